This design comes from an exercise in tuning for small area and a short achievable clock period on the open sky130 flow, not from production work.
In this exercise RTL edits were held to simulation tests only and were not proved equivalent to the original.
Order is by start time. A run may have started before the one above it ended, and the first run may already hold edits.
The series may have gaps, and a smaller design here may also do less where the tests do not look.

[design/flow/design.v]
`timescale 1ns / 100ps
module ALU(
	input wire signed [31:0] A,
	input wire signed [31:0] B,
	input wire [3:0] OP,
	output reg [31:0] C
	);
    always @(*) begin
        case (OP)
			4'b0000: begin
				C=A+B;
			end
			4'b1000: begin
				C=A-B;
			end
			4'b0111: begin
				C = A&B;
			end
			4'b0110: begin
				C = A|B;
			end
			4'b0100: begin
				C = A^B;
			end
			4'b0101: begin
				C = A >> B[4:0];
			end
			4'b1101: begin
				C = A >>> B[4:0];
			end
			4'b0001: begin
				C = A << B[4:0];
			end
			4'b0010: begin
				C = (A < B) ? 1 : 0;
			end
			4'b0011: begin
				C = ({1'b0, A} < {1'b0, B}) ? 1 : 0;
			end
			4'b1110: begin
				C = A * B;
			end
			4'b1111: begin
				if (B == 0)
					C = A;
				else if (B == -1)
					C = 0;
				else
					C = A % B;
			end
			4'b1100: begin
				C = (A % 2 == 0) ? 1 : 0;
			end
			4'b1001: begin
				C = B;
			end
			default: begin
				C=0;
			end
		endcase
    end
endmodule
`timescale 1ns / 100ps
module BCOND(
	input wire signed [31:0] A,
	input wire signed [31:0] B,
	output reg [2:0] Cout
	);
    always @(*) begin
		Cout[2] = (A == B) ? 1 : 0;
		Cout[1] = (A > B) ? 1 : 0;
		Cout[0] = ({1'b0, A} > {1'b0, B}) ? 1 : 0;
    end
endmodule
module CTRL (
    input wire [31:0] INST,
    input wire [2:0] bCond,
	output reg RegWE,
    output reg [3:0] ALUOP,
    output reg ALUsrcA,
    output reg ALUsrcB, 
    output reg [2:0] Immsrc,
    output reg MemWE,
    output reg MemLD,
    output reg PCsrc, 
    output reg isBranch,
    output reg [3:0] byteEnable
    );
    reg [6:0] OPCODE;
    always @(*) begin
        OPCODE = INST[6:0];
        byteEnable = 4'b0000;
        case (OPCODE)
			7'b0110011: begin
                RegWE = 1;
                ALUOP = {1'b0, INST[14:12]};
                if (INST[14:12] == 3'b000 || INST[14:12] == 3'b101)
                    ALUOP[3] = INST[30];
                ALUsrcA = 1;
                ALUsrcB = 1;
                Immsrc = 3'b000;  
                MemWE = 0;
                MemLD = 0;
                PCsrc = 1;
                isBranch = 0;
            end
            7'b0010011: begin
                RegWE = 1;
                ALUOP = {1'b0, INST[14:12]};
                if (INST[14:12] == 3'b101)
                    ALUOP[3] = INST[30];
                ALUsrcA = 1;
                ALUsrcB = 0;
                Immsrc = 3'b000;
                MemWE = 0;
                MemLD = 0;
                PCsrc = 1;
                isBranch = 0;
            end
			7'b0001011: begin
                RegWE = 1;
                ALUOP = {INST[14:12], INST[25]};
                ALUsrcA = 1;
                ALUsrcB = 1;
                Immsrc = 0;  
                MemWE = 0;
                MemLD = 0;
                PCsrc = 1;
                isBranch = 0;
            end
            7'b0100011: begin
                RegWE = 0; 
                ALUOP = 4'b0000;
                ALUsrcA = 1;
                ALUsrcB = 0;
                Immsrc = 3'b001;
                MemWE = 1;
                MemLD = 0;
                PCsrc = 1;
                isBranch = 0;
                case (INST[13:12])
                    2'b00: byteEnable = 4'b0001;
                    2'b01: byteEnable = 4'b0011;
                    2'b10: byteEnable = 4'b1111;
                    default: byteEnable = 4'b0000;
                endcase
            end
            7'b0000011: begin
                RegWE = 1; 
                ALUOP = 4'b0000;
                ALUsrcA = 1;
                ALUsrcB = 0;
                Immsrc = 3'b000;
                MemWE = 0;
                MemLD = 1;
                PCsrc = 1;
                isBranch = 0;
                case (INST[13:12])
                    2'b00: byteEnable = 4'b0001;
                    2'b01: byteEnable = 4'b0011;
                    2'b10: byteEnable = 4'b1111;
                    default: byteEnable = 4'b0000;
                endcase
            end
            7'b1100111: begin
                RegWE = 1; 
                ALUOP = 4'b0000;
                ALUsrcA = 1;
                ALUsrcB = 0;
                Immsrc = 3'b000;
                MemWE = 0;
                MemLD = 0;
                PCsrc = 0;
                isBranch = 0;
            end
            7'b1100011: begin
                RegWE = 0; 
                ALUOP = 4'b0000;
                ALUsrcA = 0;
                ALUsrcB = 0;
                Immsrc = 3'b010;
                MemWE = 0;
                MemLD = 0;
                PCsrc = 1;
                case (INST[14:12])
                    3'b000: isBranch = (bCond[2] == 1'b1);
                    3'b001: isBranch = (bCond[2] == 1'b0);
                    3'b100: isBranch = (bCond[1] == 1'b0 & bCond[2] == 1'b0);
                    3'b101: isBranch = (bCond[1] == 1'b1 | bCond[2] == 1'b1);
                    3'b110: isBranch = (bCond[0] == 1'b0 & bCond[2] == 1'b0);
                    3'b111: isBranch = (bCond[0] == 1'b1 | bCond[2] == 1'b1);
                    default: isBranch = 0;
                endcase
            end
            7'b1101111: begin
                RegWE = 1; 
                ALUOP = 4'b0000;
                ALUsrcA = 0;
                ALUsrcB = 0;
                Immsrc = 3'b011;
                MemWE = 0;
                MemLD = 0;
                PCsrc = 0;
                isBranch = 0;
            end
            7'b0110111: begin
                RegWE = 1; 
                ALUOP = 4'b1001;
                ALUsrcA = 1;
                ALUsrcB = 0;
                Immsrc = 3'b100;
                MemWE = 0;
                MemLD = 0;
                PCsrc = 1;
                isBranch = 0;
            end
            7'b0010111: begin
                RegWE = 1; 
                ALUOP = 4'b0000;
                ALUsrcA = 0;
                ALUsrcB = 0;
                Immsrc = 3'b100;
                MemWE = 0;
                MemLD = 0;
                PCsrc = 1;
                isBranch = 0;
            end
			default: begin
				RegWE = 0;
                ALUOP = 4'b0000;
                ALUsrcA = 1;
                ALUsrcB = 1;
                Immsrc = 3'b000;
                MemWE = 0;
                MemLD = 0;
                PCsrc = 1;
                isBranch = 0;
			end
		endcase
    end
endmodule
module RISCV_TOP (
	input wire CLK,
	input wire RSTn,
	output wire I_MEM_CSN,
	input wire [31:0] I_MEM_DI, 
	output reg [11:0] I_MEM_ADDR, 
	output wire D_MEM_CSN,
	input wire [31:0] D_MEM_DI,
	output wire [31:0] D_MEM_DOUT,
	output wire [11:0] D_MEM_ADDR, 
	output wire D_MEM_WEN,
	output wire [3:0] D_MEM_BE,
	output wire RF_WE,
	output wire [4:0] RF_RA1,
	output wire [4:0] RF_RA2,
	output wire [4:0] RF_WA1,
	input wire [31:0] RF_RD1,
	input wire [31:0] RF_RD2,
	output wire [31:0] RF_WD,
	output wire HALT,                    
	output reg [31:0] NUM_INST,          
	output wire [31:0] OUTPUT_PORT       
	);
	assign OUTPUT_PORT = RF_WD;
	always @ (posedge CLK) begin
		if (!RSTn) NUM_INST <= 32'd0;
		else NUM_INST <= NUM_INST + 1;
	end
	reg [11:0] PC;
	reg [31:0] oldInst;
	wire [11:0] PCplusFour;
	wire [19:0] PC_unused;
	reg [11:0] PC_next;
	wire [3:0] ALUOP;
	wire [31:0] ALUout;
	wire ALUsrcA;
	wire ALUsrcB;
	wire [2:0] Immsrc;
	wire MemWE;
	wire MemLD;
	reg signed [31:0] regWriteData;
	assign I_MEM_CSN = ~RSTn;
	assign D_MEM_CSN = ~RSTn;
	assign RF_RA2 = I_MEM_DI[24:20];
	assign RF_RA1 = I_MEM_DI[19:15];
	assign RF_WA1 = I_MEM_DI[11:7]; 
	assign RF_WD = regWriteData;
	assign D_MEM_WEN = ~MemWE;
	reg signed [31:0] ALUoperandA;
	reg signed [31:0] ALUoperandB;
	reg signed [31:0] immed;
	wire [3:0] byteEnable;
	reg haltReg;
	wire haltNow;
	wire PCsrc;
	wire isBranch;
	assign D_MEM_BE = byteEnable;
	assign D_MEM_DOUT = RF_RD2;
	assign D_MEM_ADDR = ALUout;
	assign haltNow = (oldInst == 32'h00c00093 && I_MEM_DI == 32'h00008067);
	assign HALT = haltReg | haltNow;
	wire [2:0] bCond;
	wire [2:0] whatBranch;
	ALU pcPlusFour (
		.A(4),
		.B({{20{1'b0}}, PC}),
		.OP(4'b0000),
		.C({PC_unused, PCplusFour})
	);
	ALU alu (
		.A(ALUoperandA),
		.B(ALUoperandB),
		.OP(ALUOP),
		.C(ALUout)
	);
	BCOND bcond (
		.A(RF_RD1),
		.B(RF_RD2),
		.Cout(bCond)
	);
	CTRL control (
		.INST(I_MEM_DI),
		.bCond(bCond),
		.RegWE(RF_WE),
		.ALUOP(ALUOP),
		.ALUsrcA(ALUsrcA),
		.ALUsrcB(ALUsrcB),
		.Immsrc(Immsrc),
		.MemWE(MemWE),
		.MemLD(MemLD),
		.PCsrc(PCsrc),
		.isBranch(isBranch),
		.byteEnable(byteEnable)
	);
	always @ (posedge CLK) begin
		if (!RSTn) begin
			PC <= 12'd0;
			haltReg <= 1'b0;
		end
		else begin
			PC <= PC_next;
			if (haltNow) haltReg <= 1'b1;
		end
		oldInst <= I_MEM_DI;
	end
	always @(*) begin
		PC_next = (isBranch | !PCsrc) ? {ALUout[31:1], 1'b0} : PCplusFour;
		I_MEM_ADDR = PC;
		case (Immsrc) 
			3'b000: immed = {{20{I_MEM_DI[31]}}, I_MEM_DI[31:20]};  
			3'b001: immed = {{20{I_MEM_DI[31]}}, I_MEM_DI[31:25], I_MEM_DI[11:7]};  
			3'b010:	immed = {{19{I_MEM_DI[31]}}, I_MEM_DI[31], I_MEM_DI[7], I_MEM_DI[30:25], I_MEM_DI[11:8], 1'b0};  
			3'b011:	immed = {{12{I_MEM_DI[31]}}, I_MEM_DI[31], I_MEM_DI[19:12], I_MEM_DI[20], I_MEM_DI[30:21], 1'b0};  
			3'b100:	immed = {I_MEM_DI[31:12], {12{1'b0}}};  
			default: immed = {{20{I_MEM_DI[31]}}, I_MEM_DI[31:20]};  
		endcase
		ALUoperandA = (ALUsrcA) ? RF_RD1 : PC;
		ALUoperandB = (ALUsrcB) ? RF_RD2 : immed;
		if (MemLD) begin
			case (I_MEM_DI[14:12])
				3'b000: regWriteData = {{24{D_MEM_DI[7]}}, D_MEM_DI[7:0]};  
				3'b001: regWriteData = {{16{D_MEM_DI[15]}}, D_MEM_DI[15:0]};  
				3'b010: regWriteData = D_MEM_DI;  
				3'b100: regWriteData = {{24{1'b0}}, D_MEM_DI[7:0]};  
				3'b101: regWriteData = {{16{1'b0}}, D_MEM_DI[15:0]};  
				default: regWriteData = D_MEM_DI;
			endcase
		end
		else if (!PCsrc)  
			regWriteData = PCplusFour;
		else if (I_MEM_DI[6:0] == 7'b1100011)
			regWriteData = (isBranch) ? 1 : 0;   
		else
			regWriteData = ALUout;
	end
endmodule
[design/flow/run.sh]
#!/bin/bash
# synth_recipe.tcl (not shown) runs the flow's synth.tcl, then flattens the netlist and writes it again
# the make line also repeats each setting of config.mk as NAME=value (left out here)
make -C /OpenROAD-flow-scripts/flow DESIGN_CONFIG=/design/flow/config.mk WORK_HOME=/design/flow/orfs CLKGATE_MAP_FILE= SYNTH_SCRIPT=/design/flow/synth_recipe.tcl finish
[design/flow/config.mk]
export PLATFORM = sky130hd
export DESIGN_NAME = RISCV_TOP
export DESIGN_NICKNAME = RISCV_TOP
export VERILOG_FILES = /design/flow/design.v
export SDC_FILE = /design/flow/constraint.sdc
export NUM_CORES = 4
export LEC_CHECK = 0
export CAP_MARGIN = 20
export CORE_MARGIN = 2
export CORE_UTILIZATION = 40
export SLEW_MARGIN = 20
[design/flow/constraint.sdc]
create_clock -name core_clock -period 200.0 [get_ports {CLK}]
set_input_delay 40.0000 -clock core_clock [delete_from_list [all_inputs] [get_ports {CLK}]]
set_output_delay 40.0000 -clock core_clock [all_outputs]
set_load 0.01 [all_outputs]
==> impl_metrics.csv, run 1 <==
group,metric,value,unit
critical_path,cp-startpoint,"I_MEM_DI[6]",
clock_network,clock_sinks,76,
clock_network,h-tree-depth,3,
floorplanning,fp-row-count,146,
global_route,grt_pass1_wl,492000,um
clock_network,cts_tree,"done",
clock_network,cts_hold_buf,0,
timing,period_needed,190.00,ns
place,gp_congestion,1.12,
place,numPortBuffers,304,
final_layout,mostFrequentLayoutCells,"1148 x nand2_1, 1053 x nor2_1, 818 x ha_1, 776 x inv_1, 656 x a21oi_1",
global_route,antenna_found_initial,23,
final_layout,n_fill_cell,16489,
floorplanning,die_y,402,um
clock_network,cts_resized,0,
drt,drt_iter0_drc,9747,
timing,slew_violations,0,
timing,fin_worst_hold_slack,0.467,ns
worst_hold_path,hold_class,"reg -> reg",
synthesis,seq_area_frac_synth,2.40,%
synthesis,synth_seq_cells,76,
global_route,grt_max_degree,85,
critical_path,reg2regPathDepth,364,
place,dp.final_hpwl,276000,um
timing,post-route-period-util,95.0,%
worst_hold_path,min_delay_path_depth,1,
final_layout,drive_gt1_share,5.78,%
synthesis,synth.distinct_cells,124,
clock_network,clockRootBuffer,"clkbuf_16",
clock_network,clk_path_buf_depth,2,
drt,drc,0,
floorplanning,dieWidth,402,um
critical_path,crit_family,"compound AO/OA/AOI/OAI gates",
synthesis,synth-simple-area-share,24.1,%
critical_path,required,160.00,ns
clock_network,cts_setup_buffers,0,
synthesis,synth_mux_area_share,2.14,%
floorplanning,io_pins,306,
final_layout,area_growth,8.99,%
synthesis,synth_flop_cell,"dfxtp_1",
timing,rsz0062_at_grt,"no",
synthesis,synth_edf_count,0,
timing,tightestPinTransition,1.29,ns
critical_path,cp-start-kind,"input port",
critical_path,cp-endpoint,"OUTPUT_PORT[29]",
synthesis,synth-xor-area-share,7.53,%
synthesis,synth_area_per_cell,6.93,um2
critical_path,slowest_delay,0.92,ns
drt,vias_per_cell,6.56,
timing,setup-violations-final,0,
critical_path,worst_path_most_repeated_cell,"a21oi_1",
synthesis,synth_fa_ha_area_share,29.1,%
timing,relSlewSlack,14.2,%
synthesis,yosysTopAreaCell,"ha_1",
timing,fin_worst_skew,0.00890,ns
synthesis,synth_area_leaders,"ha_1 16%, fa_1 13%, nand2_1 6.8%, nor2_1 6.3%, a21oi_1 5.2%",
synthesis,yosysTopAreaCellShare,16.1,%
final_layout,nets,10553,
job,drv_cap,0,
global_route,grt_overflow,0,
clock_network,cts_made_buffers,9,
synthesis,ys_warn_count,4,
critical_path,cp_slowest_cell,"or4_1",
critical_path,r2r_start,"PC[1]",
critical_path,path_max_fanout,40,
drt,ant_nets,0,
critical_path,worst-path-buf-inv,20,
critical_path,path_class,"in -> out",
drt,detail_route.wl_per_cell,30.8,um
synthesis,synth_top_family_by_area,"adder cells",
critical_path,r2r_slack,94.33,ns
final_layout,layout_commonest_cell,"nand2_1",
floorplanning,die_area,0.162,mm2
drt,drt_pre_antenna_iters,9,
synthesis,synthCells,9146,
floorplanning,start_util,40.2,%
global_route,track_usage,41.1,%
drt,wirelength,348000,um
drt,vias,73994,
global_route,grt_pass1_vias,70011,
synthesis,async_reset_ff_share,0,%
critical_path,reg2reg_to,"PC[11]",
floorplanning,coreArea,0.158,mm2
critical_path,crit_cells,374,
critical_path,cp-end-kind,"output port",
timing,final_hold_viol_count,0,
synthesis,mappedNetlistArea,0.0634,mm2
synthesis,synth_compound_area_share,26.3,%
clock_network,clock_latency,0.36,ns
clock_network,clk_pin_slew_worst_paths,0.07,ns
timing,fin_tns_setup,0,ns
critical_path,critPathArrivalTime,150.00,ns
timing,clock.fmax,0.00526,GHz
outcome,status,"complete, no violations",
[synthesized netlist by cell type (all sizes together) (66+ instances only)]
library cell     n
buf            218
nand4          109
nor3           236
xnor2          365
o21a           171
a21o           196
fa             411
nand2b          82
or3             84
nand2         1149
nand3          191
a211oi          69
a31oi          128
ha             818
o211ai          86
o22ai           78
nor2b           89
dfxtp           76
xor2           179
mux2i           84
a221oi          66
o21ai          529
inv            796
a21oi          664
clkbuf         267
nor2          1068
[how the worst min path moves through the flow]
stage,endpoint,start
3_3_place_gp,NUM_INST[0],NUM_INST[0]
4_1_cts,NUM_INST[0],NUM_INST[0]
3_5_place_dp,NUM_INST[0],NUM_INST[0]
6_report,NUM_INST[0],NUM_INST[0]
5_1_grt,NUM_INST[0],NUM_INST[0]
2_1_floorplan,NUM_INST[0],NUM_INST[0]
[area by class of cell]
class / count / area [um2] / area share [%]
multi-input combinational: 7774 / 56900 / 82.4
timing repair buffer: 522 / 4700 / 6.81
inverter: 811 / 3050 / 4.41
tap: 2072 / 2590 / 3.75
sequential: 76 / 1520 / 2.20
clock buffer: 9 / 225 / 0.326
clock inverter: 7 / 70.1 / 0.101
antenna: 13 / 32.5 / 0.0471
[stage by stage]
stage	instance area (um2)	setup slack, ns	utilization, %	std cells
3_3_place_gp	68700	15.91	43.5	11255
4_1_cts	69000	13.52	43.7	11271
3_5_place_dp	68700	13.88	43.6	11255
6_report	69100	10.0	43.8	11284
2_1_floorplan	63400	31.27	-	9146
5_1_grt	69100	4.02	43.8	11271
[worst reg2reg max path: cells and delay by family (launching register included)]
kind / cells / cell delay (ns)
AOI/OAI and AO/OA: 192 / 55.09
buffers and inverters: 17 / 3.19
DFF: 1 / 0.42
xor gates and xnor gates: 2 / 0.28
muxes: 7 / 1.64
and+or+nand+nor: 114 / 33.88
adders and majority gates: 32 / 11.10
[cell families (layout without fill, tap and decap cells)]
kind of cell	after synthesis	count (layout)
and+or+nand+nor	3345	3345
xor gates and xnor gates	544	544
DFF	76	76
other	1	14
adders and majority gates	1229	1229
muxes	129	129
AOI/OAI and AO/OA	2526	2526
buffers and inverters	1296	1349
[sequential cells by signal (all words and copies together), names as in the netlist]
signal / cells
PC: 11
NUM_INST: 32
oldInst: 32
haltReg: 1
[per-layer routing]
layer	part of all wire (%)	wire length (um)	vias up	global-route usage, %
li1	-	-	32265	-
met1	39	134000	35663	52.2
met2	42	146000	4860	62.3
met3	12	42500	1190	11.3
met4	7.2	25000	16	23.7
met5	0.030	106	-	0
Power of run 1 is not shown: the default activity estimate is doubtful for this run.
==> run 2: changes to the inputs <==
==> design/flow/design.v (replaced) <==
module MULDIV (
	input  wire [31:0] A,
	input  wire [31:0] B,
	input  wire        MUL,
	output wire [31:0] C
	);
	wire [31:0] absA = A[31] ? (32'd0 - A) : A;
	wire [31:0] absB = B[31] ? (32'd0 - B) : B;
	wire [31:0] bhz;
	assign bhz[31] = 1'b1;
	genvar j;
	generate
		for (j = 30; j >= 0; j = j - 1) begin : g_bhz
			assign bhz[j] = bhz[j+1] & ~absB[j+1];
		end
	endgenerate
	wire [31:0] rows [0:31];
	generate
		for (j = 0; j < 32; j = j + 1) begin : g_row
			wire [j:0] x;
			wire [j:0] y;
			wire [j:0] s;
			wire       co;
			wire       sel;
			if (j == 0) begin : g_first
				assign x = MUL ? 1'b0 : absA[31];
			end else begin : g_next
				assign x = {rows[j-1][j-1:0], MUL ? 1'b0 : absA[31-j]};
			end
			assign y = MUL ? (A[j:0] & {(j+1){B[31-j]}}) : ~absB[j:0];
			RADD #(.W(j+1)) add (.x(x), .y(y), .cin(~MUL), .s(s), .co(co));
			assign sel = MUL | (co & bhz[j]);
			if (j == 31) begin : g_last
				assign rows[j] = sel ? s : x;
			end else begin : g_pad
				assign rows[j] = {{(31-j){1'b0}}, sel ? s : x};
			end
		end
	endgenerate
	wire neg = ~MUL & A[31];
	assign C = neg ? (32'd0 - rows[31]) : rows[31];
endmodule
module RADD #(parameter W = 8) (
	input  wire [W-1:0] x,
	input  wire [W-1:0] y,
	input  wire         cin,
	output wire [W-1:0] s,
	output wire         co
	);
	localparam L = (W <= 2) ? 1 : (W <= 4) ? 2 : (W <= 8) ? 3 : (W <= 16) ? 4 : 5;
	wire [W-1:0] p = x ^ y;
	wire [W-1:0] g0 = x & y;
	wire [W-1:0] gl [0:L];
	wire [W-1:0] pl [0:L];
	assign gl[0] = {g0[W-1:1], g0[0] | (p[0] & cin)};
	assign pl[0] = p;
	genvar l, i;
	generate
		for (l = 0; l < L; l = l + 1) begin : g_lvl
			for (i = 0; i < W; i = i + 1) begin : g_bit
				if ((i >> l) & 1) begin : g_comb
					localparam integer K = ((i >> l) << l) - 1;
					assign gl[l+1][i] = gl[l][i] | (pl[l][i] & gl[l][K]);
					assign pl[l+1][i] = pl[l][i] & pl[l][K];
				end else begin : g_pass
					assign gl[l+1][i] = gl[l][i];
					assign pl[l+1][i] = pl[l][i];
				end
			end
		end
	endgenerate
	wire [W-1:0] c = gl[L];    
	generate
		if (W == 1) begin : g_s1
			assign s = p ^ cin;
		end else begin : g_sn
			assign s = p ^ {c[W-2:0], cin};
		end
	endgenerate
	assign co = c[W-1];
endmodule
module RISCV_TOP (
	input wire CLK,
	input wire RSTn,
	output wire I_MEM_CSN,
	input wire [31:0] I_MEM_DI, 
	output wire [11:0] I_MEM_ADDR, 
	output wire D_MEM_CSN,
	input wire [31:0] D_MEM_DI,
	output wire [31:0] D_MEM_DOUT,
	output wire [11:0] D_MEM_ADDR, 
	output wire D_MEM_WEN,
	output wire [3:0] D_MEM_BE,
	output wire RF_WE,
	output wire [4:0] RF_RA1,
	output wire [4:0] RF_RA2,
	output wire [4:0] RF_WA1,
	input wire [31:0] RF_RD1,
	input wire [31:0] RF_RD2,
	output wire [31:0] RF_WD,
	output wire HALT,                    
	output reg [31:0] NUM_INST,          
	output wire [31:0] OUTPUT_PORT       
	);
	wire [31:0] I = I_MEM_DI;
	wire [2:0] f3 = I[14:12];
	reg [11:1] PC;           
	reg haltReg;
	reg prevHaltA;           
	reg [11:1] PC_next;
	always @ (posedge CLK) begin
		if (!RSTn) NUM_INST <= 32'd0;
		else NUM_INST <= NUM_INST + 1;
	end
	wire haltNow = prevHaltA && (I == 32'h00008067);
	always @ (posedge CLK) begin
		if (!RSTn) begin
			PC <= 11'd0;
			haltReg <= 1'b0;
		end
		else begin
			PC <= PC_next;
			if (haltNow) haltReg <= 1'b1;
		end
		prevHaltA <= (I == 32'h00c00093);
	end
	assign HALT = haltReg | haltNow;
	assign I_MEM_CSN = ~RSTn;
	assign D_MEM_CSN = ~RSTn;
	assign I_MEM_ADDR = {PC, 1'b0};
	assign RF_RA1 = I[19:15];
	assign RF_RA2 = I[24:20];
	assign RF_WA1 = I[11:7];
	assign D_MEM_DOUT = RF_RD2;
	assign OUTPUT_PORT = RF_WD;
	wire [6:0] opc = I[6:0];
	wire isR    = (opc == 7'b0110011);
	wire isI    = (opc == 7'b0010011);
	wire isC    = (opc == 7'b0001011);
	wire isLD   = (opc == 7'b0000011);
	wire isST   = (opc == 7'b0100011);
	wire isBR   = (opc == 7'b1100011);
	wire isJAL  = (opc == 7'b1101111);
	wire isJALR = (opc == 7'b1100111);
	wire isLUI  = (opc == 7'b0110111);
	wire isAUI  = (opc == 7'b0010111);
	assign RF_WE = isR | isI | isC | isLD | isJALR | isJAL | isLUI | isAUI;
	assign D_MEM_WEN = ~isST;
	assign D_MEM_BE = (f3[1:0] == 2'b00) ? 4'b0001 :
	                  (f3[1:0] == 2'b01) ? 4'b0011 :
	                  (f3[1:0] == 2'b10) ? 4'b1111 : 4'b0000;
	reg [3:0] op;
	always @(*) begin
		if (isR)       op = {((f3 == 3'b000) || (f3 == 3'b101)) & I[30], f3};
		else if (isI)  op = {(f3 == 3'b101) & I[30], f3};
		else if (isC)  op = {f3, I[25]};
		else if (isLUI) op = 4'b1001;
		else           op = 4'b0000;
	end
	wire [31:0] immI = {{20{I[31]}}, I[31:20]};
	wire [31:0] immS = {{20{I[31]}}, I[31:25], I[11:7]};
	wire [11:0] immB = {I[7], I[30:25], I[11:8], 1'b0};
	wire [11:0] immJ = {I[20], I[30:21], 1'b0};
	wire [31:0] immU = {I[31:12], 12'd0};
	wire useImm = isI | isLD | isJALR | isST | isLUI;
	wire [31:0] B = useImm ? (isST ? immS : (isLUI ? immU : immI)) : RF_RD2;
	wire [31:0] A = RF_RD1;
	wire sub = (op == 4'b1000) | (op == 4'b0010) | (op == 4'b0011) | isBR;
	wire [32:0] sum = {1'b0, A} + {1'b0, B ^ {32{sub}}} + {32'd0, sub};
	wire eq  = (A == B);
	wire ltu = ~sum[32];
	wire lt  = (A[31] ^ B[31]) ? A[31] : sum[31];
	wire [4:0] sh = B[4:0];
	wire shl = (op == 4'b0001);
	reg [31:0] shin;
	reg [31:0] shout;
	integer k;
	always @(*) begin
		for (k = 0; k < 32; k = k + 1) shin[k] = shl ? A[31-k] : A[k];
	end
	wire [63:0] shr = {{32{op[3] & A[31]}}, shin} >> sh;
	always @(*) begin
		for (k = 0; k < 32; k = k + 1) shout[k] = shl ? shr[31-k] : shr[k];
	end
	wire [31:0] md;
	MULDIV muldiv (.A(RF_RD1), .B(RF_RD2), .MUL(~I[25]), .C(md));
	wire isMD = isC & (f3 == 3'b111);
	reg [31:0] alu;
	always @(*) begin
		case (op)
			4'b0000, 4'b1000: alu = sum[31:0];
			4'b0111: alu = A & B;
			4'b0110: alu = A | B;
			4'b0100: alu = A ^ B;
			4'b0001, 4'b0101, 4'b1101: alu = shout;
			4'b0010: alu = {31'd0, lt};
			4'b0011: alu = {31'd0, ltu};
			4'b1100: alu = {31'd0, ~A[0]};
			4'b1001: alu = B;
			default: alu = 32'd0;
		endcase
	end
	wire [11:0] pc = {PC, 1'b0};
	wire [11:0] pc4 = pc + 12'd4;
	wire [11:0] tgt = pc + (isJAL ? immJ : immB);
	reg taken;
	always @(*) begin
		case (f3)
			3'b000: taken = eq;
			3'b001: taken = ~eq;
			3'b100: taken = lt;
			3'b101: taken = ~lt;
			3'b110: taken = ltu;
			3'b111: taken = ~ltu;
			default: taken = 1'b0;
		endcase
	end
	wire usePC = isBR | isJAL;
	wire [31:0] res0 = usePC ? {20'd0, tgt} : (isAUI ? {immU[31:12], pc} : alu);
	wire [31:0] res  = isMD ? md : res0;
	assign D_MEM_ADDR = res[11:0];
	always @(*) begin
		if (isJAL | (isBR & taken)) PC_next = tgt[11:1];
		else if (isJALR)           PC_next = sum[11:1];
		else                       PC_next = pc4[11:1];
	end
	reg [31:0] ld;
	always @(*) begin
		case (f3)
			3'b000: ld = {{24{D_MEM_DI[7]}}, D_MEM_DI[7:0]};
			3'b001: ld = {{16{D_MEM_DI[15]}}, D_MEM_DI[15:0]};
			3'b100: ld = {24'd0, D_MEM_DI[7:0]};
			3'b101: ld = {16'd0, D_MEM_DI[15:0]};
			default: ld = D_MEM_DI;
		endcase
	end
	assign RF_WD = isLD ? ld :
	               (isJAL | isJALR) ? {20'd0, pc4} :
	               isBR ? {31'd0, taken} : res;
endmodule
--- a/design/flow/config.mk
+++ b/design/flow/config.mk
@@ -7,5 +7,6 @@
 export LEC_CHECK = 0
+export ABC_AREA = 1
 export CAP_MARGIN = 20
 export CORE_MARGIN = 2
-export CORE_UTILIZATION = 40
+export CORE_UTILIZATION = 60
 export SLEW_MARGIN = 20
==> run 2 against run 1 <==
  * Register-to-register slack better by 100 ns
  * Cell count down 24%
  * Non-clock buffer count down 76
  * Critical endpoint is now OUTPUT_PORT[28]
  * Fmax up 0.35%
==> impl_metrics.csv, run 2 <==
group,metric,value,unit
timing,relSlewSlack,19.1,%
drt,drt_iter0_drc,6314,
synthesis,yosysTopAreaCell,"ha_1",
critical_path,crit_cells,710,
outcome,status,"complete, no violations",
place,numPortBuffers,304,
drt,vias,53154,
drt,ant_nets,0,
final_layout,layout_commonest_cell,"nand2_1",
critical_path,cp-end-kind,"output port",
final_layout,mostFrequentLayoutCells,"1727 x nand2_1, 816 x inv_1, 638 x o21ai_0, 577 x ha_1, 575 x a21oi_1",
critical_path,cp-endpoint,"OUTPUT_PORT[28]",
clock_network,clk_path_buf_depth,2,
final_layout,largest_register_ffs,32,
global_route,grt_pass1_wl,289000,um
synthesis,yosysTopAreaCellShare,15.8,%
critical_path,crit_family,"compound AO/OA/AOI/OAI gates",
critical_path,r2r_start,"NUM_INST[0]",
synthesis,mappedNetlistArea,0.0456,mm2
floorplanning,io_pins,306,
floorplanning,fp-row-count,101,
critical_path,cp-start-kind,"input port",
floorplanning,die_y,280,um
synthesis,async_reset_ff_share,0,%
place,placed_cell_area,0.0481,mm2
floorplanning,start_util,60.3,%
clock_network,clock_sinks,45,
critical_path,r2r_slack,196.69,ns
worst_hold_path,hold_end,"NUM_INST[6]",
global_route,antenna_found_initial,10,
global_route,track_usage,47.4,%
final_layout,drive_gt1_share,9.97,%
floorplanning,die_area,0.0782,mm2
critical_path,reg2regPathDepth,16,
clock_network,cts_hold_buf,0,
global_route,grt_pass1_vias,49350,
synthesis,synth_common_cells,"1731 x nand2_1, 823 x inv_1, 641 x o21ai_0",
synthesis,ys_warn_count,35,
clock_network,h-tree-depth,2,
critical_path,worst-path-buf-inv,51,
place,gp_congestion,1.09,
critical_path,critPathArrivalTime,149.35,ns
critical_path,path_max_fanout,41,
timing,setup-violations-final,0,
clock_network,clockRootBuffer,"clkbuf_16",
timing,clock.fmax,0.00528,GHz
critical_path,reg2reg_to,"NUM_INST[25]",
global_route,grt_overflow,0,
synthesis,synth.most_common_cell,"nand2_1",
final_layout,reg_top3,"NUM_INST: 32 flops, PC: 11 flops",
timing,post-route-period-util,94.7,%
clock_network,clk_pin_slew_worst_paths,0.07,ns
clock_network,cts_made_buffers,5,
critical_path,slowest_delay,0.61,ns
final_layout,final_area,0.0484,mm2
final_layout,nets,8401,
timing,fin_tns_setup,0,ns
timing,tightestPinTransition,1.21,ns
floorplanning,dieWidth,280,um
critical_path,worst_path_most_repeated_cell,"nand2_1",
critical_path,path_class,"in -> out",
timing,slew_violations,0,
drt,vias_per_cell,6.24,
synthesis,synthCells,7560,
job,drv_cap,0,
final_layout,area_growth,6.31,%
place,dp.final_hpwl,144000,um
drt,drc,0,
critical_path,cp_slowest_cell,"clkdlybuf4s50_1",
worst_hold_path,hold_class,"reg -> reg",
drt,detail_route.wl_per_cell,22.4,um
drt,wirelength,191000,um
worst_hold_path,min_delay_path_depth,1,
timing,final_hold_viol_count,0,
synthesis,synth.distinct_cells,90,
timing,fin_worst_skew,0.00889,ns
global_route,grt_max_degree,195,
synthesis,synth_flop_cell,"dfxtp_1",
synthesis,synth_edf_count,0,
drt,drt_pre_antenna_iters,9,
clock_network,cts_tree,"done",
synthesis,synth_area_leaders,"ha_1 16%, nand2_1 14%, fa_1 7.1%, o21ai_0 7.0%, inv_1 6.8%",
final_layout,regMostFlops,"NUM_INST",
synthesis,seq_area_frac_synth,1.98,%
worst_hold_path,hp-start,"NUM_INST[6]",
synthesis,synth_area_per_cell,6.03,um2
timing,period_needed,189.35,ns
synthesis,synth_seq_cells,45,
critical_path,required,160.00,ns
critical_path,cp-startpoint,"RF_RD2[0]",
clock_network,clock_latency,0.30,ns
floorplanning,coreArea,0.0756,mm2
[run 2: area by class of cell]
class | count | area (um2)
clock inverter | 3 | 21.3
clock buffer | 5 | 125
tap | 978 | 1220
sequential | 45 | 901
inverter | 910 | 3490
fill | 7487 | 27100
antenna | 8 | 20.0
timing repair inverter | 4 | 20.0
multi-input combinational | 6121 | 38500
timing repair buffer | 446 | 4110
[run 2: repair_timing]
item,4_1_cts,5_1_grt
buffers inserted,0,9
setup endpoints to repair,0,76
resized for setup,0,31
[run 2: per-layer routing]
metal	share of wire, %	wire (um)	up-vias	track usage (%)
met5	0.033	63	-	0
met4	6.2	11800	10	24.5
met3	14	26200	721	13.0
met2	42	79500	3321	71.7
met1	38	73300	24305	61.4
li1	-	-	24797	-
[run 2: through the flow]
stage          setup WS [ns]  std cells  hold slack (ns)  utilization (%)
2_1_floorplan          32.11       7560            0.436                -
3_3_place_gp           11.87       8488            0.444             63.6
3_5_place_dp            7.62       8488            0.458             63.6
4_1_cts                 7.36       8496            0.470             63.8
5_1_grt              -0.0166       8514            0.493             64.1
6_report               10.65       8520            0.473             64.1
[run 2: cell families after synthesis]
kind of cell,share of synthesized area [%]
AND/OR/NAND/NOR,30.2
adder cells (fa/ha/maj),22.9
other,0.00823
flip-flops,1.98
XOR/XNOR,6.48
multiplexers,0.228
buffers and inverters,13.8
AO/OA/AOI/OAI,24.4
Power of run 2 is not shown: the default activity estimate is doubtful for this run.
==> run 3: changes to the inputs <==
--- a/design/flow/design.v
+++ b/design/flow/design.v
@@ -7,11 +7,22 @@
 	wire [31:0] absA = A[31] ? (32'd0 - A) : A;
-	wire [31:0] absB = B[31] ? (32'd0 - B) : B;
-	wire [31:0] bhz;
-	assign bhz[31] = 1'b1;
+	wire sB = B[31];
+	wire [31:0] hz;    
+	wire [31:0] ho;    
+	wire [31:0] lz;    
+	assign hz[31] = 1'b1;
+	assign ho[31] = 1'b1;
+	assign lz[0] = ~B[0];
 	genvar j;
 	generate
-		for (j = 30; j >= 0; j = j - 1) begin : g_bhz
-			assign bhz[j] = bhz[j+1] & ~absB[j+1];
+		for (j = 30; j >= 0; j = j - 1) begin : g_hz
+			assign hz[j] = hz[j+1] & ~B[j+1];
+			assign ho[j] = ho[j+1] & B[j+1];
+		end
+		for (j = 1; j < 32; j = j + 1) begin : g_lz
+			assign lz[j] = lz[j-1] & ~B[j];
 		end
 	endgenerate
+	wire [31:0] bfit = sB ? (ho & ~lz) : hz;    
+	wire [31:0] yd = ~(B ^ {32{sB}});           
+	wire cind = ~MUL & ~sB;
 	wire [31:0] rows [0:31];
@@ -29,5 +40,5 @@
 			end
-			assign y = MUL ? (A[j:0] & {(j+1){B[31-j]}}) : ~absB[j:0];
-			RADD #(.W(j+1)) add (.x(x), .y(y), .cin(~MUL), .s(s), .co(co));
-			assign sel = MUL | (co & bhz[j]);
+			assign y = MUL ? (A[j:0] & {(j+1){B[31-j]}}) : yd[j:0];
+			RADD #(.W(j+1), .ARCH(0)) add (.x(x), .y(y), .cin(cind), .s(s), .co(co));
+			assign sel = MUL | (co & bfit[j]);
 			if (j == 31) begin : g_last
@@ -42,3 +53,3 @@
 endmodule
-module RADD #(parameter W = 8) (
+module RADD #(parameter W = 8, parameter ARCH = 0) (
 	input  wire [W-1:0] x,
@@ -52,23 +63,102 @@
 	wire [W-1:0] g0 = x & y;
-	wire [W-1:0] gl [0:L];
-	wire [W-1:0] pl [0:L];
-	assign gl[0] = {g0[W-1:1], g0[0] | (p[0] & cin)};
-	assign pl[0] = p;
+	wire [W-1:0] c;    
 	genvar l, i;
 	generate
-		for (l = 0; l < L; l = l + 1) begin : g_lvl
-			for (i = 0; i < W; i = i + 1) begin : g_bit
-				if ((i >> l) & 1) begin : g_comb
-					localparam integer K = ((i >> l) << l) - 1;
-					assign gl[l+1][i] = gl[l][i] | (pl[l][i] & gl[l][K]);
-					assign pl[l+1][i] = pl[l][i] & pl[l][K];
-				end else begin : g_pass
-					assign gl[l+1][i] = gl[l][i];
-					assign pl[l+1][i] = pl[l][i];
-				end
-			end
-		end
-	endgenerate
-	wire [W-1:0] c = gl[L];    
-	generate
+		if (ARCH == 0 || (ARCH == 3 && W <= 4)) begin : g_skl
+			wire [W-1:0] gl [0:L];
+			wire [W-1:0] pl [0:L];
+			assign gl[0] = {g0[W-1:1], g0[0] | (p[0] & cin)};
+			assign pl[0] = p;
+			for (l = 0; l < L; l = l + 1) begin : g_lvl
+				for (i = 0; i < W; i = i + 1) begin : g_bit
+					if ((i >> l) & 1) begin : g_comb
+						localparam integer K = ((i >> l) << l) - 1;
+						assign gl[l+1][i] = gl[l][i] | (pl[l][i] & gl[l][K]);
+						assign pl[l+1][i] = pl[l][i] & pl[l][K];
+					end else begin : g_pass
+						assign gl[l+1][i] = gl[l][i];
+						assign pl[l+1][i] = pl[l][i];
+					end
+				end
+			end
+			assign c = gl[L];
+		end else if (ARCH == 1) begin : g_bk
+			wire [W-1:0] gu [0:L];
+			wire [W-1:0] pu [0:L];
+			wire [W-1:0] gd [0:L];
+			assign gu[0] = {g0[W-1:1], g0[0] | (p[0] & cin)};
+			assign pu[0] = p;
+			for (l = 0; l < L; l = l + 1) begin : g_up
+				for (i = 0; i < W; i = i + 1) begin : g_bit
+					if (((i + 1) % (2 << l)) == 0) begin : g_comb
+						assign gu[l+1][i] = gu[l][i] | (pu[l][i] & gu[l][i - (1 << l)]);
+						assign pu[l+1][i] = pu[l][i] & pu[l][i - (1 << l)];
+					end else begin : g_pass
+						assign gu[l+1][i] = gu[l][i];
+						assign pu[l+1][i] = pu[l][i];
+					end
+				end
+			end
+			assign gd[L] = gu[L];
+			for (l = L - 1; l >= 0; l = l - 1) begin : g_dn
+				for (i = 0; i < W; i = i + 1) begin : g_bit
+					if (((i + 1) % (2 << l)) == (1 << l) && i >= (2 << l)) begin : g_comb
+						assign gd[l][i] = gd[l+1][i] | (pu[l][i] & gd[l+1][i - (1 << l)]);
+					end else begin : g_pass
+						assign gd[l][i] = gd[l+1][i];
+					end
+				end
+			end
+			assign c = gd[0];
+		end else if (ARCH == 2) begin : g_rc
+			assign c[0] = g0[0] | (p[0] & cin);
+			for (i = 1; i < W; i = i + 1) begin : g_bit
+				assign c[i] = g0[i] | (p[i] & c[i-1]);
+			end
+		end else begin : g_sparse
+			localparam NG = (W + 3) / 4;
+			localparam LG = (NG <= 2) ? 1 : (NG <= 4) ? 2 : 3;
+			wire [NG-1:0] GG, GP;
+			for (i = 0; i < NG; i = i + 1) begin : g_grp
+				localparam integer LO = 4 * i;
+				localparam integer HI = (4 * i + 3 < W) ? 4 * i + 3 : W - 1;
+				wire [HI-LO:0] gg, gp;
+				assign gg[0] = (i == 0) ? (g0[0] | (p[0] & cin)) : g0[LO];
+				assign gp[0] = p[LO];
+				genvar b;
+				for (b = 1; b <= HI - LO; b = b + 1) begin : g_b
+					assign gg[b] = g0[LO+b] | (p[LO+b] & gg[b-1]);
+					assign gp[b] = p[LO+b] & gp[b-1];
+				end
+				assign GG[i] = gg[HI-LO];
+				assign GP[i] = gp[HI-LO];
+			end
+			wire [NG-1:0] gl [0:LG];
+			wire [NG-1:0] pl [0:LG];
+			assign gl[0] = GG;
+			assign pl[0] = GP;
+			for (l = 0; l < LG; l = l + 1) begin : g_lvl
+				for (i = 0; i < NG; i = i + 1) begin : g_bit
+					if ((i >> l) & 1) begin : g_comb
+						localparam integer K = ((i >> l) << l) - 1;
+						assign gl[l+1][i] = gl[l][i] | (pl[l][i] & gl[l][K]);
+						assign pl[l+1][i] = pl[l][i] & pl[l][K];
+					end else begin : g_pass
+						assign gl[l+1][i] = gl[l][i];
+						assign pl[l+1][i] = pl[l][i];
+					end
+				end
+			end
+			wire [NG-1:0] GC = gl[LG];
+			for (i = 0; i < NG; i = i + 1) begin : g_in
+				localparam integer LO = 4 * i;
+				localparam integer HI = (4 * i + 3 < W) ? 4 * i + 3 : W - 1;
+				wire ci = (i == 0) ? cin : GC[i-1];
+				genvar b;
+				assign c[LO] = g0[LO] | (p[LO] & ci);
+				for (b = LO + 1; b <= HI; b = b + 1) begin : g_b
+					assign c[b] = g0[b] | (p[b] & c[b-1]);
+				end
+			end
+		end
 		if (W == 1) begin : g_s1
@@ -219,4 +309,3 @@
 	wire [31:0] res0 = usePC ? {20'd0, tgt} : (isAUI ? {immU[31:12], pc} : alu);
-	wire [31:0] res  = isMD ? md : res0;
-	assign D_MEM_ADDR = res[11:0];
+	assign D_MEM_ADDR = isMD ? md[11:0] : res0[11:0];
 	always @(*) begin
@@ -236,5 +325,6 @@
 	end
-	assign RF_WD = isLD ? ld :
-	               (isJAL | isJALR) ? {20'd0, pc4} :
-	               isBR ? {31'd0, taken} : res;
+	wire [31:0] wd0 = isLD ? ld :
+	                  (isJAL | isJALR) ? {20'd0, pc4} :
+	                  isBR ? {31'd0, taken} : res0;
+	assign RF_WD = isMD ? md : wd0;
 endmodule
--- a/design/flow/config.mk
+++ b/design/flow/config.mk
@@ -10,3 +10,4 @@
 export CORE_MARGIN = 2
-export CORE_UTILIZATION = 60
+export CORE_UTILIZATION = 50
 export SLEW_MARGIN = 20
+export SYNTH_HIERARCHICAL = 1
==> run 3 against run 2 <==
  * Synthesized area up 18%
  * Routed wire length up 20%
  * Flip-flop and latch count unchanged
  * Critical endpoint is now RF_WD[30]
  * Final area up 18%
  * Register-to-register slack better by 0.15 ns
  * Die area up 41%
  * Critical path depth down 252
  * Cell count up 28%
  * Hold slack worse by 0.011 ns
  * Worst setup slack better by 34 ns
  * Count of clock-buffer cells in the layout unchanged
  * Still clean
  * Synthesized cell count up 25%
==> impl_metrics.csv, run 3 <==
group,metric,value,unit
synthesis,synth_common_cells,"2677 x nand2_1, 1308 x inv_1, 829 x nand3_1",
global_route,track_usage,39.9,%
critical_path,cp-start-kind,"input port",
timing,rsz0062_at_grt,"no",
drt,drt_iter0_drc,5674,
clock_network,cts_made_buffers,5,
clock_network,clk_pin_slew_worst_paths,0.07,ns
global_route,antenna_found_initial,4,
clock_network,clockRootBuffer,"clkbuf_16",
floorplanning,start_util,50.3,%
critical_path,slowest_delay,0.85,ns
timing,slew_violations,0,
global_route,grt_overflow,0,
final_layout,nets,10328,
synthesis,yosysTopAreaCellShare,18.7,%
timing,fin_worst_skew,0.00820,ns
timing,relSlewSlack,19.2,%
final_layout,largest_register_ffs,32,
synthesis,seq_area_frac_synth,1.67,%
synthesis,synth_edf_count,0,
worst_hold_path,hold_class,"reg -> reg",
clock_network,clock_latency,0.30,ns
place,numPortBuffers,304,
clock_network,clk_path_buf_depth,2,
floorplanning,fp-row-count,120,
clock_network,cts_setup_buffers,0,
critical_path,worst-path-buf-inv,63,
final_layout,reg_top3,"NUM_INST: 32 flops, PC: 11 flops",
place,gp_congestion,1.06,
timing,period_needed,155.17,ns
clock_network,clock_sinks,45,
synthesis,synth_seq_cells,45,
clock_network,cts_resized,0,
clock_network,h-tree-depth,2,
timing,post-route-period-util,77.6,%
timing,clock.fmax,0.00644,GHz
synthesis,ys_warn_count,41,
drt,wirelength,229000,um
place,dp.final_hpwl,181000,um
floorplanning,die_area,0.110,mm2
critical_path,path_class,"in -> out",
floorplanning,io_pins,306,
drt,vias,62161,
floorplanning,coreArea,0.107,mm2
critical_path,cp_slowest_cell,"a31oi_4",
floorplanning,dieWidth,332,um
critical_path,cp-startpoint,"RF_RD2[30]",
synthesis,synth.most_common_cell,"nand2_1",
synthesis,synth_area_leaders,"nand2_1 19%, ha_1 13%, inv_1 9.1%, nand3_1 7.7%, o21ai_0 6.2%",
synthesis,mappedNetlistArea,0.0538,mm2
synthesis,synth_area_per_cell,5.67,um2
timing,setup-violations-final,0,
final_layout,area_growth,5.93,%
worst_hold_path,hp-start,"haltReg",
critical_path,crit_family,"simple AND/OR/NAND/NOR gates",
critical_path,worst_path_most_repeated_cell,"nand2_1",
synthesis,synthCells,9480,
synthesis,synth.distinct_cells,86,
timing,tightestPinTransition,1.21,ns
critical_path,cp-end-kind,"output port",
final_layout,mostFrequentLayoutCells,"2677 x nand2_1, 1304 x inv_1, 828 x nand3_1, 653 x o21ai_0, 578 x ha_1",
floorplanning,die_y,332,um
drt,drt_pre_antenna_iters,7,
critical_path,required,160.00,ns
critical_path,r2r_start,"NUM_INST[0]",
drt,ant_nets,0,
drt,detail_route.wl_per_cell,21.0,um
final_layout,regMostFlops,"NUM_INST",
final_layout,drive_gt1_share,9.58,%
timing,final_hold_viol_count,0,
outcome,status,"complete, no violations",
job,drv_cap,0,
synthesis,yosysTopAreaCell,"nand2_1",
synthesis,async_reset_ff_share,0,%
clock_network,cts_tree,"done",
global_route,grt_max_degree,73,
final_layout,layout_commonest_cell,"nand2_1",
global_route,grt_pass1_wl,344000,um
critical_path,path_max_fanout,49,
drt,drc,0,
synthesis,synth_flop_cell,"dfxtp_1",
critical_path,critPathArrivalTime,115.17,ns
global_route,grt_pass1_vias,56945,
timing,fin_tns_setup,0,ns
clock_network,cts_hold_buf,0,
drt,vias_per_cell,5.72,
run 3: cell count changes after synthesis, moves of 66 or more:
cell	previous run	this run
nand2_1	1731	2677
a21o_1	109	15
o21ai_1	165	57
nand3_1	388	829
and2_1	35	125
inv_1	823	1308
a31oi_1	14	80
clkbuf_1	277	185
nand2_2	103	208
o21ai_2	127	17
run 3: Yosys stat by module (local to each module, per instance), excerpt:
module,cell area [um2],copies in the design,flops+latches,cells inside
MULDIV,15100,1,0,3024
RISCV_TOP,12900,1,45,2279
run 3: per-layer routing:
layer	track usage (%)	wire length, um	up-vias
met5	0	19	-
met2	63.4	98200	2930
met3	5.67	20400	575
met1	51.5	94300	28367
li1	-	-	30287
met4	23.0	15700	2
run 3: tightest hold or removal path, cell delays in order (launching register included):
cell and delay (ns):
dfxtp_1 0.30, inv_1 0.06, a21oi_1 0.06
run 3: cell type report:
cell class	instances	area, um2
Antenna cell	3	7.51
Clock buffer	5	125
Clock inverter	3	25.0
Fill cell	11583	49900
Inverter	1385	5210
Multi-Input combinational cell	7610	45100
Sequential cell	45	901
Tap cell	1403	1760
Timing Repair Buffer	412	3850
run 3: final timing paths:
| check | end | slack [ns] | cells after the start |
|---|---|---|---|
| setup / recovery | RF_WD[30] | 44.83 | 458 |
| hold / removal | haltReg | 0.46 | 2 |
| setup reg to reg | NUM_INST[30] | 196.84 | 21 |
| hold reg to reg | haltReg | 0.46 | 2 |
run 3: kinds of logic after synthesis:
group                    count (synthesis)  share of synthesized area (%)
XOR/XNOR                               289                           4.71
other                                    1                        0.00697
AND/OR/NAND/NOR                       4985                           42.5
AO/OA/AOI/OAI                         1594                           16.9
multiplexers                             2                         0.0372
flip-flops                              45                           1.67
buffers and inverters                 1825                           14.8
adder cells (fa/ha/maj)                739                           19.4
run 3: through the flow:
stage	worst slack [ns]	area, um2	hold WS [ns]	cells	utilization (%)
2_1_floorplan	56.06	53800	0.436	9480	-
4_1_cts	45.82	57000	0.460	10863	53.3
5_1_grt	38.02	57000	0.480	10863	53.3
3_5_place_dp	45.99	56800	0.449	10855	53.2
3_3_place_gp	47.02	56800	0.444	10855	53.2
6_report	44.83	57000	0.462	10866	53.3
Power of run 3 is not shown: default switching activity piles up to over one toggle a cycle in this logic, so the estimate is an artifact.
==> run 4: changes to the inputs <==
--- a/design/flow/design.v
+++ b/design/flow/design.v
@@ -27,3 +27,8 @@
 	wire cind = ~MUL & ~sB;
-	wire [31:0] rows [0:31];
+	wire [31:0] ydm = yd & {32{~MUL}};
+	wire [31:0] bkm = {32{MUL}} & {B[0], B[1], B[2], B[3], B[4], B[5], B[6], B[7],
+		B[8], B[9], B[10], B[11], B[12], B[13], B[14], B[15], B[16], B[17], B[18],
+		B[19], B[20], B[21], B[22], B[23], B[24], B[25], B[26], B[27], B[28], B[29],
+		B[30], B[31]};    
+	wire [31:0] rw [0:31];
 	generate
@@ -31,18 +36,15 @@
 			wire [j:0] x;
-			wire [j:0] y;
-			wire [j:0] s;
-			wire       co;
-			wire       sel;
+			wire [j:0] o;
+			wire xin = ~MUL & absA[31-j];
 			if (j == 0) begin : g_first
-				assign x = MUL ? 1'b0 : absA[31];
+				assign x = xin;
 			end else begin : g_next
-				assign x = {rows[j-1][j-1:0], MUL ? 1'b0 : absA[31-j]};
+				assign x = {rw[j-1][j-1:0], xin};
 			end
-			assign y = MUL ? (A[j:0] & {(j+1){B[31-j]}}) : yd[j:0];
-			RADD #(.W(j+1), .ARCH(0)) add (.x(x), .y(y), .cin(cind), .s(s), .co(co));
-			assign sel = MUL | (co & bfit[j]);
+			RROW #(.W(j+1)) row (.x(x), .a(A[j:0]), .bkm(bkm[j]), .ydm(ydm[j:0]),
+				.mul(MUL), .cin(cind), .fit(bfit[j]), .o(o));
 			if (j == 31) begin : g_last
-				assign rows[j] = sel ? s : x;
+				assign rw[j] = o;
 			end else begin : g_pad
-				assign rows[j] = {{(31-j){1'b0}}, sel ? s : x};
+				assign rw[j] = {{(31-j){1'b0}}, o};
 			end
@@ -50,4 +52,61 @@
 	endgenerate
+	wire [31:0] r = rw[31];
 	wire neg = ~MUL & A[31];
-	assign C = neg ? (32'd0 - rows[31]) : rows[31];
+	assign C = neg ? (32'd0 - r) : r;
+endmodule
+module RROW #(parameter W = 8) (
+	input  wire [W-1:0] x,
+	input  wire [W-1:0] a,
+	input  wire         bkm,
+	input  wire [W-1:0] ydm,
+	input  wire         mul,
+	input  wire         cin,
+	input  wire         fit,
+	output wire [W-1:0] o
+	);
+	localparam L = (W <= 2) ? 1 : (W <= 4) ? 2 : (W <= 8) ? 3 : (W <= 16) ? 4 : 5;
+	wire [W-1:0] y = (a & {W{bkm}}) | ydm;
+	wire [W-1:0] p = x ^ y;
+	wire [W-1:0] g0 = x & y;
+	wire [W-1:0] c;    
+	wire [W-1:0] gu [0:L];
+	wire [W-1:0] pu [0:L];
+	wire [W-1:0] gd [0:L];
+	assign gu[0] = {g0[W-1:1], g0[0] | (p[0] & cin)};
+	assign pu[0] = p;
+	genvar l, i;
+	generate
+		for (l = 0; l < L; l = l + 1) begin : g_up
+			for (i = 0; i < W; i = i + 1) begin : g_bit
+				if (((i + 1) % (2 << l)) == 0) begin : g_comb
+					assign gu[l+1][i] = gu[l][i] | (pu[l][i] & gu[l][i - (1 << l)]);
+					assign pu[l+1][i] = pu[l][i] & pu[l][i - (1 << l)];
+				end else begin : g_pass
+					assign gu[l+1][i] = gu[l][i];
+					assign pu[l+1][i] = pu[l][i];
+				end
+			end
+		end
+		assign gd[L] = gu[L];
+		for (l = L - 1; l >= 0; l = l - 1) begin : g_dn
+			for (i = 0; i < W; i = i + 1) begin : g_bit
+				if (((i + 1) % (2 << l)) == (1 << l) && i >= (2 << l)) begin : g_comb
+					assign gd[l][i] = gd[l+1][i] | (pu[l][i] & gd[l+1][i - (1 << l)]);
+				end else begin : g_pass
+					assign gd[l][i] = gd[l+1][i];
+				end
+			end
+		end
+		if (W == 1) begin : g_s1
+			assign c = gd[0];
+			wire [W-1:0] s = p ^ cin;
+			wire sel = mul | (c[W-1] & fit);
+			assign o = sel ? s : x;
+		end else begin : g_sn
+			assign c = gd[0];
+			wire [W-1:0] s = p ^ {c[W-2:0], cin};
+			wire sel = mul | (c[W-1] & fit);
+			assign o = sel ? s : x;
+		end
+	endgenerate
 endmodule
@@ -171,2 +230,34 @@
 endmodule
+module RCA #(parameter W = 8) (
+	input  wire [W-1:0] a,
+	input  wire [W-1:0] b,
+	input  wire         cin,
+	output wire [W-1:0] s,
+	output wire         co
+	);
+	wire [W:0] c;
+	assign c[0] = cin;
+	genvar i;
+	generate
+		for (i = 0; i < W; i = i + 1) begin : g_bit
+			assign s[i] = a[i] ^ b[i] ^ c[i];
+			assign c[i+1] = (a[i] & b[i]) | (c[i] & (a[i] ^ b[i]));
+		end
+	endgenerate
+	assign co = c[W];
+endmodule
+module RINC #(parameter W = 8) (
+	input  wire [W-1:0] a,
+	output wire [W-1:0] s
+	);
+	wire [W:0] c;
+	assign c[0] = 1'b1;
+	genvar i;
+	generate
+		for (i = 0; i < W; i = i + 1) begin : g_bit
+			assign s[i] = a[i] ^ c[i];
+			assign c[i+1] = a[i] & c[i];
+		end
+	endgenerate
+endmodule
 module RISCV_TOP (
@@ -200,5 +291,7 @@
 	reg [11:1] PC_next;
+	wire [31:0] numInc;
+	RINC #(.W(32)) numinc (.a(NUM_INST), .s(numInc));
 	always @ (posedge CLK) begin
 		if (!RSTn) NUM_INST <= 32'd0;
-		else NUM_INST <= NUM_INST + 1;
+		else NUM_INST <= numInc;
 	end
@@ -258,4 +351,6 @@
 	wire sub = (op == 4'b1000) | (op == 4'b0010) | (op == 4'b0011) | isBR;
-	wire [32:0] sum = {1'b0, A} + {1'b0, B ^ {32{sub}}} + {32'd0, sub};
-	wire eq  = (A == B);
+	wire [32:0] sum;
+	RCA #(.W(32)) mainadd (.a(A), .b(B ^ {32{sub}}), .cin(sub), .s(sum[31:0]), .co(sum[32]));
+	wire [31:0] axb = A ^ B;
+	wire eq  = ~|axb;
 	wire ltu = ~sum[32];
@@ -283,3 +378,3 @@
 			4'b0110: alu = A | B;
-			4'b0100: alu = A ^ B;
+			4'b0100: alu = axb;
 			4'b0001, 4'b0101, 4'b1101: alu = shout;
@@ -293,4 +388,9 @@
 	wire [11:0] pc = {PC, 1'b0};
-	wire [11:0] pc4 = pc + 12'd4;
-	wire [11:0] tgt = pc + (isJAL ? immJ : immB);
+	wire [11:0] pc4;
+	wire [11:0] tgt;
+	wire tgtc;
+	assign pc4[1:0] = pc[1:0];
+	RINC #(.W(10)) pcinc (.a(pc[11:2]), .s(pc4[11:2]));
+	RCA #(.W(11)) pcadd (.a(pc[11:1]), .b(isJAL ? immJ[11:1] : immB[11:1]), .cin(1'b0), .s(tgt[11:1]), .co(tgtc));
+	assign tgt[0] = 1'b0;
 	reg taken;
--- a/design/flow/config.mk
+++ b/design/flow/config.mk
@@ -10,3 +10,3 @@
 export CORE_MARGIN = 2
-export CORE_UTILIZATION = 50
+export CORE_UTILIZATION = 55
 export SLEW_MARGIN = 20
==> run 4 against run 3 <==
  * Non-clock buffer count grew 17
  * Count of clock-buffer cells in the layout is the same
  * Synthesized cell count shrank 22%
  * Clock skew shrank 0.0025 ns
  * Sequential share of layout area grew 0.16 points
  * Utilization grew 6.2 points
  * Flip-flop and latch count is the same
  * Critical path depth shrank 27
  * Synthesized area shrank 10%
==> impl_metrics.csv, run 4 <==
group,metric,value,unit
drt,top_layer,"met5",
final_layout,layout_commonest_cell,"nand2_1",
worst_hold_path,hold_class,"reg -> reg",
drt,drt_pre_antenna_iters,6,
worst_hold_path,min_delay_path_depth,2,
critical_path,critPathArrivalTime,107.66,ns
final_layout,nets,8474,
global_route,track_usage,42.6,%
clock_network,clockRootBuffer,"clkbuf_16",
critical_path,cp-end-kind,"output port",
floorplanning,die_y,300,um
clock_network,cts_tree,"done",
synthesis,ys_warn_count,41,
global_route,antenna_found_initial,7,
clock_network,cts_setup_buffers,0,
clock_network,clock_sinks,45,
timing,relSlewSlack,25.1,%
critical_path,cp_slowest_cell,"nor2_1",
floorplanning,io_pins,306,
critical_path,path_class,"in -> out",
clock_network,cts_hold_buf,0,
final_layout,regMostFlops,"NUM_INST",
final_layout,reg_top3,"NUM_INST: 32 flops, PC: 11 flops",
critical_path,path_max_fanout,47,
drt,wl_met1,79200,um
final_layout,mostFrequentLayoutCells,"1578 x nand2_1, 975 x inv_1, 737 x nand3_1, 561 x ha_1, 536 x a21oi_1",
synthesis,mappedNetlistArea,0.0483,mm2
timing,slew_violations,0,
drt,wl_met2,81500,um
timing,post-route-period-util,73.8,%
job,drv_cap,0,
place,numPortBuffers,304,
floorplanning,coreArea,0.0869,mm2
critical_path,slowest_delay,0.89,ns
timing,rsz0062_at_grt,"no",
drt,vias_per_cell,6.02,
clock_network,clock_latency,0.29,ns
synthesis,synthCells,7374,
timing,setup-violations-final,0,
floorplanning,die_area,0.0901,mm2
clock_network,cts_resized,0,
timing,clock.fmax,0.00677,GHz
critical_path,worst_path_most_repeated_cell,"nand2_1",
clock_network,clk_pin_slew_worst_paths,0.07,ns
floorplanning,start_util,55.5,%
place,dp.final_hpwl,151000,um
global_route,grt_pass1_wl,296000,um
final_layout,largest_register_ffs,32,
timing,fin_worst_skew,0.00571,ns
floorplanning,dieWidth,300,um
drt,vias,51756,
outcome,status,"complete, no violations",
critical_path,cp-start-kind,"input port",
synthesis,synth_area_per_cell,6.55,um2
timing,fin_tns_setup,0,ns
drt,ant_nets,0,
drt,wirelength,196000,um
timing,period_needed,147.66,ns
timing,final_hold_viol_count,0,
floorplanning,fp-row-count,108,
drt,drc,0,
clock_network,h-tree-depth,2,
global_route,grt_pass1_vias,48997,
global_route,grt_overflow,0,
critical_path,r2r_slack,193.86,ns
place,gp_congestion,1.06,
drt,detail_route.wl_per_cell,22.8,um
clock_network,clk_path_buf_depth,2,
drt,wl_met3,21700,um
final_layout,drive_gt1_share,9.64,%
drt,drt_iter0_drc,5412,
critical_path,required,160.00,ns
final_layout,area_growth,7.12,%
timing,tightestPinTransition,1.12,ns
clock_network,cts_made_buffers,5,
global_route,grt_max_degree,68,
critical_path,reg2regPathDepth,35,
[run 4: changes by cell type in the layout (fill, tap and decap cells not counted), moves of 39 or more]
cell,delta
a21o_1,+393
a21oi_2,+39
and2_1,-122
fa_1,+185
inv_1,-329
mux2_2,+42
nand2_1,-1099
nand3_1,-91
nor2_1,-106
o21ai_0,-483
or2_2,-174
[run 4: area by class of cell]
type | instances | area (um2)
diodes | 6 | 15.0
inverters | 1027 | 3870
flip-flops and latches | 45 | 901
clock inverters | 3 | 22.5
fillers | 8680 | 35200
multi-input cells | 5929 | 41400
well taps | 1155 | 1450
clock buffers | 5 | 125
repair buffers | 429 | 3920
[run 4: worst max-delay path, delay by kind of cell]
kind	cells	cell delay, ns
xor+xnor	1	0.15
simple gates	266	25.99
mux	9	3.09
fa+ha+maj	52	20.54
buf+inv	67	7.97
compound gates	36	9.62
[run 4: final timing paths]
| check | from | to |
|---|---|---|
| setup / recovery | I_MEM_DI[25] | RF_WD[30] |
| hold / removal | haltReg | haltReg |
| setup reg to reg | NUM_INST[0] | NUM_INST[31] |
| hold reg to reg | haltReg | haltReg |
[run 4: metrics by stage]
| stage | hold slack (ns) | setup slack (ns) | util (%) | area [um2] | instances |
|---|---|---|---|---|---|
| 5_1_grt | 0.516 | 46.26 | 59.5 | 51700 | 8596 |
| 6_report | 0.468 | 52.34 | 59.5 | 51700 | 8599 |
| 3_5_place_dp | 0.452 | 53.13 | 59.3 | 51500 | 8584 |
| 3_3_place_gp | 0.445 | 54.61 | 59.3 | 51500 | 8584 |
| 4_1_cts | 0.465 | 52.99 | 59.5 | 51700 | 8592 |
| 2_1_floorplan | 0.436 | 64.63 | - | 48300 | 7375 |
[run 4: metal layers]
layer  GRT usage [%]  vias to the layer above
met1            56.7                    24233
met5               0                        -
met3            8.49                      626
met2            64.1                     2758
met4            24.3                        6
li1                -                    24133
Power of run 4 is left out for the same reason.
==> run 5: changes to the inputs <==
--- a/design/flow/design.v
+++ b/design/flow/design.v
@@ -331,5 +331,6 @@
 	assign D_MEM_WEN = ~isST;
-	assign D_MEM_BE = (f3[1:0] == 2'b00) ? 4'b0001 :
-	                  (f3[1:0] == 2'b01) ? 4'b0011 :
-	                  (f3[1:0] == 2'b10) ? 4'b1111 : 4'b0000;
+	wire isMem = isLD | isST;
+	assign D_MEM_BE = {4{isMem}} & ((f3[1:0] == 2'b00) ? 4'b0001 :
+	                                (f3[1:0] == 2'b01) ? 4'b0011 :
+	                                (f3[1:0] == 2'b10) ? 4'b1111 : 4'b0000);
 	reg [3:0] op;
--- a/design/flow/config.mk
+++ b/design/flow/config.mk
@@ -10,3 +10,3 @@
 export CORE_MARGIN = 2
-export CORE_UTILIZATION = 55
+export CORE_UTILIZATION = 65
 export SLEW_MARGIN = 20
==> run 5 against run 4 <==
  * Still clean on timing, DRC and antenna
  * Die area is 15% lower
  * Routed wire length is 3.9% lower
  * Register-to-register slack hardly changed
  * Non-clock buffer count is 2 lower
  * Synthesized area hardly changed
  * Critical endpoint is now OUTPUT_PORT[30]
  * Highest routed layer unchanged
==> impl_metrics.csv, run 5 <==
group,metric,value,unit
timing,setup-violations-final,0,
timing,fin_worst_skew,0.00722,ns
floorplanning,die_area,0.0764,mm2
global_route,grt_overflow,0,
worst_hold_path,hp-start,"haltReg",
clock_network,h-tree-depth,2,
critical_path,r2r_slack,193.86,ns
timing,tightestPinTransition,1.12,ns
floorplanning,die_y,276,um
floorplanning,io_pins,306,
final_layout,final_area,0.0514,mm2
timing,rsz0062_at_grt,"no",
drt,ant_nets,0,
global_route,grt_pass1_vias,50096,
critical_path,required,160.00,ns
floorplanning,fp-row-count,99,
synthesis,synth_area_per_cell,6.56,um2
synthesis,synthCells,7349,
timing,slew_violations,0,
critical_path,cp-startpoint,"RF_RD2[30]",
clock_network,cts_tree,"done",
place,numPortBuffers,304,
drt,vias_per_cell,6.28,
critical_path,r2r_start,"NUM_INST[0]",
final_layout,n_fill_cell,6602,
critical_path,slowest_delay,0.86,ns
place,gp_congestion,1.07,
final_layout,drive_gt1_share,9.57,%
global_route,grt_max_degree,71,
global_route,antenna_found_initial,3,
place,dp.final_hpwl,143000,um
drt,drt_pre_antenna_iters,7,
floorplanning,coreArea,0.0732,mm2
timing,fin_tns_setup,0,ns
clock_network,cts_setup_buffers,0,
critical_path,cp-end-kind,"output port",
drt,wirelength,189000,um
global_route,grt_pass1_wl,289000,um
synthesis,ys_warn_count,41,
clock_network,clk_path_buf_depth,2,
drt,vias,52573,
clock_network,clk_pin_slew_worst_paths,0.07,ns
critical_path,cp-start-kind,"input port",
timing,clock.fmax,0.00679,GHz
global_route,track_usage,48.0,%
clock_network,clock_latency,0.29,ns
final_layout,area_growth,6.60,%
clock_network,cts_hold_buf,0,
clock_network,clock_sinks,45,
critical_path,worst_path_most_repeated_cell,"nand2_1",
final_layout,layout_commonest_cell,"nand2_1",
timing,period_needed,147.25,ns
timing,relSlewSlack,24.9,%
clock_network,clockRootBuffer,"clkbuf_16",
worst_hold_path,min_delay_path_depth,2,
final_layout,regMostFlops,"NUM_INST",
timing,final_hold_viol_count,0,
critical_path,cp_slowest_cell,"o21bai_4",
drt,drt_iter0_drc,6710,
worst_hold_path,hold_end,"haltReg",
place,placed_cell_area,0.0512,mm2
final_layout,mostFrequentLayoutCells,"1576 x nand2_1, 981 x inv_1, 738 x nand3_1, 561 x ha_1, 510 x a21oi_1",
critical_path,reg2regPathDepth,32,
critical_path,path_max_fanout,47,
critical_path,path_class,"in -> out",
worst_hold_path,hold_class,"reg -> reg",
final_layout,largest_register_ffs,32,
floorplanning,dieWidth,276,um
timing,post-route-period-util,73.6,%
place,place_inst,8360,
job,drv_cap,0,
floorplanning,start_util,65.9,%
critical_path,reg2reg_to,"NUM_INST[30]",
final_layout,multiInputGateArea,0.0413,mm2
outcome,status,"complete, no violations",
critical_path,critPathArrivalTime,107.25,ns
final_layout,reg_top3,"NUM_INST: 32 flops, PC: 11 flops",
drt,drc,0,
final_layout,nets,8445,
clock_network,cts_made_buffers,5,
synthesis,mappedNetlistArea,0.0482,mm2
drt,detail_route.wl_per_cell,22.5,um
clock_network,cts_resized,0,
final_layout,ff_latch_area,901,um2
final_layout,stdcell_count,8372,
[run 5: critical path: cells and delay by family]
family | cells | cell delay [ns]
adders and majority gates | 50 | 19.61
xor gates and xnor gates | 1 | 0.19
and+or+nand+nor | 278 | 27.03
buffers and inverters | 64 | 7.26
AOI/OAI and AO/OA | 37 | 9.81
muxes | 9 | 3.11
[run 5: metrics by stage]
stage	setup WS, ns	util (%)	hold WS (ns)
floorplan	64.67	-	0.436
global placement	55.58	70.0	0.445
detailed placement	53.73	70.0	0.449
CTS	53.60	70.2	0.459
global route	47.11	70.2	0.488
finish	52.75	70.2	0.456
[run 5: worst max-delay path by stage]
stage | to | slack [ns] | cells after the start
4_1_cts | OUTPUT_PORT[30] | 53.60 | 445
3_5_place_dp | OUTPUT_PORT[30] | 53.73 | 445
3_3_place_gp | RF_WD[30] | 55.58 | 434
5_1_grt | OUTPUT_PORT[30] | 47.11 | 451
2_1_floorplan | RF_WD[30] | 64.67 | 380
6_report | OUTPUT_PORT[30] | 52.75 | 439
[run 5: final cells by class]
cell class                      instances  area share (%)
Antenna cell                            4          0.0195
Clock buffer                            5           0.243
Clock inverter                          3          0.0487
Inverter                             1035            7.58
Multi-Input combinational cell       5894            80.4
Sequential cell                        45            1.75
Tap cell                              959            2.33
Timing Repair Buffer                  427            7.65
[run 5: layer usage]
metal | up-vias | track usage, % | part of all wire, %
met4 | 2 | 33.7 | 8.7
met1 | 24105 | 60.1 | 37
met2 | 3387 | 70.9 | 40
met5 | - | 0 | 0.0069
li1 | 24135 | - | -
met3 | 944 | 13.6 | 14
Power of run 5 is left out for the same reason.
==> run 6: changes to the inputs <==
==> design/flow/flow/run.sh (new file) <==
#!/bin/bash
# The standard layout, with timing repair aiming for extra setup slack so
# that the resizer also speeds up the (already passing) critical path.
set -euo pipefail
bash standard.sh SETUP_SLACK_MARGIN=65 finish > orfs_make.log 2>&1
==> design/flow/standard.sh (new file) <==
#!/bin/bash
# synth_recipe.tcl (not shown) runs the flow's synth.tcl, then flattens the netlist and writes it again
# the make line also repeats each setting of config.mk as NAME=value (left out here)
make -C /OpenROAD-flow-scripts/flow DESIGN_CONFIG=/design/flow/config.mk WORK_HOME=/design/flow/orfs CLKGATE_MAP_FILE= SYNTH_SCRIPT=/design/flow/synth_recipe.tcl "${@:-finish}"
removed: design/flow/run.sh
==> run 6 against run 5 <==
  * Synthesized area is the same
  * Synthesized cell count is the same
  * The flow now stops in global routing (5_1_grt)
==> impl_metrics.csv, run 6 <==
group,metric,value,unit
outcome,status,"did not finish",
outcome,lastStage,"global routing (5_1_grt)",
outcome,stop_error,"[ERROR GRT-0232] Routing congestion too high. Check the congestion heatmap in the GUI.",
global_route,grt_max_degree,56,
synthesis,mappedNetlistArea,0.0482,mm2
place,dp.final_hpwl,145000,um
synthesis,synthCells,7349,
clock_network,cts_made_buffers,5,
floorplanning,die_y,276,um
floorplanning,fp-row-count,99,
synthesis,ys_warn_count,41,
synthesis,synth_area_per_cell,6.56,um2
place,gp_congestion,1.08,
place,placed_cell_area,0.0512,mm2
global_route,grt_overflow,1055,
timing,worst-endpoint-pin-kind,"output port",
floorplanning,dieWidth,276,um
place,numPortBuffers,304,
clock_network,clockRootBuffer,"clkbuf_16",
global_route,track_usage,89.6,%
clock_network,cts_hold_buf,0,
clock_network,clock_sinks,45,
clock_network,h-tree-depth,2,
timing,postGrtWorstEndpoint,"OUTPUT_PORT[28]",
floorplanning,io_pins,306,
clock_network,clk_path_buf_depth,2,
floorplanning,start_util,65.9,%
## run 6: worst max path at each step
stage	from	endpoint	slack [ns]	depth (start not counted)
CTS	RF_RD2[27]	OUTPUT_PORT[20]	63.20	417
detailed placement	I_MEM_DI[25]	OUTPUT_PORT[30]	53.52	432
global placement	I_MEM_DI[25]	RF_WD[25]	55.21	430
floorplan	I_MEM_DI[25]	RF_WD[30]	65.71	380
## run 6: layer usage
layer  GRT usage, %  overflow
met4           90.6       262
met3           81.1        85
met2            101       581
met5           66.4        11
met1           87.3       116
## run 6: timing repair
| action | 4_1_cts |
|---|---|
| resized for setup | 405 |
| pin swaps | 81 |
| setup endpoints to repair | 76 |
| hold endpoints to repair | 0 |
| setup buffers | 147 |
| cloned | 38 |
## run 6: through the flow
| stage | cells | utilization (%) | setup WS (ns) | hold WS, ns |
|---|---|---|---|---|
| 4_1_cts | 8556 | 74.5 | 63.20 | 0.461 |
| 3_3_place_gp | 8363 | 70.0 | 55.21 | 0.444 |
| 3_5_place_dp | 8363 | 70.0 | 53.52 | 0.451 |
| 2_1_floorplan | 7350 | - | 65.71 | 0.436 |
==> run 7: changes to the inputs <==
--- a/design/flow/design.v
+++ b/design/flow/design.v
@@ -6,3 +6,29 @@
 	);
-	wire [31:0] absA = A[31] ? (32'd0 - A) : A;
+	genvar gl, gi;
+	wire [31:0] aaU [0:5];
+	wire [31:0] aaD [0:5];
+	assign aaU[0] = {A[30:0], 1'b0};
+	generate
+		for (gl = 0; gl < 5; gl = gl + 1) begin : g_aau
+			for (gi = 0; gi < 32; gi = gi + 1) begin : g_bit
+				if (((gi + 1) % (2 << gl)) == 0) begin : g_comb
+					assign aaU[gl+1][gi] = aaU[gl][gi] | aaU[gl][gi - (1 << gl)];
+				end else begin : g_pass
+					assign aaU[gl+1][gi] = aaU[gl][gi];
+				end
+			end
+		end
+		assign aaD[5] = aaU[5];
+		for (gl = 4; gl >= 0; gl = gl - 1) begin : g_aad
+			for (gi = 0; gi < 32; gi = gi + 1) begin : g_bit
+				if (((gi + 1) % (2 << gl)) == (1 << gl) && gi >= (2 << gl)) begin : g_comb
+					assign aaD[gl][gi] = aaD[gl+1][gi] | aaD[gl+1][gi - (1 << gl)];
+				end else begin : g_pass
+					assign aaD[gl][gi] = aaD[gl+1][gi];
+				end
+			end
+		end
+	endgenerate
+	wire [31:0] aaL = aaD[0];
+	wire [31:0] absA = A ^ ({32{A[31]}} & aaL);
 	wire sB = B[31];
@@ -54,3 +80,28 @@
 	wire neg = ~MUL & A[31];
-	assign C = neg ? (32'd0 - r) : r;
+	wire [31:0] rrU [0:5];
+	wire [31:0] rrD [0:5];
+	assign rrU[0] = {r[30:0], 1'b0};
+	generate
+		for (gl = 0; gl < 5; gl = gl + 1) begin : g_rru
+			for (gi = 0; gi < 32; gi = gi + 1) begin : g_bit
+				if (((gi + 1) % (2 << gl)) == 0) begin : g_comb
+					assign rrU[gl+1][gi] = rrU[gl][gi] | rrU[gl][gi - (1 << gl)];
+				end else begin : g_pass
+					assign rrU[gl+1][gi] = rrU[gl][gi];
+				end
+			end
+		end
+		assign rrD[5] = rrU[5];
+		for (gl = 4; gl >= 0; gl = gl - 1) begin : g_rrd
+			for (gi = 0; gi < 32; gi = gi + 1) begin : g_bit
+				if (((gi + 1) % (2 << gl)) == (1 << gl) && gi >= (2 << gl)) begin : g_comb
+					assign rrD[gl][gi] = rrD[gl+1][gi] | rrD[gl+1][gi - (1 << gl)];
+				end else begin : g_pass
+					assign rrD[gl][gi] = rrD[gl+1][gi];
+				end
+			end
+		end
+	endgenerate
+	wire [31:0] rrL = rrD[0];
+	assign C = r ^ ({32{neg}} & rrL);
 endmodule
==> design/flow/flow/run.sh (replaced) <==
#!/bin/bash
# The standard layout, except that the ports are buffered with the smallest
# buffer (buf_1) instead of the delay buffer buffer_ports picks by default.
set -euo pipefail
bash standard.sh "BUFFER_PORTS_ARGS=-buffer_cell sky130_fd_sc_hd__buf_1" finish > orfs_make.log 2>&1
--- a/design/flow/config.mk
+++ b/design/flow/config.mk
@@ -10,3 +10,3 @@
 export CORE_MARGIN = 2
-export CORE_UTILIZATION = 65
+export CORE_UTILIZATION = 55
 export SLEW_MARGIN = 20
==> run 7 against run 6 <==
  * Now clean on timing, DRC and antenna
  * Synthesized area fell by 0.45%
  * Synthesized cell count fell by 0.53%
==> impl_metrics.csv, run 7 <==
group,metric,value,unit
global_route,grt_max_degree,56,
critical_path,crit_family,"simple AND/OR/NAND/NOR gates",
timing,post-route-period-util,73.1,%
floorplanning,die_area,0.0897,mm2
timing,slew_violations,0,
final_layout,mostFrequentLayoutCells,"1582 x nand2_1, 973 x inv_1, 737 x nand3_1, 559 x ha_1, 496 x a21oi_1",
critical_path,cp-start-kind,"input port",
drt,drc,0,
place,dp_slack,54.58,ns
final_layout,regMostFlops,"NUM_INST",
synthesis,synth_area_per_cell,6.57,um2
critical_path,worst-path-buf-inv,59,
clock_network,clockRootBuffer,"clkbuf_16",
critical_path,slowest_delay,0.82,ns
clock_network,clock_sinks,45,
global_route,antenna_found_initial,11,
drt,top_layer,"met5",
critical_path,cp-endpoint,"RF_WD[30]",
synthesis,synthCells,7310,
critical_path,crit_cells,443,
critical_path,cp-end-kind,"output port",
job,drv_cap,0,
timing,fin_worst_skew,0.00692,ns
floorplanning,fp-row-count,108,
drt,wirelength,195000,um
timing,fin_tns_setup,0,ns
clock_network,clock_latency,0.29,ns
synthesis,mappedNetlistArea,0.0480,mm2
drt,drt_iter0_drc,5866,
worst_hold_path,hold_class,"reg -> reg",
worst_hold_path,hp-start,"haltReg",
drt,vias_per_cell,5.97,
final_layout,layout_commonest_cell,"nand2_1",
final_layout,final_area,0.0497,mm2
drt,vias,50985,
synthesis,ys_warn_count,41,
timing,fin_ws,53.85,ns
critical_path,worst_path_most_repeated_cell,"nand2_1",
global_route,track_usage,42.3,%
timing,fin_worst_hold_slack,0.465,ns
final_layout,area_growth,3.51,%
critical_path,reg2reg_to,"NUM_INST[31]",
critical_path,path_max_fanout,55,
drt,detail_route.wl_per_cell,22.8,um
floorplanning,io_pins,306,
critical_path,cp_slowest_cell,"o21bai_4",
outcome,status,"complete, no violations",
place,gp_congestion,1.02,
floorplanning,die_y,299,um
final_layout,nets,8416,
clock_network,cts_resized,0,
timing,final_hold_viol_count,0,
clock_network,cts_tree,"done",
critical_path,path_class,"in -> out",
floorplanning,coreArea,0.0866,mm2
critical_path,r2r_start,"NUM_INST[0]",
timing,relSlewSlack,26.0,%
drt,ant_nets,0,
place,dp.final_hpwl,149000,um
timing,clock.fmax,0.00684,GHz
clock_network,cts_hold_buf,0,
clock_network,clk_pin_slew_worst_paths,0.08,ns
clock_network,h-tree-depth,2,
drt,wl_met2,80100,um
final_layout,reg_top3,"NUM_INST: 32 flops, PC: 11 flops",
global_route,grt_pass1_vias,47739,
floorplanning,start_util,55.4,%
critical_path,reg2regPathDepth,35,
clock_network,clk_path_buf_depth,2,
timing,tightestPinTransition,1.11,ns
place,numPortBuffers,304,
clock_network,cts_made_buffers,5,
timing,setup-violations-final,0,
clock_network,cts_setup_buffers,0,
final_layout,drive_gt1_share,9.89,%
critical_path,critPathArrivalTime,106.15,ns
drt,drt_pre_antenna_iters,6,
global_route,grt_pass1_wl,293000,um
critical_path,cp-startpoint,"RF_RD2[30]",
drt,wl_met3,22800,um
critical_path,required,160.00,ns
global_route,grt_overflow,0,
timing,period_needed,146.15,ns
drt,wl_met1,78600,um
timing,rsz0062_at_grt,"no",
final_layout,largest_register_ffs,32,
critical_path,r2r_slack,193.85,ns
floorplanning,dieWidth,299,um
place,placed_cell_area,0.0495,mm2
[run 7: cell type report]
class,count,area [um2]
clock inverter,3,25.0
sequential,45,901
multi-input combinational,5862,41100
inverter,1028,3870
fill,8847,36900
timing repair buffer,439,2180
clock buffer,5,125
tap,1155,1450
antenna,5,12.5
[run 7: worst min-delay path: cells and delay by family (launching register included)]
kind                   cells  cell delay [ns]
AOI/OAI and AO/OA          1             0.06
buffers and inverters      1             0.06
DFF                        1             0.30
[run 7: stage by stage]
stage / instances / utilization, %
floorplan: 7311 / -
global placement: 8527 / 57.2
detailed placement: 8527 / 57.2
CTS: 8535 / 57.3
global route: 8538 / 57.4
finish: 8542 / 57.4
[run 7: routing by layer]
layer | track usage (%) | up-vias
met5 | 0 | -
met4 | 22.6 | 12
met3 | 8.98 | 557
met2 | 63.1 | 2629
met1 | 57.1 | 23783
li1 | - | 24004
[run 7: worst min path at each step]
stage / to / slack [ns] / cells past startpoint
CTS: haltReg / 0.46 / 2
floorplan: haltReg / 0.44 / 2
finish: haltReg / 0.47 / 2
global placement: haltReg / 0.45 / 2
global route: haltReg / 0.51 / 2
detailed placement: haltReg / 0.45 / 2
Power of run 7 is left out for the same reason.
==> run 8: changes to the inputs <==
--- a/design/flow/design.v
+++ b/design/flow/design.v
@@ -119,4 +119,10 @@
 	wire [W-1:0] y = (a & {W{bkm}}) | ydm;
-	wire [W-1:0] p = x ^ y;
-	wire [W-1:0] g0 = x & y;
+	wire [W-1:0] p;
+	wire [W-1:0] g0;
+	genvar q;
+	generate
+		for (q = 0; q < W; q = q + 1) begin : g_pg
+			PG pg (.x(x[q]), .y(y[q]), .p(p[q]), .g(g0[q]));
+		end
+	endgenerate
 	wire [W-1:0] c;    
@@ -171,4 +177,10 @@
 	localparam L = (W <= 2) ? 1 : (W <= 4) ? 2 : (W <= 8) ? 3 : (W <= 16) ? 4 : 5;
-	wire [W-1:0] p = x ^ y;
-	wire [W-1:0] g0 = x & y;
+	wire [W-1:0] p;
+	wire [W-1:0] g0;
+	genvar q;
+	generate
+		for (q = 0; q < W; q = q + 1) begin : g_pg
+			PG pg (.x(x[q]), .y(y[q]), .p(p[q]), .g(g0[q]));
+		end
+	endgenerate
 	wire [W-1:0] c;    
@@ -281,2 +293,11 @@
 endmodule
+module PG (
+	input  wire x,
+	input  wire y,
+	output wire p,
+	output wire g
+	);
+	assign p = x ^ y;
+	assign g = x & y;
+endmodule
 module RCA #(parameter W = 8) (
==> design/flow/run.sh (new file) <==
#!/bin/bash
# synth_recipe.tcl (not shown) runs the flow's synth.tcl, then flattens the netlist and writes it again
# the make line also repeats each setting of config.mk as NAME=value (left out here)
make -C /OpenROAD-flow-scripts/flow DESIGN_CONFIG=/design/flow/config.mk WORK_HOME=/design/flow/orfs CLKGATE_MAP_FILE= SYNTH_SCRIPT=/design/flow/synth_recipe.tcl finish
--- a/design/flow/config.mk
+++ b/design/flow/config.mk
@@ -10,3 +10,3 @@
 export CORE_MARGIN = 2
-export CORE_UTILIZATION = 55
+export CORE_UTILIZATION = 60
 export SLEW_MARGIN = 20
removed: design/flow/flow/run.sh
removed: design/flow/standard.sh
==> run 8 against run 7 <==
  * Worst setup slack better by 2.1 ns
  * Utilization up 7.2 points
  * Count of clock-buffer cells in the layout unchanged
  * Synthesized cell count up 0.12%
  * Largest cell class unchanged
==> impl_metrics.csv, run 8 <==
group,metric,value,unit
synthesis,mappedNetlistArea,0.0475,mm2
timing,fin_worst_skew,0.0105,ns
timing,clock.fmax,0.00694,GHz
timing,post-route-period-util,72.0,%
floorplanning,die_y,285,um
final_layout,area_growth,7.01,%
critical_path,required,160.00,ns
final_layout,drive_gt1_share,12.1,%
clock_network,clockRootBuffer,"clkbuf_16",
timing,slew_violations,0,
clock_network,cts_hold_buf,0,
critical_path,cp_slowest_cell,"clkdlybuf4s50_1",
critical_path,cp-endpoint,"OUTPUT_PORT[30]",
synthesis,synthCells,7319,
critical_path,reg2reg_to,"NUM_INST[31]",
critical_path,reg2regPathDepth,35,
clock_network,clk_pin_slew_worst_paths,0.06,ns
drt,vias_per_cell,6.16,
timing,final_hold_viol_count,0,
critical_path,r2r_start,"NUM_INST[0]",
drt,vias,52022,
critical_path,critPathArrivalTime,104.08,ns
clock_network,cts_tree,"done",
outcome,status,"complete, no violations",
critical_path,cp-startpoint,"RF_RD2[31]",
final_layout,largest_register_ffs,32,
final_layout,reg_top3,"NUM_INST: 32 flops, PC: 11 flops",
floorplanning,start_util,60.3,%
drt,wirelength,189000,um
timing,relSlewSlack,22.0,%
critical_path,cp-start-kind,"input port",
floorplanning,die_area,0.0814,mm2
global_route,antenna_found_initial,6,
clock_network,cts_setup_buffers,0,
global_route,grt_pass1_wl,285000,um
place,dp.final_hpwl,144000,um
clock_network,cts_made_buffers,5,
clock_network,cts_resized,0,
critical_path,slowest_delay,0.61,ns
critical_path,cp-end-kind,"output port",
floorplanning,coreArea,0.0787,mm2
timing,setup-violations-final,0,
timing,fin_tns_setup,0,ns
drt,drt_pre_antenna_iters,6,
global_route,grt_overflow,0,
drt,ant_nets,0,
drt,drc,0,
clock_network,clk_path_buf_depth,2,
clock_network,h-tree-depth,2,
timing,rsz0062_at_grt,"no",
worst_hold_path,hold_class,"reg -> reg",
job,drv_cap,0,
clock_network,clock_latency,0.29,ns
global_route,grt_pass1_vias,47792,
floorplanning,fp-row-count,103,
global_route,track_usage,44.7,%
critical_path,worst-path-buf-inv,37,
place,numPortBuffers,304,
final_layout,layout_commonest_cell,"nand2_1",
drt,drt_iter0_drc,5748,
timing,period_needed,144.08,ns
final_layout,mostFrequentLayoutCells,"1614 x nand2_1, 938 x ha_1, 760 x nand3_1, 606 x inv_1, 543 x a21o_1",
clock_network,clock_sinks,45,
final_layout,regMostFlops,"NUM_INST",
critical_path,crit_cells,508,
critical_path,path_max_fanout,42,
critical_path,r2r_slack,193.89,ns
critical_path,worst_path_most_repeated_cell,"nand2_1",
final_layout,nets,8502,
synthesis,ys_warn_count,41,
floorplanning,io_pins,306,
synthesis,synth_area_per_cell,6.49,um2
global_route,grt_max_degree,56,
drt,detail_route.wl_per_cell,22.4,um
place,gp_congestion,1.08,
floorplanning,dieWidth,285,um
critical_path,crit_family,"simple AND/OR/NAND/NOR gates",
timing,tightestPinTransition,1.17,ns
critical_path,path_class,"in -> out",
==> run 8: routing by layer <==
layer | up-vias | share of wire [%] | GRT usage [%]
met5 | - | 0.016 | 0
met4 | 6 | 7.3 | 26.8
met3 | 641 | 12 | 9.77
met2 | 2891 | 41 | 66.6
met1 | 23671 | 40 | 58.8
li1 | 24813 | - | -
==> run 8: worst min path at each step <==
| stage | start | to | cells after the start |
|---|---|---|---|
| global placement | haltReg | haltReg | 2 |
| floorplan | haltReg | haltReg | 2 |
| finish | haltReg | haltReg | 2 |
| global route | haltReg | haltReg | 2 |
| detailed placement | haltReg | haltReg | 2 |
| CTS | haltReg | haltReg | 2 |
==> run 8: stage by stage <==
stage          setup WS (ns)  utilization (%)  hold WS [ns]  instance area, um2  std cells
4_1_cts                56.49             64.5         0.457               50800       8442
6_report               55.92             64.6         0.455               50800       8446
5_1_grt                50.03             64.5         0.485               50800       8442
3_3_place_gp           57.29             64.3         0.443               50700       8433
3_5_place_dp           56.56             64.3         0.447               50700       8434
2_1_floorplan          67.82                -         0.436               47500       7320
==> run 8: tightest hold or removal path: stages, from the launching register on <==
cell     delay [ns]
dfxtp_1        0.30
inv_1          0.06
a21oi_1        0.06
==> run 8: layout make-up <==
| class | count | area [um2] |
|---|---|---|
| diodes | 4 | 10.0 |
| clock buffers | 5 | 125 |
| well taps | 1050 | 1310 |
| clock inverters | 3 | 25.0 |
| inverters | 677 | 2550 |
| repair buffers | 429 | 3920 |
| multi-input cells | 6233 | 42000 |
| flip-flops and latches | 45 | 901 |
| fillers | 7507 | 27900 |
Power of run 8 is left out for the same reason.
==> run 9: changes to the inputs <==
--- a/design/flow/design.v
+++ b/design/flow/design.v
@@ -169,126 +169,2 @@
 endmodule
-module RADD #(parameter W = 8, parameter ARCH = 0) (
-	input  wire [W-1:0] x,
-	input  wire [W-1:0] y,
-	input  wire         cin,
-	output wire [W-1:0] s,
-	output wire         co
-	);
-	localparam L = (W <= 2) ? 1 : (W <= 4) ? 2 : (W <= 8) ? 3 : (W <= 16) ? 4 : 5;
-	wire [W-1:0] p;
-	wire [W-1:0] g0;
-	genvar q;
-	generate
-		for (q = 0; q < W; q = q + 1) begin : g_pg
-			PG pg (.x(x[q]), .y(y[q]), .p(p[q]), .g(g0[q]));
-		end
-	endgenerate
-	wire [W-1:0] c;    
-	genvar l, i;
-	generate
-		if (ARCH == 0 || (ARCH == 3 && W <= 4)) begin : g_skl
-			wire [W-1:0] gl [0:L];
-			wire [W-1:0] pl [0:L];
-			assign gl[0] = {g0[W-1:1], g0[0] | (p[0] & cin)};
-			assign pl[0] = p;
-			for (l = 0; l < L; l = l + 1) begin : g_lvl
-				for (i = 0; i < W; i = i + 1) begin : g_bit
-					if ((i >> l) & 1) begin : g_comb
-						localparam integer K = ((i >> l) << l) - 1;
-						assign gl[l+1][i] = gl[l][i] | (pl[l][i] & gl[l][K]);
-						assign pl[l+1][i] = pl[l][i] & pl[l][K];
-					end else begin : g_pass
-						assign gl[l+1][i] = gl[l][i];
-						assign pl[l+1][i] = pl[l][i];
-					end
-				end
-			end
-			assign c = gl[L];
-		end else if (ARCH == 1) begin : g_bk
-			wire [W-1:0] gu [0:L];
-			wire [W-1:0] pu [0:L];
-			wire [W-1:0] gd [0:L];
-			assign gu[0] = {g0[W-1:1], g0[0] | (p[0] & cin)};
-			assign pu[0] = p;
-			for (l = 0; l < L; l = l + 1) begin : g_up
-				for (i = 0; i < W; i = i + 1) begin : g_bit
-					if (((i + 1) % (2 << l)) == 0) begin : g_comb
-						assign gu[l+1][i] = gu[l][i] | (pu[l][i] & gu[l][i - (1 << l)]);
-						assign pu[l+1][i] = pu[l][i] & pu[l][i - (1 << l)];
-					end else begin : g_pass
-						assign gu[l+1][i] = gu[l][i];
-						assign pu[l+1][i] = pu[l][i];
-					end
-				end
-			end
-			assign gd[L] = gu[L];
-			for (l = L - 1; l >= 0; l = l - 1) begin : g_dn
-				for (i = 0; i < W; i = i + 1) begin : g_bit
-					if (((i + 1) % (2 << l)) == (1 << l) && i >= (2 << l)) begin : g_comb
-						assign gd[l][i] = gd[l+1][i] | (pu[l][i] & gd[l+1][i - (1 << l)]);
-					end else begin : g_pass
-						assign gd[l][i] = gd[l+1][i];
-					end
-				end
-			end
-			assign c = gd[0];
-		end else if (ARCH == 2) begin : g_rc
-			assign c[0] = g0[0] | (p[0] & cin);
-			for (i = 1; i < W; i = i + 1) begin : g_bit
-				assign c[i] = g0[i] | (p[i] & c[i-1]);
-			end
-		end else begin : g_sparse
-			localparam NG = (W + 3) / 4;
-			localparam LG = (NG <= 2) ? 1 : (NG <= 4) ? 2 : 3;
-			wire [NG-1:0] GG, GP;
-			for (i = 0; i < NG; i = i + 1) begin : g_grp
-				localparam integer LO = 4 * i;
-				localparam integer HI = (4 * i + 3 < W) ? 4 * i + 3 : W - 1;
-				wire [HI-LO:0] gg, gp;
-				assign gg[0] = (i == 0) ? (g0[0] | (p[0] & cin)) : g0[LO];
-				assign gp[0] = p[LO];
-				genvar b;
-				for (b = 1; b <= HI - LO; b = b + 1) begin : g_b
-					assign gg[b] = g0[LO+b] | (p[LO+b] & gg[b-1]);
-					assign gp[b] = p[LO+b] & gp[b-1];
-				end
-				assign GG[i] = gg[HI-LO];
-				assign GP[i] = gp[HI-LO];
-			end
-			wire [NG-1:0] gl [0:LG];
-			wire [NG-1:0] pl [0:LG];
-			assign gl[0] = GG;
-			assign pl[0] = GP;
-			for (l = 0; l < LG; l = l + 1) begin : g_lvl
-				for (i = 0; i < NG; i = i + 1) begin : g_bit
-					if ((i >> l) & 1) begin : g_comb
-						localparam integer K = ((i >> l) << l) - 1;
-						assign gl[l+1][i] = gl[l][i] | (pl[l][i] & gl[l][K]);
-						assign pl[l+1][i] = pl[l][i] & pl[l][K];
-					end else begin : g_pass
-						assign gl[l+1][i] = gl[l][i];
-						assign pl[l+1][i] = pl[l][i];
-					end
-				end
-			end
-			wire [NG-1:0] GC = gl[LG];
-			for (i = 0; i < NG; i = i + 1) begin : g_in
-				localparam integer LO = 4 * i;
-				localparam integer HI = (4 * i + 3 < W) ? 4 * i + 3 : W - 1;
-				wire ci = (i == 0) ? cin : GC[i-1];
-				genvar b;
-				assign c[LO] = g0[LO] | (p[LO] & ci);
-				for (b = LO + 1; b <= HI; b = b + 1) begin : g_b
-					assign c[b] = g0[b] | (p[b] & c[b-1]);
-				end
-			end
-		end
-		if (W == 1) begin : g_s1
-			assign s = p ^ cin;
-		end else begin : g_sn
-			assign s = p ^ {c[W-2:0], cin};
-		end
-	endgenerate
-	assign co = c[W-1];
-endmodule
 module PG (
==> design/flow/flow/run.sh (new file) <==
#!/bin/bash
# The standard layout, except that the ports are buffered with the smallest
# buffer (buf_1) instead of the delay buffer buffer_ports picks by default.
set -euo pipefail
bash standard.sh "BUFFER_PORTS_ARGS=-buffer_cell sky130_fd_sc_hd__buf_1" finish > orfs_make.log 2>&1
==> design/flow/standard.sh (new file) <==
#!/bin/bash
# synth_recipe.tcl (not shown) runs the flow's synth.tcl, then flattens the netlist and writes it again
# the make line also repeats each setting of config.mk as NAME=value (left out here)
make -C /OpenROAD-flow-scripts/flow DESIGN_CONFIG=/design/flow/config.mk WORK_HOME=/design/flow/orfs CLKGATE_MAP_FILE= SYNTH_SCRIPT=/design/flow/synth_recipe.tcl "${@:-finish}"
removed: design/flow/run.sh
==> run 9 against run 8 <==
  * Count of clock-buffer cells in the layout is the same
  * Synthesized cell count is the same
  * First-iteration DRC count shrank 0.68%
  * Critical path depth shrank 5
  * Synthesized area is the same
  * Utilization shrank 2.3 points
  * Worst setup slack gained 0.25 ns
  * Critical path type unchanged
  * Critical endpoint is now RF_WD[30]
==> impl_metrics.csv, run 9 <==
group,metric,value,unit
timing,slew_violations,0,
critical_path,cp-end-kind,"output port",
synthesis,synthCells,7319,
critical_path,path_max_fanout,36,
outcome,status,"complete, no violations",
timing,tightestPinTransition,1.18,ns
final_layout,nets,8501,
final_layout,largest_register_ffs,32,
clock_network,h-tree-depth,2,
job,drv_cap,0,
global_route,antenna_found_initial,9,
timing,final_hold_viol_count,0,
critical_path,slowest_delay,0.50,ns
clock_network,clockRootBuffer,"clkbuf_16",
critical_path,worst_path_most_repeated_cell,"nand2_1",
clock_network,cts_setup_buffers,0,
timing,period_needed,143.82,ns
critical_path,r2r_start,"NUM_INST[0]",
floorplanning,die_area,0.0814,mm2
global_route,grt_pass1_vias,47401,
drt,drt_pre_antenna_iters,8,
floorplanning,dieWidth,285,um
global_route,grtUsageMet2,66.5,%
critical_path,worst-path-buf-inv,36,
drt,ant_nets,0,
clock_network,cts_resized,0,
global_route,track_usage,43.9,%
synthesis,synth_area_per_cell,6.49,um2
critical_path,reg2reg_to,"NUM_INST[31]",
floorplanning,coreArea,0.0787,mm2
place,gp_congestion,1.03,
final_layout,layout_commonest_cell,"nand2_1",
global_route,grt_max_degree,62,
global_route,grt_overflow,0,
place,dp.final_hpwl,141000,um
timing,rsz0062_at_grt,"no",
drt,detail_route.wl_per_cell,22.0,um
critical_path,path_class,"in -> out",
drt,drc,0,
critical_path,cp_slowest_cell,"mux2_1",
worst_hold_path,hold_class,"reg -> reg",
clock_network,cts_tree,"done",
drt,vias,51761,
critical_path,crit_cells,503,
final_layout,mostFrequentLayoutCells,"1614 x nand2_1, 938 x ha_1, 760 x nand3_1, 605 x inv_1, 543 x a21o_1",
final_layout,reg_top3,"NUM_INST: 32 flops, PC: 11 flops",
global_route,busiest_layer,"met2",
critical_path,critPathArrivalTime,103.82,ns
final_layout,area_growth,3.15,%
critical_path,crit_family,"simple AND/OR/NAND/NOR gates",
synthesis,ys_warn_count,41,
clock_network,clock_sinks,45,
timing,fin_worst_skew,0.00599,ns
final_layout,drive_gt1_share,12.1,%
critical_path,required,160.00,ns
drt,drt_iter0_drc,5709,
clock_network,clock_latency,0.30,ns
drt,vias_per_cell,6.13,
timing,clock.fmax,0.00695,GHz
clock_network,clk_path_buf_depth,2,
critical_path,cp-startpoint,"RF_RD2[31]",
timing,post-route-period-util,71.9,%
floorplanning,die_y,285,um
timing,relSlewSlack,20.9,%
place,numPortBuffers,304,
floorplanning,io_pins,306,
clock_network,cts_hold_buf,0,
synthesis,mappedNetlistArea,0.0475,mm2
floorplanning,start_util,60.3,%
clock_network,cts_made_buffers,5,
critical_path,r2r_slack,193.88,ns
global_route,grt_pass1_wl,281000,um
final_layout,regMostFlops,"NUM_INST",
drt,wirelength,186000,um
timing,fin_tns_setup,0,ns
critical_path,cp-endpoint,"RF_WD[30]",
critical_path,cp-start-kind,"input port",
timing,setup-violations-final,0,
floorplanning,fp-row-count,103,
global_route,grt_use_met1,57.7,%
global_route,grt_use_met3,9.29,%
clock_network,clk_pin_slew_worst_paths,0.07,ns
critical_path,reg2regPathDepth,34,
-- run 9: per-layer routing --
metal	vias to the layer above	part of all wire, %
li1	24804	-
met1	23632	41
met2	2732	41
met3	585	12
met4	8	6.6
met5	-	0.029
-- run 9: tightest hold or removal path: cells and delay by family (launching register included) --
kind | cells | cell delay, ns
buf+inv | 1 | 0.06
flops | 1 | 0.30
compound gates | 1 | 0.06
-- run 9: layout make-up --
class	count	area, um2
multi-input combinational	6233	42000
fill	7833	29700
inverter	677	2550
timing repair buffer	428	2100
tap	1050	1310
sequential	45	901
clock buffer	5	125
clock inverter	3	25.0
antenna	5	12.5
-- run 9: worst min-delay path by stage --
stage | from | depth (start not counted) | endpoint
global route | haltReg | 2 | haltReg
detailed placement | haltReg | 2 | haltReg
floorplan | haltReg | 2 | haltReg
CTS | haltReg | 2 | haltReg
global placement | haltReg | 2 | haltReg
finish | haltReg | 2 | haltReg
-- run 9: through the flow --
| step | cells | hold WS [ns] | cell area [um2] | setup slack [ns] | utilization (%) |
|---|---|---|---|---|---|
| floorplan | 7320 | 0.436 | 47500 | 67.82 | - |
| global placement | 8433 | 0.444 | 48800 | 58.46 | 62.0 |
| detailed placement | 8433 | 0.452 | 48800 | 56.79 | 62.0 |
| CTS | 8441 | 0.462 | 49000 | 56.70 | 62.2 |
| global route | 8443 | 0.498 | 49000 | 49.96 | 62.2 |
| finish | 8446 | 0.459 | 49000 | 56.18 | 62.2 |
Power of run 9 is left out for the same reason.
==> run 10: changes to the inputs <==
--- a/design/flow/design.v
+++ b/design/flow/design.v
@@ -37,5 +37,25 @@
 	wire [31:0] lz;    
+	assign lz[0] = ~B[0];
+	wire [31:0] nzs [0:5];    
+	wire [31:0] nos [0:5];    
+	genvar sl, sk;
+	generate
+		for (sk = 0; sk < 32; sk = sk + 1) begin : g_s0
+			assign nzs[0][sk] = ~B[31-sk];
+			assign nos[0][sk] = B[31-sk];
+		end
+		for (sl = 0; sl < 5; sl = sl + 1) begin : g_sl
+			for (sk = 0; sk < 32; sk = sk + 1) begin : g_sk
+				if ((sk >> sl) & 1) begin : g_comb
+					assign nzs[sl+1][sk] = nzs[sl][sk] & nzs[sl][((sk >> sl) << sl) - 1];
+					assign nos[sl+1][sk] = nos[sl][sk] & nos[sl][((sk >> sl) << sl) - 1];
+				end else begin : g_pass
+					assign nzs[sl+1][sk] = nzs[sl][sk];
+					assign nos[sl+1][sk] = nos[sl][sk];
+				end
+			end
+		end
+	endgenerate
 	assign hz[31] = 1'b1;
 	assign ho[31] = 1'b1;
-	assign lz[0] = ~B[0];
 	genvar j;
@@ -43,4 +63,4 @@
 		for (j = 30; j >= 0; j = j - 1) begin : g_hz
-			assign hz[j] = hz[j+1] & ~B[j+1];
-			assign ho[j] = ho[j+1] & B[j+1];
+			assign hz[j] = nzs[5][30-j];
+			assign ho[j] = nos[5][30-j];
 		end
==> run 10 against run 9 <==
  * Still clean
  * Utilization is essentially flat
  * Non-clock buffer count shrank 2
  * Cell count grew 0.30%
  * Count of clock-buffer cells in the layout is the same
==> impl_metrics.csv, run 10 <==
group,metric,value,unit
timing,fin_worst_skew,0.00265,ns
timing,fin_tns_setup,0,ns
clock_network,clk_path_buf_depth,2,
timing,setup-violations-final,0,
timing,final_hold_viol_count,0,
outcome,status,"complete, no violations",
timing,fin_worst_hold_slack,0.461,ns
synthesis,ys_warn_count,41,
clock_network,cts_resized,0,
critical_path,slowest_delay,0.51,ns
final_layout,mostFrequentLayoutCells,"1631 x nand2_1, 938 x ha_1, 764 x nand3_1, 617 x inv_1, 543 x a21o_1",
critical_path,r2r_start,"NUM_INST[0]",
drt,wirelength,191000,um
critical_path,r2r_slack,193.90,ns
floorplanning,die_y,286,um
global_route,grt_overflow,0,
clock_network,clock_latency,0.29,ns
timing,tightestPinTransition,1.25,ns
floorplanning,dieWidth,286,um
clock_network,cts_setup_buffers,0,
final_layout,regMostFlops,"NUM_INST",
floorplanning,fp-row-count,103,
critical_path,reg2regPathDepth,35,
place,numPortBuffers,304,
timing,period_needed,142.88,ns
critical_path,worst_path_most_repeated_cell,"nand2_1",
final_layout,nets,8526,
worst_hold_path,hold_class,"reg -> reg",
synthesis,synthCells,7351,
drt,vias_per_cell,6.19,
final_layout,largest_register_ffs,32,
clock_network,cts_tree,"done",
global_route,grt_pass1_vias,47737,
place,gp_congestion,1.06,
critical_path,cp-end-kind,"output port",
clock_network,clk_pin_slew_worst_paths,0.07,ns
final_layout,layout_commonest_cell,"nand2_1",
final_layout,reg_top3,"NUM_INST: 32 flops, PC: 11 flops",
floorplanning,io_pins,306,
clock_network,clock_sinks,45,
synthesis,synth_area_per_cell,6.48,um2
clock_network,cts_made_buffers,5,
job,drv_cap,0,
timing,post-route-period-util,71.4,%
floorplanning,coreArea,0.0789,mm2
floorplanning,die_area,0.0817,mm2
place,dp.final_hpwl,145000,um
drt,detail_route.wl_per_cell,22.6,um
global_route,grt_max_degree,56,
drt,drt_pre_antenna_iters,8,
global_route,antenna_found_initial,11,
critical_path,cp-start-kind,"input port",
critical_path,path_class,"in -> out",
drt,drt_iter0_drc,5695,
global_route,track_usage,44.8,%
clock_network,cts_hold_buf,0,
critical_path,cp_slowest_cell,"nand2_2",
critical_path,critPathArrivalTime,102.88,ns
clock_network,h-tree-depth,2,
drt,drc,0,
worst_hold_path,hp-start,"haltReg",
timing,rsz0062_at_grt,"no",
critical_path,cp-endpoint,"RF_WD[31]",
timing,slew_violations,0,
synthesis,mappedNetlistArea,0.0477,mm2
final_layout,drive_gt1_share,12.0,%
floorplanning,start_util,60.4,%
critical_path,required,160.00,ns
timing,relSlewSlack,16.5,%
critical_path,path_max_fanout,44,
timing,clock.fmax,0.00700,GHz
critical_path,cp-startpoint,"I_MEM_DI[25]",
drt,ant_nets,0,
global_route,grt_pass1_wl,286000,um
drt,vias,52395,
final_layout,area_growth,3.03,%
critical_path,reg2reg_to,"NUM_INST[31]",
clock_network,clockRootBuffer,"clkbuf_16",
[run 10: layout make-up]
class                           instances  area, um2
Antenna cell                            5       12.5
Clock buffer                            5        125
Clock inverter                          3       22.5
Fill cell                            7811      29800
Inverter                              680       2560
Multi-Input combinational cell       6257      42100
Sequential cell                        45        901
Tap cell                             1050       1310
Timing Repair Buffer                  426       2080
[run 10: layer usage]
metal	part of all wire, %	GRT usage [%]
met3	12	10.0
met2	40	67.1
met1	40	58.3
met5	0.10	0.988
met4	7.2	26.8
[run 10: worst min path at each step]
stage	endpoint	cells after the start	slack, ns
3_3_place_gp	haltReg	2	0.45
3_5_place_dp	haltReg	2	0.46
2_1_floorplan	haltReg	2	0.44
5_1_grt	haltReg	2	0.50
6_report	haltReg	2	0.46
4_1_cts	haltReg	2	0.46
[run 10: through the flow]
step	utilization, %	area (um2)	std cells	setup slack (ns)
2_1_floorplan	-	47700	7352	68.27
3_3_place_gp	62.1	48900	8458	59.47
3_5_place_dp	62.1	48900	8458	57.85
4_1_cts	62.3	49100	8466	57.76
5_1_grt	62.3	49100	8467	51.73
6_report	62.3	49100	8471	57.12
[run 10: critical path, delay by kind of cell]
kind                     cells  cell delay [ns]
multiplexers                 9             3.60
AO/OA/AOI/OAI               23             3.72
buffers and inverters       38             5.49
AND/OR/NAND/NOR            342            31.86
adder cells (fa/ha/maj)     77            17.78
XOR/XNOR                     1             0.14
Power of run 10 is left out for the same reason.
==> run 11: changes to the inputs <==
--- a/design/flow/design.v
+++ b/design/flow/design.v
@@ -308,3 +308,2 @@
 		else if (isC)  op = {f3, I[25]};
-		else if (isLUI) op = 4'b1001;
 		else           op = 4'b0000;
@@ -315,5 +314,4 @@
 	wire [11:0] immJ = {I[20], I[30:21], 1'b0};
-	wire [31:0] immU = {I[31:12], 12'd0};
-	wire useImm = isI | isLD | isJALR | isST | isLUI;
-	wire [31:0] B = useImm ? (isST ? immS : (isLUI ? immU : immI)) : RF_RD2;
+	wire useImm = isI | isLD | isJALR | isST;
+	wire [31:0] B = useImm ? (isST ? immS : immI) : RF_RD2;
 	wire [31:0] A = RF_RD1;
@@ -329,3 +327,3 @@
 	reg [31:0] shin;
-	reg [31:0] shout;
+	reg [31:0] shrev;
 	integer k;
@@ -336,3 +334,3 @@
 	always @(*) begin
-		for (k = 0; k < 32; k = k + 1) shout[k] = shl ? shr[31-k] : shr[k];
+		for (k = 0; k < 32; k = k + 1) shrev[k] = shr[31-k];
 	end
@@ -341,17 +339,14 @@
 	wire isMD = isC & (f3 == 3'b111);
-	reg [31:0] alu;
-	always @(*) begin
-		case (op)
-			4'b0000, 4'b1000: alu = sum[31:0];
-			4'b0111: alu = A & B;
-			4'b0110: alu = A | B;
-			4'b0100: alu = axb;
-			4'b0001, 4'b0101, 4'b1101: alu = shout;
-			4'b0010: alu = {31'd0, lt};
-			4'b0011: alu = {31'd0, ltu};
-			4'b1100: alu = {31'd0, ~A[0]};
-			4'b1001: alu = B;
-			default: alu = 32'd0;
-		endcase
-	end
+	wire oSum = (op == 4'b0000) | (op == 4'b1000);
+	wire oAnd = (op == 4'b0111);
+	wire oOr  = (op == 4'b0110);
+	wire oXor = (op == 4'b0100);
+	wire oShr = (op == 4'b0101) | (op == 4'b1101);
+	wire oB   = (op == 4'b1001);
+	wire [31:0] alu = ({32{oSum}} & sum[31:0]) | ({32{oAnd}} & (A & B)) |
+	                  ({32{oOr}} & (A | B)) | ({32{oXor}} & axb) |
+	                  ({32{oShr}} & shr[31:0]) | ({32{shl}} & shrev) |
+	                  ({32{oB}} & B) |
+	                  {31'd0, ((op == 4'b0010) & lt) | ((op == 4'b0011) & ltu) |
+	                          ((op == 4'b1100) & ~A[0])};
 	wire [11:0] pc = {PC, 1'b0};
@@ -377,4 +372,4 @@
 	wire usePC = isBR | isJAL;
-	wire [31:0] res0 = usePC ? {20'd0, tgt} : (isAUI ? {immU[31:12], pc} : alu);
-	assign D_MEM_ADDR = isMD ? md[11:0] : res0[11:0];
+	wire [11:0] res0 = usePC ? tgt : isAUI ? pc : isLUI ? 12'd0 : alu[11:0];
+	assign D_MEM_ADDR = isMD ? md[11:0] : res0;
 	always @(*) begin
@@ -394,6 +389,10 @@
 	end
-	wire [31:0] wd0 = isLD ? ld :
-	                  (isJAL | isJALR) ? {20'd0, pc4} :
-	                  isBR ? {31'd0, taken} : res0;
-	assign RF_WD = isMD ? md : wd0;
+	wire isJ = isJAL | isJALR;
+	wire isU = isLUI | isAUI;
+	wire wAlu = ~(isLD | isJ | isBR | isU | isMD);
+	wire [31:0] wd0 = ({32{isLD}} & ld) | ({32{isJ}} & {20'd0, pc4}) |
+	                  {31'd0, isBR & taken} |
+	                  ({32{isU}} & {I[31:12], isAUI ? pc : 12'd0}) |
+	                  ({32{wAlu}} & alu);
+	assign RF_WD = ({32{isMD}} & md) | wd0;
 endmodule
==> run 11 against run 10 <==
  * Flip-flop and latch count stayed put
  * Routed wire length is 4.1% lower
  * Register-to-register slack worse by 0.05 ns
  * Die area is 1.4% lower
  * Critical path depth is 8 higher
  * Fmax is 0.54% higher
  * Sequential share of layout area hardly changed
  * Largest cell class unchanged
  * Worst setup slack better by 0.76 ns
  * Non-clock buffer count is 5 higher
  * Clock skew is 0.0087 ns higher
==> impl_metrics.csv, run 11 <==
group,metric,value,unit
final_layout,reg_top3,"NUM_INST: 32 flops, PC: 11 flops",
timing,final_hold_viol_count,0,
final_layout,mostFrequentLayoutCells,"1692 x nand2_1, 938 x ha_1, 683 x nand3_1, 599 x inv_1, 543 x a21o_1",
global_route,grt_use_met1,59.3,%
global_route,grt_use_met3,6.95,%
drt,ant_nets,0,
final_layout,layout_commonest_cell,"nand2_1",
floorplanning,coreArea,0.0775,mm2
drt,detail_route.wl_per_cell,21.9,um
drt,wirelength,183000,um
clock_network,clk_path_buf_depth,2,
drt,drt_pre_antenna_iters,6,
global_route,grt_pass1_vias,46645,
synthesis,synthCells,7231,
clock_network,clk_pin_slew_worst_paths,0.07,ns
clock_network,cts_setup_buffers,0,
global_route,antenna_found_initial,4,
critical_path,path_max_fanout,45,
floorplanning,dieWidth,284,um
global_route,grt_overflow,0,
critical_path,cp-end-kind,"output port",
critical_path,cp-start-kind,"input port",
drt,drt_iter0_drc,5761,
timing,relSlewSlack,17.0,%
place,dp.final_hpwl,140000,um
drt,drc,0,
drt,vias,51047,
critical_path,worst_path_most_repeated_cell,"nand2_1",
synthesis,mappedNetlistArea,0.0470,mm2
outcome,status,"complete, no violations",
timing,post-route-period-util,71.1,%
global_route,grt_pass1_wl,276000,um
global_route,busiest_layer,"met2",
timing,setup-violations-final,0,
synthesis,ys_warn_count,41,
timing,rsz0062_at_grt,"no",
timing,slew_violations,0,
global_route,grt_max_degree,70,
floorplanning,fp-row-count,102,
clock_network,clock_latency,0.29,ns
critical_path,cp_slowest_cell,"mux2_1",
final_layout,largest_register_ffs,32,
clock_network,cts_hold_buf,0,
global_route,track_usage,43.5,%
timing,period_needed,142.11,ns
drt,vias_per_cell,6.11,
synthesis,synth_area_per_cell,6.50,um2
floorplanning,die_y,284,um
job,drv_cap,0,
timing,fin_worst_skew,0.0114,ns
critical_path,path_class,"in -> out",
clock_network,clockRootBuffer,"clkbuf_16",
worst_hold_path,hold_class,"reg -> reg",
floorplanning,start_util,60.7,%
final_layout,stdcell_count,8359,
place,place_inst,8348,
final_layout,nets,8426,
place,gp_congestion,1.07,
clock_network,clock_sinks,45,
final_layout,area_growth,3.31,%
final_layout,drive_gt1_share,12.0,%
final_layout,regMostFlops,"NUM_INST",
timing,fin_worst_hold_slack,0.459,ns
clock_network,h-tree-depth,2,
place,numPortBuffers,304,
critical_path,required,160.00,ns
clock_network,cts_resized,0,
critical_path,slowest_delay,0.49,ns
floorplanning,io_pins,306,
clock_network,cts_tree,"done",
final_layout,postLayoutCoreUtil,62.7,%
global_route,grtUsageMet2,66.4,%
floorplanning,die_area,0.0806,mm2
timing,fin_tns_setup,0,ns
clock_network,cts_made_buffers,5,
critical_path,critPathArrivalTime,102.11,ns
timing,clock.fmax,0.00704,GHz
timing,tightestPinTransition,1.25,ns
## run 11: layout make-up
cell class	count	area (um2)
well taps	1040	1300
multi-input cells	6175	41600
clock inverters	3	21.3
diodes	3	7.51
flip-flops and latches	45	901
clock buffers	5	125
repair buffers	431	2120
fillers	7530	28900
inverters	657	2480
## run 11: worst paths after layout
path / slack [ns] / to / cells after the start / startpoint
worst max-delay path: 57.89 / RF_WD[31] / 498 / RF_RD1[31]
worst min-delay path: 0.46 / haltReg / 2 / haltReg
worst max register to register: 193.85 / NUM_INST[31] / 35 / NUM_INST[0]
worst min register to register: 0.46 / haltReg / 2 / haltReg
## run 11: routing by layer
metal / up-vias / part of all wire [%]
li1: 24461 / -
met2: 2669 / 42
met3: 514 / 11
met4: 4 / 5.6
met5: - / 0.016
met1: 23399 / 41
## run 11: worst max-delay path, delay by kind of cell
| kind | cells | cell delay [ns] |
|---|---|---|
| adder cells (fa/ha/maj) | 79 | 17.86 |
| XOR/XNOR | 1 | 0.16 |
| AO/OA/AOI/OAI | 20 | 3.06 |
| AND/OR/NAND/NOR | 350 | 32.09 |
| buffers and inverters | 39 | 5.04 |
| multiplexers | 9 | 3.64 |
## run 11: per-stage QoR
| step | setup slack, ns | cell area [um2] |
|---|---|---|
| 2_1_floorplan | 68.26 | 47000 |
| 3_3_place_gp | 60.13 | 48400 |
| 3_5_place_dp | 58.46 | 48400 |
| 4_1_cts | 58.40 | 48500 |
| 5_1_grt | 52.39 | 48500 |
| 6_report | 57.89 | 48600 |
Power of run 11 is left out for the same reason.
==> run 12: changes to the inputs <==
==> design/flow/run.sh (new file) <==
#!/bin/bash
# synth_recipe.tcl (not shown) runs the flow's synth.tcl, then flattens the netlist and writes it again
# the make line also repeats each setting of config.mk as NAME=value (left out here)
make -C /OpenROAD-flow-scripts/flow DESIGN_CONFIG=/design/flow/config.mk WORK_HOME=/design/flow/orfs CLKGATE_MAP_FILE= SYNTH_SCRIPT=/design/flow/synth_recipe.tcl finish
removed: design/flow/flow/run.sh
removed: design/flow/standard.sh
==> run 12 against run 11 <==
  * Still clean on timing, DRC and antenna
  * Clock skew is 0.0068 ns lower
  * Global-route usage grew 0.72 points
  * Cell count about the same
  * Worst setup slack got worse by 0.59 ns
  * Synthesized cell count unchanged
  * Routed wire length grew 1.5%
  * Utilization increased by 2.3 points
  * Critical path depth rose by 2
  * Register-to-register slack got worse by 0.05 ns
  * Sequential share of layout area shrank 0.067 points
==> impl_metrics.csv, run 12 <==
group,metric,value,unit
timing,fin_ws,57.30,ns
critical_path,r2r_start,"NUM_INST[0]",
outcome,status,"complete, no violations",
clock_network,cts_tree,"done",
clock_network,clock_sinks,45,
timing,post-route-period-util,71.3,%
critical_path,reg2reg_to,"NUM_INST[31]",
timing,period_needed,142.70,ns
critical_path,cp_slowest_cell,"clkdlybuf4s50_1",
synthesis,synthCells,7231,
global_route,grt_pass1_vias,47555,
clock_network,clock_latency,0.29,ns
synthesis,synth_area_per_cell,6.50,um2
timing,slew_violations,0,
floorplanning,coreArea,0.0775,mm2
place,dp_slack,58.09,ns
clock_network,h-tree-depth,2,
worst_hold_path,hold_end,"haltReg",
place,gp_congestion,1.06,
critical_path,path_max_fanout,45,
critical_path,critPathArrivalTime,102.70,ns
drt,drc,0,
clock_network,cts_made_buffers,5,
synthesis,mappedNetlistArea,0.0470,mm2
global_route,grt_max_degree,70,
timing,fin_worst_skew,0.00455,ns
worst_hold_path,hp-start,"haltReg",
final_layout,area_growth,7.16,%
drt,vias_per_cell,6.16,
timing,fin_tns_setup,0,ns
synthesis,ys_warn_count,41,
critical_path,reg2regPathDepth,35,
critical_path,path_class,"in -> out",
final_layout,largest_register_ffs,32,
drt,drt_iter0_drc,5364,
clock_network,cts_hold_buf,0,
floorplanning,dieWidth,284,um
clock_network,clk_path_buf_depth,2,
final_layout,stdcell_count,8353,
clock_network,cts_resized,0,
global_route,antenna_found_initial,12,
critical_path,worst_path_most_repeated_cell,"nand2_1",
final_layout,nets,8421,
timing,final_hold_viol_count,0,
global_route,grt_overflow,0,
critical_path,required,160.00,ns
clock_network,clockRootBuffer,"clkbuf_16",
timing,rsz0062_at_grt,"no",
drt,drt_pre_antenna_iters,6,
drt,detail_route.wl_per_cell,22.3,um
critical_path,cp-start-kind,"input port",
timing,relSlewSlack,14.5,%
final_layout,regMostFlops,"NUM_INST",
timing,setup-violations-final,0,
final_layout,mostFrequentLayoutCells,"1692 x nand2_1, 938 x ha_1, 683 x nand3_1, 600 x inv_1, 543 x a21o_1",
final_layout,reg_top3,"NUM_INST: 32 flops, PC: 11 flops",
floorplanning,die_y,284,um
clock_network,clk_pin_slew_worst_paths,0.07,ns
place,place_inst,8341,
place,numPortBuffers,304,
floorplanning,fp-row-count,102,
timing,clock.fmax,0.00701,GHz
floorplanning,die_area,0.0806,mm2
drt,vias,51443,
final_layout,layout_commonest_cell,"nand2_1",
drt,wirelength,186000,um
drt,ant_nets,0,
clock_network,cts_setup_buffers,0,
worst_hold_path,min_delay_path_depth,2,
floorplanning,io_pins,306,
global_route,track_usage,44.2,%
timing,fin_worst_hold_slack,0.463,ns
worst_hold_path,hold_class,"reg -> reg",
critical_path,r2r_slack,193.80,ns
job,drv_cap,0,
critical_path,cp-end-kind,"output port",
global_route,grt_pass1_wl,281000,um
final_layout,drive_gt1_share,11.8,%
floorplanning,start_util,60.7,%
timing,tightestPinTransition,1.28,ns
critical_path,slowest_delay,0.91,ns
place,dp.final_hpwl,142000,um
[run 12: worst max-delay path, delay by kind of cell]
family / cells / cell delay [ns]
compound gates: 20 / 2.95
xor+xnor: 1 / 0.16
buf+inv: 36 / 4.83
mux: 9 / 3.70
fa+ha+maj: 77 / 17.31
simple gates: 357 / 33.37
[run 12: metal layers]
layer  GRT usage [%]  part of all wire [%]  up-vias  wire [um]
met5               0                 0.053        -         99
met4            24.4                   6.7       14      12500
met3            9.91                    12      646      22300
met2            67.1                    41     2693      76400
met1            57.8                    40    23653      74900
li1                -                     -    24437          -
[run 12: how the worst max path moves through the flow]
stage                             from               to  slack [ns]  depth (start not counted)
after global placement      RF_RD2[25]        RF_WD[31]       59.84                        500
after detailed placement    RF_RD2[25]  OUTPUT_PORT[31]       58.09                        500
after global routing        RF_RD1[31]  OUTPUT_PORT[31]       51.89                        492
after floorplan           I_MEM_DI[25]        RF_WD[31]       68.26                        441
after CTS                   RF_RD2[25]        RF_WD[31]       57.97                        500
final                       RF_RD2[25]        RF_WD[31]       57.30                        500
[run 12: layout make-up]
cell class,count,area [um2]
Sequential cell,45,901
Fill cell,7496,27100
Multi-Input combinational cell,6175,41600
Antenna cell,2,5.00
Tap cell,1040,1300
Clock buffer,5,125
Inverter,657,2480
Clock inverter,3,25.0
Timing Repair Buffer,426,3920
[run 12: metrics by stage]
step | instance area (um2) | utilization (%)
6_report | 50400 | 65.0
3_5_place_dp | 50200 | 64.8
4_1_cts | 50300 | 65.0
2_1_floorplan | 47000 | -
5_1_grt | 50400 | 65.0
3_3_place_gp | 50200 | 64.8
Power of run 12 is left out for the same reason.
==> run 13: changes to the inputs <==
--- a/design/flow/design.v
+++ b/design/flow/design.v
@@ -100,22 +100,11 @@
 	wire neg = ~MUL & A[31];
-	wire [31:0] rrU [0:5];
-	wire [31:0] rrD [0:5];
-	assign rrU[0] = {r[30:0], 1'b0};
+	wire [31:0] rrS [0:5];
+	assign rrS[0] = {r[30:0], 1'b0};
 	generate
-		for (gl = 0; gl < 5; gl = gl + 1) begin : g_rru
+		for (gl = 0; gl < 5; gl = gl + 1) begin : g_rrs
 			for (gi = 0; gi < 32; gi = gi + 1) begin : g_bit
-				if (((gi + 1) % (2 << gl)) == 0) begin : g_comb
-					assign rrU[gl+1][gi] = rrU[gl][gi] | rrU[gl][gi - (1 << gl)];
+				if ((gi >> gl) & 1) begin : g_comb
+					assign rrS[gl+1][gi] = rrS[gl][gi] | rrS[gl][((gi >> gl) << gl) - 1];
 				end else begin : g_pass
-					assign rrU[gl+1][gi] = rrU[gl][gi];
-				end
-			end
-		end
-		assign rrD[5] = rrU[5];
-		for (gl = 4; gl >= 0; gl = gl - 1) begin : g_rrd
-			for (gi = 0; gi < 32; gi = gi + 1) begin : g_bit
-				if (((gi + 1) % (2 << gl)) == (1 << gl) && gi >= (2 << gl)) begin : g_comb
-					assign rrD[gl][gi] = rrD[gl+1][gi] | rrD[gl+1][gi - (1 << gl)];
-				end else begin : g_pass
-					assign rrD[gl][gi] = rrD[gl+1][gi];
+					assign rrS[gl+1][gi] = rrS[gl][gi];
 				end
@@ -124,3 +113,3 @@
 	endgenerate
-	wire [31:0] rrL = rrD[0];
+	wire [31:0] rrL = rrS[5];
 	assign C = r ^ ({32{neg}} & rrL);
==> design/flow/flow/run.sh (new file) <==
#!/bin/bash
# The standard layout, except that the ports are buffered with the smallest
# buffer (buf_1) instead of the delay buffer buffer_ports picks by default.
set -euo pipefail
bash standard.sh "BUFFER_PORTS_ARGS=-buffer_cell sky130_fd_sc_hd__buf_1" finish > orfs_make.log 2>&1
==> design/flow/standard.sh (new file) <==
#!/bin/bash
# synth_recipe.tcl (not shown) runs the flow's synth.tcl, then flattens the netlist and writes it again
# the make line also repeats each setting of config.mk as NAME=value (left out here)
make -C /OpenROAD-flow-scripts/flow DESIGN_CONFIG=/design/flow/config.mk WORK_HOME=/design/flow/orfs CLKGATE_MAP_FILE= SYNTH_SCRIPT=/design/flow/synth_recipe.tcl "${@:-finish}"
removed: design/flow/run.sh
==> run 13 against run 12 <==
  * Synthesized area down 0.14%
  * Worst setup slack got worse by 0.072 ns
  * Cell count about the same
  * Fmax barely moved
  * Hold slack got worse by 0.0045 ns
  * Critical path depth is 5 lower
  * Non-clock buffer count shrank 2
  * Flip-flop and latch count did not move
  * Clock skew increased by 0.0063 ns
  * Routed wire length fell by 1.2%
  * Via count fell by 0.86%
  * Register-to-register slack gained 0.03 ns
  * Critical path type unchanged
  * Critical endpoint is now OUTPUT_PORT[31]
  * Largest cell class unchanged
  * Highest routed layer unchanged
==> impl_metrics.csv, run 13 <==
group,metric,value,unit
outcome,status,"complete, no violations",
timing,setup-violations-final,0,
timing,fin_tns_setup,0,ns
drt,drt_iter0_drc,5776,
clock_network,clock_latency,0.29,ns
global_route,grt_pass1_wl,279000,um
clock_network,h-tree-depth,2,
final_layout,nets,8425,
drt,vias_per_cell,6.10,
timing,tightestPinTransition,1.13,ns
timing,period_needed,142.77,ns
clock_network,cts_hold_buf,0,
critical_path,cp_slowest_cell,"buf_1",
timing,clock.fmax,0.00700,GHz
timing,final_hold_viol_count,0,
clock_network,cts_tree,"done",
global_route,busiest_layer,"met2",
clock_network,clk_pin_slew_worst_paths,0.07,ns
worst_hold_path,hold_class,"reg -> reg",
floorplanning,die_area,0.0805,mm2
floorplanning,die_y,284,um
critical_path,required,160.00,ns
floorplanning,start_util,60.6,%
drt,detail_route.wl_per_cell,22.0,um
critical_path,critPathArrivalTime,102.77,ns
place,numPortBuffers,304,
global_route,grt_use_met1,59.3,%
clock_network,clock_sinks,45,
drt,drc,0,
critical_path,reg2regPathDepth,35,
timing,relSlewSlack,24.4,%
drt,vias,51003,
clock_network,clockRootBuffer,"clkbuf_16",
floorplanning,coreArea,0.0775,mm2
critical_path,path_max_fanout,36,
final_layout,regMostFlops,"NUM_INST",
final_layout,postLayoutCoreUtil,62.6,%
worst_hold_path,min_delay_path_depth,2,
critical_path,path_class,"in -> out",
place,place_inst,8347,
synthesis,synth_area_per_cell,6.48,um2
timing,slew_violations,0,
drt,ant_nets,0,
final_layout,num_antenna_cells,0,
global_route,grt_pass1_vias,46997,
drt,wirelength,184000,um
critical_path,worst_path_most_repeated_cell,"nand2_1",
critical_path,cp-end-kind,"output port",
synthesis,ys_warn_count,41,
global_route,antenna_found_initial,4,
place,dp.final_hpwl,140000,um
final_layout,drive_gt1_share,11.8,%
timing,rsz0062_at_grt,"no",
floorplanning,io_pins,306,
final_layout,area_growth,3.29,%
global_route,track_usage,44.0,%
clock_network,cts_resized,0,
final_layout,reg_top3,"NUM_INST: 32 flops, PC: 11 flops",
global_route,grt_use_met3,7.84,%
synthesis,synthCells,7238,
synthesis,mappedNetlistArea,0.0469,mm2
clock_network,cts_setup_buffers,0,
job,drv_cap,0,
global_route,grt_max_degree,75,
final_layout,layout_commonest_cell,"nand2_1",
global_route,grtUsageMet2,66.0,%
final_layout,largest_register_ffs,32,
global_route,grt_overflow,0,
place,gp_congestion,1.07,
final_layout,n_fill_cell,7669,
clock_network,cts_made_buffers,5,
final_layout,mostFrequentLayoutCells,"1697 x nand2_1, 938 x ha_1, 691 x nand3_1, 599 x inv_1, 543 x a21o_1",
timing,fin_worst_hold_slack,0.459,ns
critical_path,cp-start-kind,"input port",
floorplanning,dieWidth,284,um
floorplanning,fp-row-count,102,
drt,drt_pre_antenna_iters,9,
final_layout,stdcell_count,8355,
timing,fin_worst_skew,0.0109,ns
clock_network,clk_path_buf_depth,2,
timing,post-route-period-util,71.4,%
critical_path,slowest_delay,0.54,ns
[run 13: path summary, 6_finish.rpt]
kind | slack [ns] | to | start
max | 57.23 | OUTPUT_PORT[31] | RF_RD2[30]
min | 0.46 | haltReg | haltReg
max reg2reg | 193.83 | NUM_INST[31] | NUM_INST[0]
min reg2reg | 0.46 | haltReg | haltReg
[run 13: final cells by class]
type / instances / area, um2 / share of cell area (%)
clock buffer: 5 / 125 / 0.258
clock inverter: 3 / 21.3 / 0.0439
inverter: 658 / 2480 / 5.11
multi-input combinational: 6180 / 41600 / 85.7
sequential: 45 / 901 / 1.86
tap: 1040 / 1300 / 2.68
timing repair buffer: 424 / 2080 / 4.30
[run 13: per-stage QoR]
stage,setup slack [ns],area (um2)
after CTS,57.89,48500
after global placement,59.70,48300
final,57.23,48500
after detailed placement,57.94,48300
after global routing,51.77,48500
after floorplan,68.65,46900
[run 13: routing by layer]
| metal | part of all wire (%) | up-vias |
|---|---|---|
| met5 | 0.042 | - |
| li1 | - | 24473 |
| met1 | 41 | 23396 |
| met3 | 11 | 545 |
| met4 | 6.6 | 2 |
| met2 | 41 | 2587 |
[run 13: critical path: cells and delay by family]
family | cells | cell delay, ns
xor+xnor | 1 | 0.14
mux | 9 | 3.59
buf+inv | 35 | 4.14
compound gates | 21 | 3.37
simple gates | 352 | 33.68
fa+ha+maj | 77 | 17.59
Power of run 13 is left out for the same reason.

## separate check: timing with driven ports
In the flow no input, the clock included, has a driving cell. The finished layouts below were timed again as built, in two steps. Step 1: set_driving_cell puts a clkbuf_16 on CLK and a buf_2 on each other input, an assumption about the parent block. Step 2 also shifts input and output timing later by t, the mid clock arrival at the registers, as if the neighbouring blocks saw the same clock. Slacks: no drivers / after step 1 / after step 2; pairs: no drivers / after step 1.
run	t, ns	setup slack, ns	clock arrival spread, ns	slew at the worst register clock pin (ns)
run 1	0.394	9.996 / 9.930 / 9.930	0.010 / 0.010	0.07 / 0.07
run 2	0.332	10.653 / 10.632 / 10.632	0.009 / 0.009	0.07 / 0.07
run 3	0.339	44.828 / 44.799 / 44.799	0.008 / 0.008	0.07 / 0.07
run 4	0.329	52.340 / 52.313 / 52.313	0.006 / 0.006	0.07 / 0.07
run 5	0.326	52.745 / 52.717 / 52.717	0.008 / 0.007	0.07 / 0.07
run 7	0.333	53.850 / 53.827 / 53.827	0.010 / 0.010	0.08 / 0.08
run 8	0.331	55.925 / 55.905 / 55.905	0.012 / 0.011	0.07 / 0.07
run 9	0.333	56.176 / 56.153 / 56.153	0.007 / 0.007	0.07 / 0.07
run 10	0.327	57.125 / 57.098 / 57.098	0.003 / 0.003	0.07 / 0.07
run 11	0.319	57.887 / 57.863 / 57.863	0.011 / 0.012	0.07 / 0.07
run 12	0.330	57.301 / 57.277 / 57.277	0.005 / 0.005	0.07 / 0.07
run 13	0.327	57.229 / 57.201 / 57.201	0.011 / 0.012	0.07 / 0.07
After both steps setup and hold are still met in every run listed. The setup slack of run 1, which loses most, moves by -0.066 ns with the drivers and by -0.066 ns with both steps.
